Background: an optimization exercise with open tools, aiming at small area, a short achievable clock period and few clock cycles. Do not read the settings as production practice.
RTL that was checked went through simulation tests only; none was proved equivalent to the original.
Runs are listed by start time; runs that overlapped did not see each other's results, and the first one shown may already differ from the original design.
Some runs may be left out. An edit can pass the tests and still lose a function that they never use.
The RTL of runs 2, 4 and 5 was laid out without a check of its function.

[design/flow/run.sh]
#!/bin/bash
# synth_recipe.tcl (not shown) runs the flow's synth.tcl, then flattens the netlist and writes it again
# the make line also repeats each setting of config.mk as NAME=value (left out here)
make -C /OpenROAD-flow-scripts/flow DESIGN_CONFIG=/design/flow/config.mk WORK_HOME=/design/flow/orfs CLKGATE_MAP_FILE= SYNTH_SCRIPT=/design/flow/synth_recipe.tcl finish
[design/flow/config.mk]
export PLATFORM = sky130hd
export DESIGN_NAME = processor
export DESIGN_NICKNAME = processor
export VERILOG_FILES = /design/flow/design.v
export SDC_FILE = /design/flow/constraint.sdc
export NUM_CORES = 4
export LEC_CHECK = 0
export CAP_MARGIN = 20
export CORE_MARGIN = 2
export CORE_UTILIZATION = 40
export SLEW_MARGIN = 20
[design/flow/constraint.sdc]
create_clock -name core_clock -period 11.0 [get_ports {clk}]
set_input_delay 2.2000 -clock core_clock [delete_from_list [all_inputs] [get_ports {clk}]]
set_output_delay 2.2000 -clock core_clock [all_outputs]
set_load 0.01 [all_outputs]
[design/flow/design.v]
`timescale 1ns / 1ps
module processor(clk,rst,ld,kernel,o_img_re,o_img_addr,i_img_data,
                 o_out_we,o_out_addr,o_out_data,o_complete);
input clk,rst,ld;
input [143:0] kernel;
output o_img_re;
output [16:0] o_img_addr;
input [7:0] i_img_data;
output o_out_we;
output [15:0] o_out_addr;
output [7:0] o_out_data;
output o_complete;
wire pc_ctrl_sig;
wire [31:0] new_pc,o_pc,o_instr;
wire [36:0] WB_DATA;
wire wb_en;
wire [2:0] o_ctrl_alu;
wire o_bse,o_rd_ctrl,o_en;
wire [5:0] o_funct;
wire [4:0] o_shift_amt;
wire [31:0] o_a,o_b,o_b_ex,o_se,o_aluout_ex,o_mem_data,o_aluout_mem;
wire [4:0] o_rd,o_rd_ex,o_rd_mem;
wire [2:0] o_ctrl_mux,o_ctrl_mux_ex;
wire complete;
assign o_complete = complete;
IF    instruction_fetch(clk,rst,ld,kernel,new_pc,pc_ctrl_sig,o_pc,o_instr,complete);
ID    instruction_decode(clk,rst,ld,wb_en,WB_DATA[36:32],WB_DATA[31:0],o_pc,o_instr,o_ctrl_alu,o_bse,o_funct,o_shift_amt,o_a,o_b,o_se,o_rd,o_ctrl_mux,new_pc,pc_ctrl_sig);
EX    execute(clk,rst,ld,o_ctrl_alu,o_bse,o_funct,o_shift_amt,o_a,o_b,o_se,o_rd,o_ctrl_mux,o_ctrl_mux_ex,o_aluout_ex,o_b_ex,o_rd_ex);
ME    memory (clk,rst,ld,o_ctrl_mux_ex,o_aluout_ex,o_rd_ex,o_img_re,o_img_addr,i_img_data,o_rd_ctrl,o_en,o_mem_data,o_aluout_mem,o_rd_mem);
MW    mem_write(o_ctrl_mux_ex,o_aluout_ex,o_b_ex,complete,o_out_we,o_out_addr,o_out_data);
WB    wirte_back(o_rd_ctrl,o_en,o_mem_data,o_aluout_mem,o_rd_mem,WB_DATA,wb_en);
endmodule
`timescale 1ns / 1ps
module p_c(clk,rst,ld,run,ppc,npc);
input clk,rst,ld,run;
input [31:0] ppc;
output reg [31:0] npc;
always @(posedge clk) begin
        if(rst | ld)
            npc <= 0;
        else if(run)
            npc <= ppc;
end
endmodule
module IRAM(mul_1,mul_2,mul_3,mul_4,mul_5,mul_6,mul_7,mul_8,mul_9,pc,instr);
input [15:0] mul_1,mul_2,mul_3,mul_4,mul_5,mul_6,mul_7,mul_8,mul_9;
input [31:0] pc;
output reg [31:0] instr;
localparam AAD   = 6'b000001,
           AADI  = 6'b000010,
           MULI  = 6'b000011,
           SUBI  = 6'b000100,
           BEQ   = 6'b000101,
           JUMP  = 6'b000110,
           STORE = 6'b000111,
           LOAD  = 6'b001000,
           NOOP  = 6'b001001;
localparam REG_0  = 5'b00000,
           REG_1  = 5'b00001,
           REG_2  = 5'b00010,
           REG_3  = 5'b00011,
           REG_4  = 5'b00100,
           REG_5  = 5'b00101,
           REG_6  = 5'b00110,
           REG_7  = 5'b00111,
           REG_8  = 5'b01000,
           REG_9  = 5'b01001,
           REG_10 = 5'b01010,
           REG_11 = 5'b01011,
           REG_12 = 5'b01100,
           REG_13 = 5'b01101,
           REG_14 = 5'b01110,
           REG_15 = 5'b01111,
           REG_16 = 5'b10000,
           REG_17 = 5'b10001,
           REG_18 = 5'b10010,
           REG_19 = 5'b10011,
           REG_20 = 5'b10100,
           REG_21 = 5'b10101,
           REG_22 = 5'b10110,
           REG_23 = 5'b10111,
           REG_24 = 5'b11000,
           REG_25 = 5'b11001,
           REG_26 = 5'b11010,
           REG_27 = 5'b11011,
           REG_28 = 5'b11100,
           REG_29 = 5'b11101,
           REG_30 = 5'b11110,
           REG_31 = 5'b11111;
always @(*) begin
            instr = {NOOP,REG_0 ,REG_0 ,16'b0000_0000_0000_0000};
            case (pc[31:2])
                0 : instr = {AADI,REG_0,REG_1,16'b0000_0000_0000_0000};      
                1 : instr = {AADI,REG_0,REG_2,16'b0000_0000_0000_0000};      
                2 : instr = {AADI,REG_0,REG_3,16'b0000_0000_0000_0000};      
                3 : instr = {AADI,REG_0,REG_4,16'b0000_0000_0000_0000};      
                4 : instr = {AADI,REG_0,REG_5,16'b0000_0000_0000_0000};      
                5 : instr = {AADI,REG_0,REG_6,16'b0000_0000_0000_0000};      
                6 : instr = {AADI,REG_0,REG_7,16'b0000_0000_0000_0000};      
                7 : instr = {AADI,REG_0,REG_8,16'b0000_0000_0000_0000};      
                8 : instr = {AADI,REG_0,REG_9,16'b0000_0000_0000_0000};      
                9 : instr = {AADI,REG_0,REG_10,16'b0000_0000_0000_0000};      
               10 : instr = {AADI,REG_0,REG_25,16'b0000_0000_0000_0000};      
               11 : instr = {AADI,REG_0,REG_26,16'b0000_0001_0000_0000};      
               12 : instr = {AADI,REG_0,REG_27,16'b0000_0000_0000_0000};      
               13 : instr = {AADI,REG_0,REG_28,16'b0000_0000_0000_0000};      
               14 : instr = {AADI,REG_0,REG_29,16'b0000_0000_0000_0000};      
               15 : instr = {AADI,REG_0,REG_30,16'b0000_0000_0000_0000};      
               16 : instr = {AADI,REG_0,REG_31,16'b0000_0000_0000_0000};      
               17 : instr = {NOOP,REG_0 ,REG_0 ,16'b0000_0000_0000_0000};      
               18 : instr = {NOOP,REG_0 ,REG_0 ,16'b0000_0000_0000_0000};      
               19 : instr = {NOOP,REG_0 ,REG_0 ,16'b0000_0000_0000_0000};      
               20 : instr = {NOOP,REG_0 ,REG_0 ,16'b0000_0000_0000_0000};      
               21 : instr = {NOOP,REG_0 ,REG_0 ,16'b0000_0000_0000_0000};      
               22 : instr = {MULI,REG_30,REG_29,16'b0000_0001_0000_0010};      
               23 : instr = {NOOP,REG_0 ,REG_0 ,16'b0000_0000_0000_0000};      
               24 : instr = {NOOP,REG_0 ,REG_0 ,16'b0000_0000_0000_0000};      
               25 : instr = {NOOP,REG_0 ,REG_0 ,16'b0000_0000_0000_0000};      
               26 : instr = {NOOP,REG_0 ,REG_0 ,16'b0000_0000_0000_0000};      
               27 : instr = {NOOP,REG_0 ,REG_0 ,16'b0000_0000_0000_0000};      
               28 : instr = {AAD ,REG_29,REG_31,REG_29,5'b00000,6'b000000};    
               29 : instr = {NOOP,REG_0 ,REG_0 ,16'b0000_0000_0000_0000};      
               30 : instr = {NOOP,REG_0 ,REG_0 ,16'b0000_0000_0000_0000};      
               31 : instr = {NOOP,REG_0 ,REG_0 ,16'b0000_0000_0000_0000};      
               32 : instr = {NOOP,REG_0 ,REG_0 ,16'b0000_0000_0000_0000};      
               33 : instr = {NOOP,REG_0 ,REG_0 ,16'b0000_0000_0000_0000};      
               34 : instr = {AADI,REG_29,REG_28,16'b0000_0001_0000_0010};      
               35 : instr = {AADI,REG_29,REG_27,16'b0000_0010_0000_0100};      
               36 : instr = {LOAD,REG_29,REG_1,16'b0000_0000_0000_0000};       
               37 : instr = {LOAD,REG_29,REG_2,16'b0000_0000_0000_0001};       
               38 : instr = {LOAD,REG_29,REG_3,16'b0000_0000_0000_0010};       
               39 : instr = {LOAD,REG_28,REG_4,16'b0000_0000_0000_0000};       
               40 : instr = {LOAD,REG_28,REG_5,16'b0000_0000_0000_0001};       
               41 : instr = {LOAD,REG_28,REG_6,16'b0000_0000_0000_0010};       
               42 : instr = {LOAD,REG_27,REG_7,16'b0000_0000_0000_0000};       
               43 : instr = {LOAD,REG_27,REG_8,16'b0000_0000_0000_0001};       
               44 : instr = {LOAD,REG_27,REG_9,16'b0000_0000_0000_0010};       
               45 : instr = {MULI,REG_1 ,REG_1,mul_1};                         
               46 : instr = {MULI,REG_2 ,REG_2,mul_2};                         
               47 : instr = {MULI,REG_3 ,REG_3,mul_3};                         
               48 : instr = {MULI,REG_4 ,REG_4,mul_4};                         
               49 : instr = {MULI,REG_5 ,REG_5,mul_5};                         
               50 : instr = {MULI,REG_6 ,REG_6,mul_6};                         
               51 : instr = {MULI,REG_7 ,REG_7,mul_7};                         
               52 : instr = {MULI,REG_8 ,REG_8,mul_8};                         
               53 : instr = {MULI,REG_9 ,REG_9,mul_9};                         
               54 : instr = {AAD ,REG_1 ,REG_2 ,REG_2 ,5'b00000,6'b000000};    
               55 : instr = {AAD ,REG_3 ,REG_4 ,REG_4 ,5'b00000,6'b000000};    
               56 : instr = {AAD ,REG_5 ,REG_6 ,REG_6 ,5'b00000,6'b000000};    
               57 : instr = {AAD ,REG_7 ,REG_8 ,REG_8 ,5'b00000,6'b000000};    
               58 : instr = {NOOP,REG_0 ,REG_0 ,16'b0000_0000_0000_0000};      
               59 : instr = {AAD ,REG_2 ,REG_9 ,REG_2 ,5'b00000,6'b000000};    
               60 : instr = {AAD ,REG_4 ,REG_6 ,REG_4 ,5'b00000,6'b000000};    
               61 : instr = {NOOP,REG_0 ,REG_0 ,16'b0000_0000_0000_0000};      
               62 : instr = {NOOP,REG_0 ,REG_0 ,16'b0000_0000_0000_0000};      
               63 : instr = {NOOP,REG_0 ,REG_0 ,16'b0000_0000_0000_0000};      
               64 : instr = {AAD ,REG_2 ,REG_8 ,REG_2 ,5'b00000,6'b000000};    
               65 : instr = {NOOP,REG_0 ,REG_0 ,16'b0000_0000_0000_0000};      
               66 : instr = {NOOP,REG_0 ,REG_0 ,16'b0000_0000_0000_0000};      
               67 : instr = {NOOP,REG_0 ,REG_0 ,16'b0000_0000_0000_0000};      
               68 : instr = {NOOP,REG_0 ,REG_0 ,16'b0000_0000_0000_0000};      
               69 : instr = {AAD ,REG_4 ,REG_2 ,REG_10 ,5'b00000,6'b000000};    
               70 : instr = {AADI ,REG_31 ,REG_31,16'b0000_0000_0000_0001};    
               71 : instr = {NOOP,REG_0 ,REG_0 ,16'b0000_0000_0000_0000};      
               72 : instr = {NOOP,REG_0 ,REG_0 ,16'b0000_0000_0000_0000};      
               73 : instr = {NOOP,REG_0 ,REG_0 ,16'b0000_0000_0000_0000};      
               74 : instr = {STORE,REG_25,REG_10 ,16'b0000_0000_0000_0000};    
               75 : instr = {AADI ,REG_25 ,REG_25,16'b0000_0000_0000_0001};    
               76 : instr = {BEQ  ,REG_31 ,REG_26,16'b0000_0000_0000_0011};    
               77 : instr = {NOOP,REG_0 ,REG_0 ,16'b0000_0000_0000_0000};      
               78 : instr = {NOOP,REG_0 ,REG_0 ,16'b0000_0000_0000_0000};      
               79 : instr = {JUMP , 26'b00_0000_0000_0000_0000_0001_0101};  
               80 : instr = {NOOP,REG_0 ,REG_0 ,16'b0000_0000_0000_0000};      
               81 : instr = {AADI ,REG_0 ,REG_31 ,16'b0000_0000_0000_0000};    
               82 : instr = {AADI ,REG_30 ,REG_30,16'b0000_0000_0000_0001};    
               83 : instr = {NOOP,REG_0 ,REG_0 ,16'b0000_0000_0000_0000};      
               84 : instr = {NOOP,REG_0 ,REG_0 ,16'b0000_0000_0000_0000};      
               85 : instr = {NOOP,REG_0 ,REG_0 ,16'b0000_0000_0000_0000};      
               86 : instr = {NOOP,REG_0 ,REG_0 ,16'b0000_0000_0000_0000};      
               87 : instr = {BEQ  ,REG_30 ,REG_26,16'b0000_0000_0000_0011};    
               88 : instr = {NOOP,REG_0 ,REG_0 ,16'b0000_0000_0000_0000};      
               89 : instr = {JUMP , 26'b00_0000_0000_0000_0000_0001_0101};  
               90 : instr = {NOOP,REG_0 ,REG_0 ,16'b0000_0000_0000_0000};      
               91 : instr = {NOOP,REG_0 ,REG_0 ,16'b0000_0000_0000_0000};      
               default : instr = {NOOP,REG_0 ,REG_0 ,16'b0000_0000_0000_0000};
            endcase
end
endmodule
module inc_pc(ppc,npc);
input  [31:0] ppc;
output [31:0] npc;
assign npc = ppc + 4;
endmodule
module if_mux(c_sig,inc_pc,jump_addr,pc);
input c_sig;
input [31:0] inc_pc;
input [31:0] jump_addr;
output reg [31:0] pc;
always @(*) begin
       case(c_sig)
             0 : pc = inc_pc;
             1 : pc = jump_addr;
             default : pc = inc_pc;
       endcase
end
endmodule
module IF(clk,rst,ld,kernel,new_pc,pc_ctrl_sig,o_pc,o_instr,comp);
input clk,rst,ld;
input [143:0] kernel;
input [31:0] new_pc;
input pc_ctrl_sig;
output reg [31:0] o_pc,o_instr;
output comp;
localparam NOOP_INSTR = {6'b001001,26'b0};
wire [31:0] ppc,npc,incre_pc;
wire [31:0] instr;
reg complete;
reg run;
reg [15:0] k1,k2,k3,k4,k5,k6,k7,k8,k9;
assign comp = complete;
always @(posedge clk) begin
      if(ld) begin
          k1 <= kernel[15:0];
          k2 <= kernel[31:16];
          k3 <= kernel[47:32];
          k4 <= kernel[63:48];
          k5 <= kernel[79:64];
          k6 <= kernel[95:80];
          k7 <= kernel[111:96];
          k8 <= kernel[127:112];
          k9 <= kernel[143:128];
      end
end
wire at_end = (npc[31:2] == 92);
always @(posedge clk) begin
      if(rst) begin
          run <= 0;
          complete <= 0;
      end
      else if(ld) begin
          run <= 1;
          complete <= 0;
      end
      else if(run & at_end) begin
          run <= 0;
          complete <= 1;
      end
end
p_c    pc(clk,rst,ld,run & ~at_end,ppc,npc);
IRAM   iram(k1,k2,k3,k4,k5,k6,k7,k8,k9,npc,instr);
inc_pc increment_pc(npc,incre_pc);
if_mux IF_mucx(pc_ctrl_sig,incre_pc,new_pc,ppc);
always @(posedge clk) begin
      if(rst | ld) begin
          o_pc <= 0;
          o_instr <= NOOP_INSTR;
      end
      else begin
          o_pc <= incre_pc;
          o_instr <= (run & ~at_end) ? instr : NOOP_INSTR;
      end
end
endmodule
`timescale 1ns / 1ps
module control_unit(opcode,c_sig);
input [5:0] opcode;
output reg [10:0]c_sig;
always @(*) begin
       case(opcode)
           1 : c_sig = 11'b0_0_0_0_0_000_0_0_1;  
           2 : c_sig = 11'b0_1_0_0_1_001_0_0_1;  
           3 : c_sig = 11'b0_1_0_0_1_010_0_0_1;  
           4 : c_sig = 11'b0_1_0_0_1_011_0_0_1;  
           5 : c_sig = 11'b1_0_1_0_0_111_0_0_0;  
           6 : c_sig = 11'b1_0_0_1_0_111_0_0_0;  
           7 : c_sig = 11'b0_1_0_0_1_001_0_1_0;  
           8 : c_sig = 11'b0_1_0_0_1_001_1_0_1;  
           default : c_sig = 11'b0_0_0_0_0_111_0_0_0;  
       endcase
end
endmodule
module sign_extend(in_1,out);
input [15:0] in_1;
output reg [31:0] out;
wire s_bit = in_1[15];
always @(*) begin
       out = {s_bit,{16{1'b0}},in_1[14:0]};
end
endmodule
module branch_npc_add(in_1,in_2,out);
input [31:0] in_1,in_2;
output reg [31:0] out;
always @(*) begin
     if(in_1[31] == in_2[31]) begin
           out[30:0] =   in_1[30:0] + in_2[30:0];
           out[31] = in_1[31];
     end
     else begin
          if(in_1[30:0] > in_2[30:0]) begin
                out[30:0] =   in_1[30:0] - in_2[30:0];
                out[31] = in_1[31];
          end
          else begin
                out[30:0] =   in_2[30:0] - in_1[30:0];
                out[31] = in_2[31];
          end
     end
end
endmodule
module regbank(clk,rs,rt,we,rd,i_data,a,b,comp_sig);
input clk;
input [4:0] rs,rt,rd;
input we;
input [31:0] i_data;
output reg [31:0] a,b;
output comp_sig;
reg [31:0] regs [0:31];
function exists;
input [4:0] n;
begin
      exists = (n >= 1 && n <= 10) || (n >= 25);
end
endfunction
always @(posedge clk) begin
      if(we && exists(rd))
            regs[rd] <= i_data;
end
always @(*) begin
      if(!exists(rs))
            a = 0;
      else if(we && rd == rs)
            a = i_data;
      else
            a = regs[rs];
      if(!exists(rt))
            b = 0;
      else if(we && rd == rt)
            b = i_data;
      else
            b = regs[rt];
end
assign comp_sig = (a == b);
endmodule
module ID(clk,rst,ld,i_we,i_rd,wb,i_pc,i_instr,o_ctrl_alu,o_bse,o_funct,o_shift_amt,o_a,o_b,o_se,o_rd,o_ctrl_mux,new_pc,pc_ctrl_sig);
input clk,rst,ld;
input i_we;
input [4:0]  i_rd;
input [31:0] wb;
input [31:0] i_pc,i_instr;
output reg [2:0] o_ctrl_alu;
output reg o_bse;
output reg [5:0] o_funct;
output reg [4:0] o_shift_amt;
output reg [31:0] o_a,o_b,o_se;
output reg [4:0] o_rd;
output reg [2:0] o_ctrl_mux;
output [31:0] new_pc;
output pc_ctrl_sig;
wire [10:0] c_sig;
wire [31:0] a,b,se,npc_se,npc_branch;
wire [4:0] rd;
wire comp_sig;
control_unit      cu(i_instr[31:26],c_sig);
regbank           reg_bank(clk,i_instr[25:21],i_instr[20:16],i_we,i_rd,wb,a,b,comp_sig);
sign_extend       sig_ext(i_instr[15:0],se);
assign rd = c_sig[9] ?  i_instr[20:16] : i_instr[15:11];
branch_npc_add bna({i_instr[15],{14{1'b0}},i_instr[14:0],2'b00},i_pc[31:0],npc_se);
assign npc_branch = (c_sig[8]&comp_sig) ? npc_se : i_pc[31:0];
assign new_pc = c_sig[7] ? {i_pc[31:28],i_instr[25:0],2'b00} : npc_branch;
assign pc_ctrl_sig = c_sig[10];
always @(posedge clk) begin
    o_ctrl_alu <= c_sig[5:3];
    o_bse <= c_sig[6];
    o_funct <= i_instr[5:0];
    o_shift_amt <= i_instr[10:6];
    o_a <= a;
    o_b <= b;
    o_se <= se;
    o_rd <= rd;
    if(rst | ld)
        o_ctrl_mux <= 3'b000;
    else
        o_ctrl_mux <= {c_sig[2],c_sig[1],c_sig[0]};
end
endmodule
`timescale 1ns / 1ps
module ctrl_alu(c_sig,i_func,i_shift_amt,func,shift_amt);
input [2:0]c_sig;
input [5:0] i_func;
input [4:0] i_shift_amt;
output reg [5:0] func;
output reg [4:0] shift_amt;
always @(*) begin
     shift_amt = i_shift_amt;
     case(c_sig)
          0 : func = i_func;       
          1 : func = 6'b0;         
          2 : func = 6'b000011;    
          3 : func = 6'b000001;    
          default : func = 6'b0;
     endcase
end
endmodule
module alu(func,shiftamt,a,b,o_data);
input [5:0] func;
input [4:0] shiftamt;
input [31:0] a,b;
output reg [31:0] o_data;
always @(*) begin
              o_data = 0;
              case(func)
                   0 : begin
                        if(a[31] == b[31]) begin
                             o_data[30:0] =   a[30:0] + b[30:0];
                             o_data[31] = a[31];
                        end
                       else begin
                            if(a[30:0] > b[30:0]) begin
                                  o_data[30:0] =   a[30:0] - b[30:0];
                                  o_data[31] =     a[31];
                            end
                       else begin
                                  o_data[30:0] =   b[30:0] - a[30:0];
                                  o_data[31] = b[31];
                       end
                  end
                   end
                   1 : o_data = a - b;
                   3 : begin
                         o_data[31]  = a[31]^b[31];
                         o_data[30:0]= a[30:0] * b[30:0];
                   end
                   4 : o_data = b >> shiftamt;
                   5 : o_data = b << shiftamt;
                   6 : o_data = a >> shiftamt;
                   7 : o_data = a << shiftamt;
                   default : o_data = 0;
              endcase
end
endmodule
module EX(clk,rst,ld,i_c_sig,i_bse,i_funct,i_shift_amt,i_a,i_b,i_se,i_rd,i_ctrl_mux,o_ctrl_mux,o_aluout,o_b,o_rd);
input clk,rst,ld;
input [2:0] i_c_sig;
input i_bse;
input [5:0] i_funct;
input [4:0] i_shift_amt;
input [31:0] i_a,i_b,i_se;
input [4:0] i_rd;
input [2:0] i_ctrl_mux;
output reg [2:0]  o_ctrl_mux;
output reg [31:0] o_aluout,o_b;
output reg [4:0]  o_rd;
wire [5:0] func;
wire [4:0] shift_amt;
wire [31:0] b_se,aluout;
ctrl_alu control_alu(i_c_sig,i_funct,i_shift_amt,func,shift_amt);
alu      ALU(func,shift_amt,i_a,b_se,aluout);
assign b_se = i_bse ? i_se : i_b;
always @(posedge clk) begin
      o_aluout   <= aluout;
      o_b        <= i_b;
      o_rd       <= i_rd;
      if(rst | ld)
            o_ctrl_mux <= 3'b000;
      else
            o_ctrl_mux <= i_ctrl_mux;
end
endmodule
`timescale 1ns / 1ps
module ME(clk,rst,ld,i_ctrl_mux_ex,i_aluout_ex,i_rd_ex,o_img_re,o_img_addr,i_img_data,o_rd_ctrl,o_en,o_mem_data,o_aluout_mem,o_rd_mem);
input clk,rst,ld;
input [2:0]  i_ctrl_mux_ex;
input [31:0] i_aluout_ex;
input [4:0]  i_rd_ex;
output o_img_re;
output [16:0] o_img_addr;
input [7:0] i_img_data;
output reg o_rd_ctrl,o_en;
output reg [31:0] o_mem_data,o_aluout_mem;
output reg [4:0] o_rd_mem;
assign o_img_re   = (i_ctrl_mux_ex[2:1] == 2);
assign o_img_addr = i_aluout_ex[16:0];
always @(posedge clk) begin
       o_rd_ctrl <= i_ctrl_mux_ex[2];
       if(rst | ld)
             o_en <= 1'b0;
       else
             o_en <= i_ctrl_mux_ex[0];
       o_mem_data <= {24'b0,i_img_data};
       o_aluout_mem <= i_aluout_ex;
       o_rd_mem <= i_rd_ex;
end
endmodule
module MW(i_ctrl_mux_ex,i_aluout_ex,i_b_ex,complete,o_we,o_addr,o_data);
input [2:0]  i_ctrl_mux_ex;
input [31:0] i_aluout_ex,i_b_ex;
input complete;
output o_we;
output [15:0] o_addr;
output reg [7:0] o_data;
assign o_we   = (i_ctrl_mux_ex[2:1] == 1) & ~complete;
assign o_addr = i_aluout_ex[15:0];
always @(*) begin
          if(i_b_ex[31] == 1)
              o_data = 8'b00000000;
          else if(i_b_ex >= 255)
              o_data = 8'b11111111;
          else
              o_data = i_b_ex[7:0];
end
endmodule
`timescale 1ns / 1ps
module WB(i_rd_ctrl,i_en,i_mem_data,i_aluout_mem,i_rd_mem,WB_DATA,o_we);
input i_rd_ctrl,i_en;
input [31:0] i_mem_data,i_aluout_mem;
input [4:0] i_rd_mem;
output [36:0] WB_DATA;
output o_we;
wire [31:0] data = i_rd_ctrl ? i_mem_data : i_aluout_mem;
assign WB_DATA = {i_rd_mem,data};
assign o_we = i_en;
endmodule
==> summary.md, run 1 <==
| Metric | Value |
|---|---|
| Critical path class | `register to register` |
| Initial DRC Count | `9189` |
| # rows | `177` |
| Mapped cell area | `93500 sq um` |
| Most used DFF post-synth | `edfxtp_1` |
| IO Pins | `199` |
| Setup Buffers After CTS | `0` |
| Max-slew violations | `0` |
| Initial antenna violation count | `26` |
| XOR/XNOR Fraction of Synth Area | `1.90%` |
| Synth top cells by count | `edfxtp_1, nor2_1, nand2_1` |
| RSZ-0062 raised after global routing | `false` |
| Area contributors post-synth | `edfxtp_1, mux4_2, fa_1` |
| Tightest Pin Transition | `1.24 ns` |
| Critical path launch point type | `register` |
| Htree depth | `4` |
| Most numerous cell in the Yosys netlist | `edfxtp_1` |
| Routed WL | `381 mm` |
| Final Hold Vio Count | `0` |
| Via density | `6.22` |
| Final setup fails | `0` |
| Clock sinks | `1481` |
| EDFF count, synth | `1168` |
| Mux cell area share after synthesis | `14.9%` |
| Maxcap violations | `0` |
| Vias after detailed routing | `72800` |
| Post-DP HPWL | `271 mm` |
| CTS tree | `done` |
| RD Place Congestion | `1.07` |
| TritonCTS buffer count | `165` |
| Crit. Startpoint | `instruction_decode.o_bse$_DFF_P_` |
| Fin crit period | `8.95 ns` |
| Die width | `488 microns` |
| #FFs+latches synth | `1481` |
| Area taken by multi-input logic gates | `49200 sq um` |
| Status | `timing/DRC/antenna clean` |
| Worst hold path class | `register to register` |
| Post-route ant nets | `0` |
| Post-synth ARST share | `0%` |
| Vias in the first global route | `71800` |
| Layout Area Growth over Synthesis | `13.2%` |
| Highest Clock Rate | `112 MHz` |
| Clk latency of the worst-skew pair | `0.85 ns` |
| Complex-gate fraction of the synthesized area | `11.7%` |
| Sequential-to-total area share from yosys stat | `44.2%` |
| Register Area | `41400 sq um` |
| Reg clk slew, reported paths | `0.06 ns` |
| Fin crit share | `81.3%` |
| Root Driver | `clkbuf_16` |
| First-pass GRT wire length | `535 mm` |
| DRC | `0` |
| CP Data Required Time | `11.75 ns` |
| Slew HR | `17.2%` |
| Largest family of logic cells by synthesized area | `multiplexers` |
| Clk_skew | `0.0751 ns` |
| Post-Syn Instances | `8005` |
| Distinct cells, synth | `108` |
| RR Startpoint | `instruction_decode.o_bse$_DFF_P_` |
| Post-DR wirelength/cell | `32.6 microns` |
| Critical path capture point type | `register` |
| Largest area contributor in the netlist | `edfxtp_1` |
| Pre-antenna DRT Iters | `8` |
| Port Buf Inserts | `198` |
| Mean Syn Cell Area | `11.7 sq um` |
| Die area | `238000 sq um` |
| Fillers | `21400` |
| Core region area | `233000 sq um` |
| Die span in y | `488 microns` |
| Clk buf depth | `3` |
| Starting Density | `40.2%` |
| Post-cts sizing count | `0` |
| GRT Total Usage | `31.6%` |
| Adder-cell share of the synthesized area | `11.7%` |
| TNS Setup | `0 ns` |
| Final #Nets | `9313` |
| Pin count of the biggest net entering global routing | `108` |
| Post-CTS Hold Buffers | `0` |
| Simple-Gate Fraction of Synth Area | `9.99%` |
| Layout cells sized above 1 | `13.1%` |
| YS warnings | `14` |
| Yosys top cell area share | `37.5%` |
| Worst-path fanout max | `16` |
| Gr ovfl total | `0` |
| Arrival @ worst endpoint | `9.69 ns` |
| Hold Startpoint | `execute.o_rd[3]$_DFF_P_` |
==> routing by layer <==
layer / wire [microns] / part of all wire, % / vias to the layer above / track usage [%]
met2: 168000 / 44 / 4464 / 47.9
met4: 29100 / 7.6 / 10 / 20.2
met1: 146000 / 38 / 37000 / 41.0
met3: 37900 / 9.9 / 1106 / 6.89
li1: - / - / 30200 / -
met5: 79 / 0.021 / - / 0
==> final cells by class <==
| type | count | area share (%) |
|---|---|---|
| repair buffers | 453 | 3.73 |
| inverters | 519 | 1.84 |
| well taps | 3043 | 3.60 |
| clock buffers | 219 | 4.23 |
| multi-input cells | 5891 | 46.5 |
| diodes | 14 | 0.0331 |
| flip-flops and latches | 1481 | 39.1 |
| clock inverters | 87 | 0.991 |
==> registers in the layout, summed over array words and instances (netlist names), 16 cells and up <==
register,flops
instruction_decode.reg_bank.regs,1024
execute.o_aluout,32
execute.o_b,32
instruction_decode.o_a,32
instruction_decode.o_b,32
instruction_fetch.o_pc,32
instruction_fetch.pc.npc,32
memory.o_aluout_mem,32
instruction_fetch.o_instr,26
instruction_fetch.k1,16
instruction_fetch.k2,16
instruction_fetch.k3,16
instruction_fetch.k4,16
instruction_fetch.k5,16
instruction_fetch.k6,16
instruction_fetch.k7,16
instruction_fetch.k8,16
instruction_fetch.k9,16
==> critical path, cell delays in order, from the launching register on <==
cell and delay [ns]:
dfxtp_2 0.65, mux2i_2 0.33, buf_4 0.35, clkinv_1 0.70, ha_1 0.66, fa_1 0.56, inv_1 0.07, fa_1 0.49
fa_1 0.52, fa_1 0.52, inv_1 0.05, fa_1 0.55, fa_1 0.43, fa_1 0.51, fa_1 0.47, ha_1 0.34
nor2_1 0.06, or2_2 0.32, a311oi_1 0.29, o21ai_0 0.26, a21boi_0 0.29, mux2i_1 0.13, a211o_1 0.27
==> kinds of logic after synthesis <==
family,count (synthesis)
flip-flops,1481
multiplexers,839
AO/OA/AOI/OAI,1656
XOR/XNOR,203
buffers and inverters,1112
other,1
AND/OR/NAND/NOR,2066
adder cells (fa/ha/maj),647
==> layout by cell type (no fill, tap or decap), types with 42 or more instances in the layout <==
master	n
a21o_1	61
a21oi_1	365
a22oi_1	126
a31oi_1	51
and3_1	42
buf_4	250
clkbuf_1	42
clkbuf_16	167
clkdlybuf4s50_1	197
clkinv_1	54
conb_1	480
dfxtp_1	288
edfxtp_1	1168
fa_1	385
ha_1	262
inv_1	484
mux2_2	66
mux2i_1	334
mux4_2	415
nand2_1	663
nand2b_1	59
nand3_1	131
nand4_1	50
nor2_1	698
nor2b_1	47
nor3_1	101
nor4_1	49
o211ai_1	48
o21ai_0	381
o22ai_1	129
xnor2_1	139
xor2_1	62
==> final timing paths <==
| kind | endpoint | slack (ns) | cells after the start |
|---|---|---|---|
| min | memory.o_rd_mem[3]$_DFF_P_ | 0.27 | 0 |
| max | execute.o_aluout[29]$_DFF_P_ | 2.05 | 22 |
| max reg2reg | execute.o_aluout[29]$_DFF_P_ | 2.05 | 22 |
| min reg2reg | memory.o_rd_mem[3]$_DFF_P_ | 0.27 | 0 |
==> per-stage QoR <==
stage / hold slack, ns / instances / worst slack [ns] / util [%] / area (sq um)
6_report: 0.270 / 11700 / 2.05 / 45.5 / 106000
5_1_grt: 0.286 / 11700 / 1.91 / 45.5 / 106000
4_1_cts: 0.286 / 11700 / 2.10 / 45.5 / 106000
3_5_place_dp: 0.314 / 11400 / 2.12 / 43.1 / 100000
3_3_place_gp: 0.312 / 11400 / 2.18 / 43.1 / 100000
2_1_floorplan: 0.310 / 8484 / 2.66 / - / 95300
Testbench counts, summed over its fixed seeds: cycles 23,998,584.
Power of run 1 is not shown: the default activity estimate is doubtful for this run.
## Run 2: large edit since run 1, in outline
design/flow/design.v: 522 -> 4467 lines; modules unchanged: 0
  processor: edited, 31 -> 4466 lines, shown in part
  removed: p_c, IRAM, inc_pc, if_mux, IF, control_unit, sign_extend, branch_npc_add, regbank, ID, ctrl_alu, alu, EX, ME, MW, WB
  code outside the modules changed too, not shown
==> module processor, changes in run 2, first 49 of 4477 lines <==
@@ -9,23 +9,4458 @@
 output [15:0] o_out_addr;
 output [7:0] o_out_data;
 output o_complete;
-wire pc_ctrl_sig;
-wire [31:0] new_pc,o_pc,o_instr;
-wire [36:0] WB_DATA;
-wire wb_en;
-wire [2:0] o_ctrl_alu;
-wire o_bse,o_rd_ctrl,o_en;
-wire [5:0] o_funct;
-wire [4:0] o_shift_amt;
-wire [31:0] o_a,o_b,o_b_ex,o_se,o_aluout_ex,o_mem_data,o_aluout_mem;
-wire [4:0] o_rd,o_rd_ex,o_rd_mem;
-wire [2:0] o_ctrl_mux,o_ctrl_mux_ex;
-wire complete;
+reg [15:0] k00;
+reg [15:0] k01;
+reg [15:0] k02;
+reg [15:0] k10;
+reg [15:0] k11;
+reg [15:0] k12;
+reg [15:0] k20;
+reg [15:0] k21;
+reg [15:0] k22;
+wire [15:0] kin00 = kernel[15:0];
+wire [15:0] kin01 = kernel[31:16];
+wire [15:0] kin02 = kernel[47:32];
+wire [15:0] kin10 = kernel[63:48];
+wire [15:0] kin11 = kernel[79:64];
+wire [15:0] kin12 = kernel[95:80];
+wire [15:0] kin20 = kernel[111:96];
+wire [15:0] kin21 = kernel[127:112];
+wire [15:0] kin22 = kernel[143:128];
+always @(posedge clk) begin
+    if (ld) begin
+        k00 <= kin00[15] ? (16'd0 - {1'b0, kin00[14:0]}) : {1'b0, kin00[14:0]};
+        k01 <= kin01[15] ? (16'd0 - {1'b0, kin01[14:0]}) : {1'b0, kin01[14:0]};
+        k02 <= kin02[15] ? (16'd0 - {1'b0, kin02[14:0]}) : {1'b0, kin02[14:0]};
+        k10 <= kin10[15] ? (16'd0 - {1'b0, kin10[14:0]}) : {1'b0, kin10[14:0]};
+        k11 <= kin11[15] ? (16'd0 - {1'b0, kin11[14:0]}) : {1'b0, kin11[14:0]};
+        k12 <= kin12[15] ? (16'd0 - {1'b0, kin12[14:0]}) : {1'b0, kin12[14:0]};
+        k20 <= kin20[15] ? (16'd0 - {1'b0, kin20[14:0]}) : {1'b0, kin20[14:0]};
+        k21 <= kin21[15] ? (16'd0 - {1'b0, kin21[14:0]}) : {1'b0, kin21[14:0]};
+        k22 <= kin22[15] ? (16'd0 - {1'b0, kin22[14:0]}) : {1'b0, kin22[14:0]};
+    end
+end
+wire [16:0] kx_k00 = {k00[15], k00};
+wire [16:0] kx_k01 = {k01[15], k01};
==> run 2 against run 1 <==
Against the previous run: global-route usage increased by 3.2 points; register-to-register slack improved by 3.9 ns; hold slack better by 0.042 ns; maximum frequency up 78%; via count shrank 44%; highest routed layer is now met4.
==> summary.md, run 2 <==
| Metric | Value |
|---|---|
| Commonest non-fill, non-tap cells in the layout | `inv_1, fa_1, dfxtp_1, mux2_2, nand2_1` |
| Starting Density | `40.4%` |
| Status | `timing/DRC/antenna clean` |
| IO Pins | `199` |
| Sequential-to-total area share from yosys stat | `34.1%` |
| Area contributors post-synth | `fa_1, dfxtp_1, edfxtp_1` |
| Port Buf Inserts | `198` |
| First-pass GRT wire length | `327 mm` |
| Critical path capture point type | `register` |
| Slew HR | `11.7%` |
| Layout cells sized above 1 | `14.9%` |
| Non-Filler Instances | `6878` |
| Maxcap violations | `0` |
| Critical Path, Cell by Cell | `nor2b_2 > a22oi_1 > fa_1 > fa_1 > inv_1 > fa_1 > fa_1` |
| Final Hold Vio Count | `0` |
| Die span in y | `372 microns` |
| Delay-heaviest family, CP | `adder cells` |
| DRC | `0` |
| Setup Buffers After CTS | `0` |
| RSZ-0062 raised after global routing | `false` |
| TNS Setup | `0 ns` |
| Tightest Pin Transition | `1.33 ns` |
| Pre-antenna DRT Iters | `6` |
| Post-Syn Instances | `4947` |
| Routed WL | `239 mm` |
| Post-DP HPWL | `179 mm` |
| Hold Startpoint | `sr17[3]$_DFF_P_` |
| Largest area contributor in the netlist | `fa_1` |
| Max-slew violations | `0` |
| Critical path launch point type | `register` |
| Inst Count DP | `6687` |
| Post-cts sizing count | `0` |
| Largest register FFs | `152` |
| Reg clk slew, reported paths | `0.06 ns` |
| YS warnings | `1` |
| Most common library cell in the layout ignoring fill and taps | `inv_1` |
| Arrival @ worst endpoint | `5.60 ns` |
| Hold path cells | `0` |
| Vias in the first global route | `40400` |
| Largest registers | `p1: 152 flops, ra: 27 flops, rb: 27 flops` |
| Die area | `138000 sq um` |
| Synth top cells by count | `inv_1, fa_1, dfxtp_1` |
| Worst hold path class | `register to register` |
| R2R Setup Slk | `5.99 ns` |
| CP Data Required Time | `11.59 ns` |
| Worst reg2reg endpoint | `p1[138]$_DFF_P_` |
| Critical path class | `register to register` |
| Worst stage delay on the critical path | `1.06 ns` |
| Clk latency of the worst-skew pair | `0.78 ns` |
| Worst-path fanout max | `21` |
| Clk buf depth | `3` |
| Largest Register | `p1` |
| Mapped cell area | `54100 sq um` |
| Distinct cells, synth | `73` |
| Fin crit share | `45.6%` |
| Post-route ant nets | `0` |
| Root Driver | `clkbuf_16` |
| Fin crit period | `5.01 ns` |
| Yosys top cell area share | `23.1%` |
| CTS tree | `done` |
| Initial antenna violation count | `15` |
| Pin count of the biggest net entering global routing | `102` |
| RD Place Congestion | `1.08` |
| Highest Clock Rate | `199 MHz` |
| RR Startpoint | `sr36[6]$_DFF_P_` |
| Most used DFF post-synth | `dfxtp_1` |
| EDFF count, synth | `221` |
| # rows | `134` |
| Cell mode on critical path | `fa_1` |
| Gr ovfl total | `0` |
| Most numerous cell in the Yosys netlist | `inv_1` |
| Reg2Reg Depth | `7` |
| #FFs+latches synth | `811` |
| CP bufs+invs | `1` |
| Htree depth | `3` |
| Clock sinks | `811` |
| Post-synth ARST share | `0%` |
| Initial DRC Count | `4664` |
| Hold path endpoint | `sr18[3]$_DFF_P_` |
| Mean Syn Cell Area | `10.9 sq um` |
| Clk_skew | `0.0830 ns` |
| TritonCTS buffer count | `92` |
| Final setup fails | `0` |
| Via density | `5.89` |
| Final #Nets | `5939` |
| Layout Area Growth over Synthesis | `13.4%` |
| Post-DR wirelength/cell | `34.8 microns` |
| Slowest cell on crit path | `nor2b_2` |
| Core region area | `134000 sq um` |
| Die width | `372 microns` |
| Vias after detailed routing | `40500` |
| Post-CTS Hold Buffers | `0` |
| GRT Total Usage | `34.8%` |
-- run 2: cell count changes after synthesis, moves of 131 or more --
cell / previous run / this run
edfxtp_1: 1168 / 221
nor2_1: 721 / 113
mux4_2: 415 / 0
mux2_2: 66 / 448
mux2i_1: 340 / 5
nand2_1: 663 / 335
a21oi_1: 365 / 65
dfxtp_1: 313 / 590
o21ai_0: 387 / 116
fa_1: 385 / 625
a22o_1: 26 / 233
inv_1: 485 / 672
a22oi_1: 126 / 312
ha_1: 262 / 131
-- run 2: per-stage QoR --
| stage | setup slack, ns | util (%) | hold slack [ns] | area (sq um) |
|---|---|---|---|---|
| 2_1_floorplan | 6.97 | - | 0.310 | 54100 |
| 3_3_place_gp | 6.25 | 43.2 | 0.310 | 57800 |
| 3_5_place_dp | 6.36 | 43.2 | 0.312 | 57800 |
| 4_1_cts | 6.32 | 45.7 | 0.313 | 61100 |
| 5_1_grt | 5.90 | 45.8 | 0.315 | 61300 |
| 6_report | 5.99 | 45.8 | 0.312 | 61300 |
-- run 2: kinds of logic after synthesis --
kind of cell	synth area share, %
compound gates	12.6
buf+inv	6.89
fa+ha+maj	26.2
xor+xnor	3.45
simple gates	7.37
flops	34.1
mux	9.43
-- run 2: cell type report --
cell class | instances | area, sq um
fill | 12500 | 72500
timing repair buffer | 295 | 2760
inverter | 672 | 2520
multi-input combinational | 3156 | 32000
tap | 1768 | 2210
clock inverter | 53 | 744
antenna | 6 | 15.0
sequential | 811 | 18500
clock buffer | 117 | 2570
-- run 2: worst max path at each step --
| stage | start | to | slack, ns | cells past startpoint |
|---|---|---|---|---|
| after floorplan | ld | cc[0]$_SDFFCE_PN0P_ | 6.97 | 3 |
| after global placement | sr38[0]$_DFF_P_ | p1[36]$_DFF_P_ | 6.25 | 7 |
| after detailed placement | sr36[6]$_DFF_P_ | p1[138]$_DFF_P_ | 6.36 | 7 |
| after CTS | sr36[6]$_DFF_P_ | p1[138]$_DFF_P_ | 6.32 | 7 |
| after global routing | sr36[6]$_DFF_P_ | p1[138]$_DFF_P_ | 5.90 | 7 |
| final | sr36[6]$_DFF_P_ | p1[138]$_DFF_P_ | 5.99 | 7 |
-- run 2: per-layer routing --
layer / GRT usage, % / part of all wire (%) / wire (microns) / vias to the layer above
li1: - / - / - / 16900
met1: 41.9 / 38 / 91200 / 20500
met2: 50.6 / 42 / 101000 / 2380
met3: 13.6 / 11 / 26400 / 697
met4: 25.0 / 8.8 / 21000 / 0
met5: 0 / 0 / 0 / -
Power of run 2 is not shown: the default activity estimate is doubtful for this run.
## Run 3: large edit since run 2, in outline
design/flow/design.v: 4467 -> 4938 lines; modules unchanged: 0
  processor: edited, 4466 -> 4920 lines, shown in part
  csa_fa: new, 6 lines
  csa_ha: new, 6 lines
  sel3: new, 5 lines
==> module processor, changes in run 3, first 99 of 6970 lines <==
@@ -67,26 +67,28 @@
 wire c_end = (cc == 257);
 wire s_end = (rs == 15);
 always @(posedge clk) begin
-    if (rst) begin
+    if (rst)
         rd_run <= 1'b0;
-    end else if (ld) begin
+    else if (ld)
         rd_run <= 1'b1;
+    else if (r_end & c_end & s_end)
+        rd_run <= 1'b0;
+end
+always @(posedge clk) begin
+    if (ld) begin
         rr <= 0; cc <= 0; rs <= 0; addr <= 0;
-    end else if (rd_run) begin
-        if (!r_end) begin
-            rr <= rr + 1'b1;
-            addr <= addr + 17'd258;
+    end else if (!r_end) begin
+        rr <= rr + 1'b1;
+        addr <= addr + 17'd258;
+    end else begin
+        rr <= 0;
+        if (!c_end) begin
+            cc <= cc + 1'b1;
+            addr <= addr - 17'd4385;
         end else begin
-            rr <= 0;
-            if (!c_end) begin
-                cc <= cc + 1'b1;
-                addr <= addr - 17'd4385;
-            end else begin
-                cc <= 0;
-                rs <= rs + 1'b1;
-                addr <= addr - 17'd515;
-                if (s_end) rd_run <= 1'b0;
-            end
+            cc <= 0;
+            rs <= rs + 1'b1;
+            addr <= addr - 17'd515;
         end
     end
 end
@@ -173,611 +175,611 @@
 wire z1;
 wire z2;
 wire z3;
-wire r4;
-wire r5;
-wire r6;
-wire r7;
-wire r8;
-wire r9;
-wire r10;
-wire r11;
-wire r12;
-wire r13;
-wire r14;
-wire r15;
-wire r16;
-wire r17;
-wire r18;
-wire r19;
-wire r20;
+wire y4;
+wire y5;
+wire y6;
+wire y7;
+wire y8;
+wire y9;
+wire y10;
+wire y11;
+wire y12;
+wire y13;
+wire y14;
+wire y15;
+wire y16;
+wire y17;
+wire y18;
+wire y19;
+wire z20;
 wire z21;
 wire z22;
-wire z23;
-wire r24;
-wire r25;
-wire r26;
-wire r27;
-wire r28;
-wire r29;
-wire r30;
-wire r31;
-wire r32;
-wire r33;
-wire r34;
-wire r35;
-wire r36;
==> module csa_fa as of run 3 <==
module csa_fa(a, b, c, s, co);
input a, b, c;
output s, co;
assign s = a ^ b ^ c;
assign co = (a & b) | (a & c) | (b & c);
endmodule
==> module csa_ha as of run 3 <==
module csa_ha(a, b, s, co);
input a, b;
output s, co;
assign s = a ^ b;
assign co = a & b;
endmodule
==> module sel3 as of run 3 <==
module sel3(z1, z2, z3, a, b, c, y);
input z1, z2, z3, a, b, c;
output y;
assign y = ~((z1 & a) | (z2 & b) | (z3 & c));
endmodule
--- a/design/flow/config.mk
+++ b/design/flow/config.mk
@@ -9,3 +9,5 @@
 export CORE_MARGIN = 2
 export CORE_UTILIZATION = 40
 export SLEW_MARGIN = 20
+export SYNTH_HIERARCHICAL = 1
+export SYNTH_MINIMUM_KEEP_SIZE = 0
==> run 3 against run 2 <==
Against the previous run: register-to-register slack improved by 0.89 ns; hold slack better by 0.0056 ns; wire length is 16% lower; non-clock buffer count shrank 28; via count fell by 7.5%; global-route usage is 2.2 points lower; final cell count decreased by 19%; setup slack better by 0.73 ns; flip-flop and latch count is 64 higher; count of clock-buffer cells in the layout up 7; first-iteration DRC count grew 75%; critical endpoint is now k11[13]$_DFFE_PP_; largest cell class unchanged; highest routed layer is now met5.
==> summary.md, run 3 <==
| Metric | Value |
|---|---|
| Status | `timing/DRC/antenna clean` |
| CTS tree | `done` |
| Largest Register | `p1` |
| Pin count of the biggest net entering global routing | `85` |
| Final #Nets | `4884` |
| R2R Setup Slk | `6.88 ns` |
| Sequential-to-total area share from yosys stat | `40.0%` |
| Largest area contributor in the netlist | `dfxtp_1` |
| TritonCTS buffer count | `93` |
| Mapped cell area | `47300 sq um` |
| Tightest Pin Transition | `1.40 ns` |
| Setup Buffers After CTS | `0` |
| Crit. Startpoint | `kernel[67]` |
| Critical path class | `primary input to register` |
| Inst Count DP | `5413` |
| Most used DFF post-synth | `dfxtp_1` |
| Post-synth ARST share | `0%` |
| Reg2Reg Depth | `10` |
| Post-cts sizing count | `0` |
| Fin crit period | `4.29 ns` |
| Critical path launch point type | `primary input` |
| Post-route ant nets | `0` |
| CP endpoint | `k11[13]$_DFFE_PP_` |
| RR Startpoint | `k00[1]$_DFFE_PP_` |
| Highest Clock Rate | `233 MHz` |
| Die area | `121000 sq um` |
| DRC | `0` |
| Routed WL | `201 mm` |
| Fillers | `10500` |
| Post-DP HPWL | `146 mm` |
| GRT Total Usage | `32.6%` |
| Post-DR wirelength/cell | `36.0 microns` |
| Die span in y | `348 microns` |
| Distinct cells, synth | `79` |
| Non-Filler Instances | `5588` |
| Maxcap violations | `0` |
| YS warnings | `7` |
| Core region area | `118000 sq um` |
| Reg clk slew, reported paths | `0.07 ns` |
| First-pass GRT wire length | `279 mm` |
| Vias in the first global route | `37600` |
| Max-slew violations | `0` |
| Fin crit share | `39.0%` |
| Gr ovfl total | `0` |
| Final Hold Vio Count | `0` |
| Post-Syn Instances | `3651` |
| Port Buf Inserts | `198` |
| RSZ-0062 raised after global routing | `false` |
| Vias after detailed routing | `37500` |
| Htree depth | `3` |
| Layout cells sized above 1 | `8.37%` |
| Clk latency of the worst-skew pair | `0.70 ns` |
| Mean Syn Cell Area | `13.0 sq um` |
| Starting Density | `40.2%` |
| Commonest non-fill, non-tap cells in the layout | `dfxtp_1, fa_1, a222oi_1, nand2_1, clkdlybuf4s50_1` |
| TNS Setup | `0 ns` |
| Initial DRC Count | `8173` |
| Slew HR | `6.76%` |
| Post-CTS Hold Buffers | `0` |
| Synth top cells by count | `dfxtp_1, fa_1, a222oi_1` |
| Area taken by multi-input logic gates | `27900 sq um` |
| Die width | `348 microns` |
| IO Pins | `199` |
| Pre-antenna DRT Iters | `19` |
| # rows | `126` |
| RD Place Congestion | `1.02` |
| Worst-path fanout max | `4` |
| EDFF count, synth | `144` |
| #FFs+latches synth | `875` |
| Worst hold path class | `register to register` |
| Root Driver | `clkbuf_16` |
| Critical path capture point type | `register` |
| Layout Area Growth over Synthesis | `16.3%` |
| Arrival @ worst endpoint | `4.73 ns` |
| Final setup fails | `0` |
| Clk buf depth | `3` |
| CP Data Required Time | `11.45 ns` |
| Worst reg2reg endpoint | `kp_k00k01[15]$_DFF_P_` |
| Most numerous cell in the Yosys netlist | `dfxtp_1` |
| Initial antenna violation count | `5` |
| Via density | `6.71` |
| Register Area | `19000 sq um` |
| Clock sinks | `875` |
| Largest register FFs | `216` |
| Clk_skew | `0.0594 ns` |
| Yosys top cell area share | `30.9%` |
| Most common library cell in the layout ignoring fill and taps | `dfxtp_1` |
| Largest registers | `p1: 216 flops, ra: 27 flops, rb: 27 flops` |
| Area contributors post-synth | `dfxtp_1, fa_1, a222oi_1` |
run 3: cells by family (layout without fill, tap and decap cells):
| group | Yosys count | in the layout | synth area share (%) |
|---|---|---|---|
| DFF | 875 | 875 | 40.0 |
| muxes | 36 | 36 | 0.856 |
| xor gates and xnor gates | 206 | 206 | 3.81 |
| and+or+nand+nor | 690 | 690 | 7.17 |
| AOI/OAI and AO/OA | 906 | 906 | 16.6 |
| buffers and inverters | 180 | 569 | 1.43 |
| other | 1 | 13 | 0.00792 |
| adders and majority gates | 757 | 757 | 30.1 |
run 3: layout make-up:
type,instances,share of cell area (%)
Antenna cell,1,0.00454
Multi-Input combinational cell,2607,50.7
Clock buffer,124,4.74
Clock inverter,50,1.23
Inverter,128,0.872
Tap cell,1536,3.49
Timing Repair Buffer,267,4.54
Sequential cell,875,34.4
run 3: modules after synthesis (local to each module, per instance):
module	flip-flops and latches	times used	cells	area, sq um
sel3	0	512	1	10.0
csa_ha	0	5	1	12.5
csa_fa	0	630	1	20.0
processor	875	1	2504	29500
run 3: how the worst min path moves through the flow:
| stage | from | end | slack [ns] | cells past startpoint |
|---|---|---|---|---|
| 2_1_floorplan | p1[0]$_DFF_P_ | ra[0]$_DFF_P_ | 0.31 | 0 |
| 3_3_place_gp | sr33[5]$_DFF_P_ | sr34[5]$_DFF_P_ | 0.31 | 0 |
| 3_5_place_dp | sr21[7]$_DFF_P_ | sr22[7]$_DFF_P_ | 0.31 | 0 |
| 4_1_cts | sr34[2]$_DFF_P_ | sr35[2]$_DFF_P_ | 0.32 | 0 |
| 5_1_grt | sr26[6]$_DFF_P_ | sr27[6]$_DFF_P_ | 0.32 | 0 |
| 6_report | sr34[2]$_DFF_P_ | sr35[2]$_DFF_P_ | 0.32 | 0 |
run 3: through the flow:
step	util (%)	hold WS, ns	area, sq um	worst slack (ns)
final	46.8	0.317	55100	6.71
after global routing	46.8	0.325	55100	6.57
after CTS	46.8	0.319	55100	6.76
after detailed placement	44.0	0.312	51800	6.02
after global placement	44.0	0.310	51800	6.09
after floorplan	-	0.310	47400	7.13
run 3: worst max-delay path: stages:
cell             delay (ns)
clkdlybuf4s50_1        0.47
nor3_1                 0.29
nand2b_1               0.24
nor4_1                 0.61
nand2_1                0.16
or3_1                  0.41
o31ai_1                0.26
xnor2_1                0.09
run 3: routing by layer:
metal  vias up  wire length [microns]  part of all wire [%]  track usage [%]
li1      14800                      -                     -                -
met5         -                    318                  0.16             1.32
met1     18700                  77100                    38             41.5
met4        16                  11900                   5.9             15.3
met3       838                  28400                    14             14.0
met2      3128                  83300                    41             47.7
Testbench counts for the RTL of run 3, summed over its fixed seeds: cycles 445,848.
Power of run 3 is not shown: the default activity estimate is doubtful for this run.
--- run 4: outline of the changes from run 3 ---
design/flow/design.v: 4938 -> 4874 lines; modules unchanged: 3
  processor: edited, 4920 -> 4856 lines, shown in part
==> module processor, changes in run 4, first 25 of 1297 lines <==
@@ -4031,613 +4031,613 @@
 csa_fa u_s1333 (.a(s1321), .b(s1323), .c(s1325), .s(s1333), .co(c1334));
 csa_fa u_s1335 (.a(c1306), .b(c1308), .c(s1327), .s(s1335), .co(c1336));
 csa_fa u_s1337 (.a(s1329), .b(s1331), .c(s1333), .s(s1337), .co(c1338));
-csa_fa u_s1339 (.a(1'b1), .b(r681), .c(r764), .s(s1339), .co(c1340));
-csa_fa u_s1341 (.a(r847), .b(r930), .c(r1013), .s(s1341), .co(c1342));
-csa_fa u_s1343 (.a(r613), .b(r630), .c(r647), .s(s1343), .co(c1344));
-csa_fa u_s1345 (.a(r664), .b(r696), .c(r713), .s(s1345), .co(c1346));
-csa_fa u_s1347 (.a(r730), .b(r747), .c(r779), .s(s1347), .co(c1348));
-csa_fa u_s1349 (.a(r796), .b(r813), .c(r830), .s(s1349), .co(c1350));
-csa_fa u_s1351 (.a(r862), .b(r879), .c(r896), .s(s1351), .co(c1352));
-csa_fa u_s1353 (.a(r913), .b(r945), .c(r962), .s(s1353), .co(c1354));
-csa_fa u_s1355 (.a(r979), .b(r996), .c(c1314), .s(s1355), .co(c1356));
-csa_fa u_s1357 (.a(s1339), .b(s1341), .c(c1316), .s(s1357), .co(c1358));
-csa_fa u_s1359 (.a(c1318), .b(c1320), .c(c1322), .s(s1359), .co(c1360));
-csa_fa u_s1361 (.a(c1324), .b(c1326), .c(s1343), .s(s1361), .co(c1362));
-csa_fa u_s1363 (.a(s1345), .b(s1347), .c(s1349), .s(s1363), .co(c1364));
-csa_fa u_s1365 (.a(s1351), .b(s1353), .c(s1355), .s(s1365), .co(c1366));
-csa_fa u_s1367 (.a(c1328), .b(c1330), .c(c1332), .s(s1367), .co(c1368));
-csa_fa u_s1369 (.a(c1334), .b(s1357), .c(s1359), .s(s1369), .co(c1370));
-csa_fa u_s1371 (.a(1'b1), .b(r682), .c(r765), .s(s1371), .co(c1372));
-csa_fa u_s1373 (.a(r848), .b(r931), .c(r1014), .s(s1373), .co(c1374));
-csa_fa u_s1375 (.a(r1097), .b(r614), .c(r631), .s(s1375), .co(c1376));
-csa_fa u_s1377 (.a(r648), .b(r665), .c(r697), .s(s1377), .co(c1378));
-csa_fa u_s1379 (.a(r714), .b(r731), .c(r748), .s(s1379), .co(c1380));
removed: design/flow/run.sh
==> design/flow/flow/run.sh (new file) <==
#!/bin/bash
set -euo pipefail
MARGIN=${MARGIN:-7.0}
bash standard.sh finish \
  "BUFFER_PORTS_ARGS=-buffer_cell sky130_fd_sc_hd__buf_2" \
  "SETUP_SLACK_MARGIN=$MARGIN" > standard_finish.log 2>&1
==> design/flow/standard.sh (new file) <==
#!/bin/bash
# synth_recipe.tcl (not shown) runs the flow's synth.tcl, then flattens the netlist and writes it again
# the make line also repeats each setting of config.mk as NAME=value (left out here)
make -C /OpenROAD-flow-scripts/flow DESIGN_CONFIG=/design/flow/config.mk WORK_HOME=/design/flow/orfs CLKGATE_MAP_FILE= SYNTH_SCRIPT=/design/flow/synth_recipe.tcl "${@:-finish}"
==> run 4 against run 3 <==
Against the previous run: design area shrank 4.6%; first-iteration DRC count rose by 8.2%; flip-flop and latch count down 64; count of clock-buffer cells in the layout is 14 lower; critical path type is now register to register; critical endpoint is now p1[120]$_DFF_P_; largest cell class unchanged.
==> summary.md, run 4 <==
| Metric | Value |
|---|---|
| CP Data Required Time | `11.53 ns` |
| Post-synth ARST share | `0%` |
| Die span in y | `343 microns` |
| CTS tree | `done` |
| Largest register FFs | `152` |
| Area contributors post-synth | `dfxtp_1, fa_1, a222oi_1` |
| Vias after detailed routing | `37200` |
| TNS Setup | `0 ns` |
| Most numerous cell in the Yosys netlist | `dfxtp_1` |
| Final setup fails | `0` |
| Fin crit share | `37.0%` |
| First-pass GRT wire length | `274 mm` |
| Reg clk slew, reported paths | `0.09 ns` |
| RSZ-0062 raised after global routing | `false` |
| Root Driver | `clkbuf_16` |
| Critical Path, Cell by Cell | `nor2b_4 > a222oi_1 > fa_1 > fa_1 > fa_1 > fa_1` |
| Worst stage delay on the critical path | `0.83 ns` |
| #FFs+latches synth | `811` |
| # rows | `124` |
| Maxcap violations | `0` |
| Commonest non-fill, non-tap cells in the layout | `dfxtp_1, fa_1, a222oi_1, nand2_1, buf_2` |
| Worst reg2reg endpoint | `p1[120]$_DFF_P_` |
| WP depth | `6` |
| Slowest cell on crit path | `nor2b_4` |
| Initial DRC Count | `8845` |
| Worst-path fanout max | `16` |
| Simple-Gate Fraction of Synth Area | `7.37%` |
| Routed WL | `197 mm` |
| Sequential-to-total area share from yosys stat | `38.4%` |
| Initial antenna violation count | `5` |
| Die width | `343 microns` |
| Largest family of logic cells by synthesized area | `adder cells` |
| Critical path capture point type | `register` |
| Mux cell area share after synthesis | `0.880%` |
| Pre-antenna DRT Iters | `22` |
| Largest registers | `p1: 152 flops, ra: 27 flops, rb: 27 flops` |
| Clk latency of the worst-skew pair | `0.71 ns` |
| Most used DFF post-synth | `dfxtp_1` |
| Port Buf Inserts | `198` |
| Post-DP HPWL | `143 mm` |
| Post-DR wirelength/cell | `35.9 microns` |
| YS warnings | `7` |
| Status | `timing/DRC/antenna clean` |
| Clock sinks | `811` |
| Adder-cell share of the synthesized area | `30.9%` |
| Tightest Pin Transition | `1.18 ns` |
| Clk buf depth | `3` |
| Post-route ant nets | `0` |
| Vias in the first global route | `37300` |
| Worst hold path class | `register to register` |
| R2R Setup Slk | `6.93 ns` |
| DRC | `0` |
| Cell mode on critical path | `fa_1` |
| Yosys top cell area share | `29.0%` |
| Highest Clock Rate | `246 MHz` |
| Complex-gate fraction of the synthesized area | `17.1%` |
| Critical path class | `register to register` |
| Layout Area Growth over Synthesis | `14.1%` |
| Delay-heaviest family, CP | `adder cells` |
| Synth top cells by count | `dfxtp_1, fa_1, a222oi_1` |
| Fillers | `10300` |
| Layout cells sized above 1 | `13.6%` |
| Slew HR | `21.1%` |
| Core region area | `114000 sq um` |
| Final Hold Vio Count | `0` |
| Crit. Startpoint | `sr2[6]$_DFF_P_` |
| Distinct cells, synth | `79` |
| Final #Nets | `4813` |
| Via density | `6.79` |
| Arrival @ worst endpoint | `4.61 ns` |
| Fin crit period | `4.07 ns` |
| RD Place Congestion | `1.03` |
| IO Pins | `199` |
| Max-slew violations | `0` |
| Clk_skew | `0.0646 ns` |
| RR Startpoint | `sr2[6]$_DFF_P_` |
| Hold path cells | `0` |
| Starting Density | `40.3%` |
| Post-Syn Instances | `3587` |
| Pin count of the biggest net entering global routing | `82` |
| Mapped cell area | `46100 sq um` |
| Mean Syn Cell Area | `12.8 sq um` |
| Gr ovfl total | `0` |
| EDFF count, synth | `144` |
| Htree depth | `3` |
| Die area | `118000 sq um` |
| Largest Register | `p1` |
| Critical path launch point type | `register` |
| CP bufs+invs | `0` |
| Largest area contributor in the netlist | `dfxtp_1` |
| TritonCTS buffer count | `86` |
| Most common library cell in the layout ignoring fill and taps | `dfxtp_1` |
| XOR/XNOR Fraction of Synth Area | `3.92%` |
| GRT Total Usage | `32.8%` |
| CP endpoint | `p1[120]$_DFF_P_` |
| Reg2Reg Depth | `6` |
==> run 4: cell count changes in the layout (fill, tap and decap cells not counted), sizes merged <==
cell,change
buf,+196
bufinv,-8
clkbuf,-13
clkdlybuf4s50,-197
clkinv,+7
clkinvlp,-2
dfxtp,-64
diode,+3
==> run 4: modules after synthesis, one instance, submodules excluded <==
| module | flops+latches | cell area [sq um] | cells |
|---|---|---|---|
| csa_fa | 0 | 20.0 | 1 |
| csa_ha | 0 | 12.5 | 1 |
| processor | 811 | 28300 | 2440 |
| sel3 | 0 | 10.0 | 1 |
==> run 4: worst reg2reg max path: cells and delay by family (launching register included) <==
| family | cells | cell delay [ns] |
|---|---|---|
| AOI/OAI and AO/OA | 1 | 0.38 |
| adders and majority gates | 4 | 2.25 |
| DFF | 1 | 0.45 |
| and+or+nand+nor | 1 | 0.83 |
==> run 4: final cells by class <==
type                    instances  area [sq um]  share of cell area (%)
clock inverters                47           524                   0.997
multi-input cells            2607         28100                    53.4
repair buffers                267          1530                    2.91
flip-flops and latches        811         17700                    33.6
diodes                          4          10.0                  0.0190
inverters                     128           480                   0.914
clock buffers                 110          2390                    4.56
well taps                    1512          1890                    3.60
==> run 4: worst min path at each step <==
| stage | slack [ns] | start | to |
|---|---|---|---|
| after floorplan | 0.31 | p1[0]$_DFF_P_ | ra[0]$_DFF_P_ |
| after global placement | 0.31 | sr31[5]$_DFF_P_ | sr32[5]$_DFF_P_ |
| final | 0.30 | sr33[4]$_DFF_P_ | sr34[4]$_DFF_P_ |
| after CTS | 0.31 | sr17[6]$_DFF_P_ | sr18[6]$_DFF_P_ |
| after global routing | 0.31 | sr30[1]$_DFF_P_ | sr31[1]$_DFF_P_ |
| after detailed placement | 0.31 | sr15[7]$_DFF_P_ | sr16[7]$_DFF_P_ |
==> run 4: cells by family (layout without fill, tap and decap cells) <==
| logic type | count (synthesis) | after routing |
|---|---|---|
| muxes | 36 | 36 |
| adders and majority gates | 757 | 757 |
| xor gates and xnor gates | 206 | 206 |
| other | 1 | 16 |
| DFF | 811 | 811 |
| AOI/OAI and AO/OA | 906 | 906 |
| and+or+nand+nor | 690 | 690 |
| buffers and inverters | 180 | 552 |
==> run 4: metal layers <==
layer	global-route usage [%]	share of wire [%]	vias up
li1	-	-	14500
met1	41.6	38	18600
met4	17.1	6.7	6
met3	15.3	15	911
met2	46.4	40	3204
met5	0.921	0.062	-
==> run 4: what timing repair did <==
| action | in CTS | in global routing |
|---|---|---|
| gates resized for setup | 7 | 15 |
| pin swaps | 2 | 1 |
| buffers inserted | 1 | 2 |
| cloned | 0 | 0 |
| endpoints found under the setup margin | 49 | 67 |
| hold buffers | 0 | 0 |
==> run 4: through the flow <==
stage | std cells | hold slack [ns] | util, % | cell area [sq um] | setup WS (ns)
floorplan | 3598 | 0.310 | - | 46100 | 7.13
global placement | 5321 | 0.309 | 43.3 | 49500 | 6.11
detailed placement | 5321 | 0.312 | 43.3 | 49500 | 6.15
CTS | 5479 | 0.309 | 45.9 | 52500 | 7.00
global route | 5483 | 0.314 | 46.0 | 52500 | 7.01
finish | 5486 | 0.302 | 46.0 | 52600 | 6.93
Power of run 4 is not shown: the default activity estimate is doubtful for this run.
## Run 5: large edit since run 4, in outline
design/flow/design.v: 4874 -> 4957 lines; modules unchanged: 3
  processor: edited, 4856 -> 4939 lines, shown in part
==> module processor, changes in run 5, first 45 of 1306 lines <==
@@ -2722,6 +2722,24 @@
 wire c2548;
 wire s2549;
 wire c2550;
+wire s2551;
+wire c2552;
+wire s2553;
+wire c2554;
+wire s2555;
+wire c2556;
+wire s2557;
+wire c2558;
+wire s2559;
+wire c2560;
+wire s2561;
+wire c2562;
+wire s2563;
+wire c2564;
+wire s2565;
+wire c2566;
+wire s2567;
+wire c2568;
 assign z1 = sr38[0] & ~sr20[0];
 assign z2 = ~sr38[0] & sr20[0];
 assign z3 = sr38[0] & sr20[0];
@@ -4005,638 +4023,647 @@
 csa_fa u_s1281 (.a(1'b1), .b(r677), .c(r609), .s(s1281), .co(c1282));
 csa_fa u_s1283 (.a(r626), .b(r643), .c(r660), .s(s1283), .co(c1284));
 csa_fa u_s1285 (.a(r678), .b(r761), .c(r610), .s(s1285), .co(c1286));
-csa_fa u_s1287 (.a(r627), .b(r644), .c(r661), .s(s1287), .co(c1288));
-csa_fa u_s1289 (.a(r693), .b(r710), .c(r727), .s(s1289), .co(c1290));
-csa_fa u_s1291 (.a(r744), .b(c1282), .c(c1284), .s(s1291), .co(c1292));
-csa_fa u_s1293 (.a(s1285), .b(s1287), .c(s1289), .s(s1293), .co(c1294));
+csa_fa u_s1287 (.a(r693), .b(r627), .c(r710), .s(s1287), .co(c1288));
+csa_fa u_s1289 (.a(r644), .b(r727), .c(r661), .s(s1289), .co(c1290));
+csa_fa u_s1291 (.a(r744), .b(s1287), .c(c1284), .s(s1291), .co(c1292));
+csa_fa u_s1293 (.a(s1289), .b(s1285), .c(c1282), .s(s1293), .co(c1294));
 csa_fa u_s1295 (.a(r679), .b(r762), .c(r845), .s(s1295), .co(c1296));
-csa_fa u_s1297 (.a(r611), .b(r628), .c(r645), .s(s1297), .co(c1298));
-csa_fa u_s1299 (.a(r662), .b(r694), .c(r711), .s(s1299), .co(c1300));
-csa_fa u_s1301 (.a(r728), .b(r745), .c(r777), .s(s1301), .co(c1302));
-csa_fa u_s1303 (.a(r794), .b(r811), .c(r828), .s(s1303), .co(c1304));
-csa_fa u_s1305 (.a(s1295), .b(c1286), .c(c1288), .s(s1305), .co(c1306));
-csa_fa u_s1307 (.a(c1290), .b(s1297), .c(s1299), .s(s1307), .co(c1308));
-csa_fa u_s1309 (.a(s1301), .b(s1303), .c(c1292), .s(s1309), .co(c1310));
==> design/flow/flow/run.sh (replaced) <==
#!/bin/bash
set -euo pipefail
MARGIN=${MARGIN:-7.5}
bash standard.sh finish \
  "BUFFER_PORTS_ARGS=-buffer_cell sky130_fd_sc_hd__buf_2" \
  "SETUP_SLACK_MARGIN=$MARGIN" > standard_finish.log 2>&1
--- a/design/flow/config.mk
+++ b/design/flow/config.mk
@@ -6,8 +6,12 @@
 export NUM_CORES = 4
 export LEC_CHECK = 0
 export CAP_MARGIN = 20
+export CELL_PAD_IN_SITES_DETAIL_PLACEMENT = 1
 export CORE_MARGIN = 2
 export CORE_UTILIZATION = 40
+export CTS_BUF_LIST = sky130_fd_sc_hd__clkbuf_8
+export CTS_CLUSTER_SIZE = 24
+export PLACE_DENSITY = 0.5
 export SLEW_MARGIN = 20
 export SYNTH_HIERARCHICAL = 1
 export SYNTH_MINIMUM_KEEP_SIZE = 0
==> run 5 against run 4 <==
Against the previous run: register-to-register slack better by 0.25 ns; flip-flop and latch count up 3; area after synthesis up 0.37%; count of clock-buffer cells in the layout up 59; largest cell class unchanged.
==> summary.md, run 5 <==
| Metric | Value |
|---|---|
| Clk buf depth | `3` |
| Largest area contributor in the netlist | `dfxtp_1` |
| IO Pins | `199` |
| Root Driver | `clkbuf_8` |
| RD Place Congestion | `0.957` |
| # rows | `124` |
| Reg clk slew, reported paths | `0.07 ns` |
| GRT Total Usage | `29.1%` |
| Util after Layout | `48.8%` |
| DRC | `0` |
| Pin count of the biggest net entering global routing | `78` |
| Most common library cell in the layout ignoring fill and taps | `dfxtp_1` |
| Yosys top cell area share | `29.0%` |
| Clock sinks | `814` |
| Synth top cells by count | `dfxtp_1, fa_1, a222oi_1` |
| CP Data Required Time | `11.71 ns` |
| Die area | `118000 sq um` |
| Crit. Startpoint | `sr20[0]$_DFF_P_` |
| Vias in the first global route | `37700` |
| TritonCTS buffer count | `144` |
| Post-synth ARST share | `0%` |
| CTS tree | `done` |
| Pre-antenna DRT Iters | `17` |
| Hold Startpoint | `sr22[7]$_DFF_P_` |
| Worst hold path class | `register to register` |
| CP endpoint | `p1[77]$_DFF_P_` |
| TNS Setup | `0 ns` |
| Clk latency of the worst-skew pair | `0.88 ns` |
| Mapped cell area | `46200 sq um` |
| Commonest non-fill, non-tap cells in the layout | `dfxtp_1, fa_1, a222oi_1, nand2_1` |
| Final Hold Slack | `0.311 ns` |
| Vias after detailed routing | `36200` |
| Post-DP HPWL | `129 mm` |
| Worst reg2reg endpoint | `p1[77]$_DFF_P_` |
| Htree depth | `4` |
| RSZ-0062 raised after global routing | `true` |
| Final setup fails | `0` |
| Initial antenna violation count | `13` |
| Core region area | `115000 sq um` |
| Largest register FFs | `152` |
| Highest Clock Rate | `261 MHz` |
| Post-CTS Hold Buffers | `0` |
| Area taken by multi-input logic gates | `28800 sq um` |
| Final #Nets | `5065` |
| Register Area | `18000 sq um` |
| Status | `timing/DRC/antenna clean` |
| Fin crit period | `3.83 ns` |
| Final Hold Vio Count | `0` |
| Fillers | `11800` |
| Arrival @ worst endpoint | `4.54 ns` |
| Layout cells sized above 1 | `24.8%` |
| Starting Density | `40.4%` |
| Critical path capture point type | `register` |
| Clk_skew | `0.0539 ns` |
| Largest Register | `p1` |
| Post-route ant nets | `0` |
| Initial DRC Count | `6482` |
| Critical path launch point type | `register` |
| Area contributors post-synth | `dfxtp_1, fa_1, a222oi_1` |
| Worst-path fanout max | `8` |
| Critical path class | `register to register` |
| Largest registers | `p1: 152 flops, p2: 57 flops` |
| Distinct cells, synth | `70` |
| Die width | `344 microns` |
| R2R Setup Slk | `7.17 ns` |
| Max-slew violations | `0` |
| Most used DFF post-synth | `dfxtp_1` |
| Routed WL | `174 mm` |
| Gr ovfl total | `0` |
| Die span in y | `344 microns` |
| RR Startpoint | `sr20[0]$_DFF_P_` |
| Reg2Reg Depth | `6` |
| Layout Area Growth over Synthesis | `21.0%` |
| #FFs+latches synth | `814` |
| Tightest Pin Transition | `1.17 ns` |
| Most numerous cell in the Yosys netlist | `dfxtp_1` |
| First-pass GRT wire length | `253 mm` |
| YS warnings | `7` |
| Via density | `6.26` |
| Post-DR wirelength/cell | `30.1 microns` |
| Sequential-to-total area share from yosys stat | `38.4%` |
| Maxcap violations | `0` |
| EDFF count, synth | `144` |
| Post-Syn Instances | `3591` |
| Port Buf Inserts | `198` |
| Fin crit share | `34.8%` |
| Mean Syn Cell Area | `12.9 sq um` |
| Slew HR | `22.0%` |
==> run 5: cell count changes after synthesis, moves of 4 or more <==
cell	previous run	this run
nand2_1	247	239
xor2_1	58	68
nand3_1	30	23
mux2i_1	2	9
o31a_1	11	19
nor2_1	116	99
inv_1	128	134
o41ai_1	21	17
a211oi_1	12	8
a22oi_1	4	0
or3_1	32	28
a21o_1	21	25
o21bai_1	5	10
ha_1	121	131
==> run 5: stage by stage <==
step | instance area, sq um | std cells | worst slack, ns
floorplan | 46600 | 3602 | 7.30
global placement | 49700 | 5318 | 6.80
detailed placement | 49700 | 5319 | 6.76
CTS | 55200 | 5728 | 7.18
global route | 55900 | 5779 | 7.15
finish | 55900 | 5779 | 7.17
==> run 5: cells by family after synthesis <==
logic type | after synthesis | share of synthesized area [%]
AOI/OAI and AO/OA | 904 | 16.9
DFF | 814 | 38.4
adders and majority gates | 766 | 31.0
and+or+nand+nor | 659 | 7.04
xor gates and xnor gates | 215 | 4.07
buffers and inverters | 190 | 1.55
muxes | 42 | 0.999
other | 1 | 0.00811
==> run 5: how the worst min path moves through the flow <==
stage	to	slack (ns)	depth (start not counted)
floorplan	p2[0]$_DFF_P_	0.31	0
finish	sr23[7]$_DFF_P_	0.31	0
detailed placement	sr24[1]$_DFF_P_	0.31	0
CTS	sr18[1]$_DFF_P_	0.31	0
global route	sr35[4]$_DFF_P_	0.32	0
global placement	sr15[6]$_DFF_P_	0.31	0
==> run 5: final cells by class <==
cell class	count	area share [%]
Inverter	134	0.899
Sequential cell	814	32.1
Clock inverter	98	1.48
Timing Repair Buffer	451	6.42
Tap cell	1512	3.38
Antenna cell	2	0.00895
Multi-Input combinational cell	2599	51.5
Clock buffer	169	4.16
==> run 5: per-layer routing <==
metal  share of wire (%)  vias to the layer above  global-route usage (%)
li1                    -                    15100                       -
met3                  11                      535                    8.47
met1                  38                    18200                    36.7
met4                 6.5                       10                    15.9
met2                  45                     2292                    45.2
met5               0.038                        -                  0.0401
==> run 5: Yosys stat by module, one instance, submodules excluded <==
module	cells	copies in the design	cell area [sq um]	flip-flops and latches
csa_fa	1	629	20.0	0
csa_ha	1	15	12.5	0
processor	2435	1	28300	814
sel3	1	512	10.0	0
==> run 5: timing repair <==
action / CTS / global route
resized for setup: 371 / 118
pin swaps: 177 / 190
buffers inserted: 138 / 43
endpoints found under the setup margin: 190 / 154
gates cloned: 4 / 4
==> run 5: critical path, cell delays in order (launching register included) <==
cell and delay (ns):
dfxtp_4 0.40, and2_4 0.20, a222oi_1 0.96, fa_1 0.60
fa_2 0.47, fa_2 0.60, fa_2 0.43
Power of run 5 is not shown: the default activity estimate is doubtful for this run.
--- run 6: outline of the changes from run 5 ---
design/flow/design.v: 4957 -> 5151 lines; modules unchanged: 3
  processor: edited, 4939 -> 5126 lines, shown in part
  pair_dec: new, 7 lines
==> module processor, changes in run 6, first 34 of 5192 lines <==
@@ -27,17 +27,170 @@
 wire [15:0] kin20 = kernel[111:96];
 wire [15:0] kin21 = kernel[127:112];
 wire [15:0] kin22 = kernel[143:128];
+wire [15:0] ktc00;
+assign ktc00[0] = kin00[0];
+assign ktc00[1] = kin00[1] ^ (kin00[15] & (|kin00[0:0]));
+assign ktc00[2] = kin00[2] ^ (kin00[15] & (|kin00[1:0]));
+assign ktc00[3] = kin00[3] ^ (kin00[15] & (|kin00[2:0]));
+assign ktc00[4] = kin00[4] ^ (kin00[15] & (|kin00[3:0]));
+assign ktc00[5] = kin00[5] ^ (kin00[15] & (|kin00[4:0]));
+assign ktc00[6] = kin00[6] ^ (kin00[15] & (|kin00[5:0]));
+assign ktc00[7] = kin00[7] ^ (kin00[15] & (|kin00[6:0]));
+assign ktc00[8] = kin00[8] ^ (kin00[15] & (|kin00[7:0]));
+assign ktc00[9] = kin00[9] ^ (kin00[15] & (|kin00[8:0]));
+assign ktc00[10] = kin00[10] ^ (kin00[15] & (|kin00[9:0]));
+assign ktc00[11] = kin00[11] ^ (kin00[15] & (|kin00[10:0]));
+assign ktc00[12] = kin00[12] ^ (kin00[15] & (|kin00[11:0]));
+assign ktc00[13] = kin00[13] ^ (kin00[15] & (|kin00[12:0]));
+assign ktc00[14] = kin00[14] ^ (kin00[15] & (|kin00[13:0]));
+assign ktc00[15] = kin00[15] & (|kin00[14:0]);
+wire [15:0] ktc01;
+assign ktc01[0] = kin01[0];
+assign ktc01[1] = kin01[1] ^ (kin01[15] & (|kin01[0:0]));
+assign ktc01[2] = kin01[2] ^ (kin01[15] & (|kin01[1:0]));
+assign ktc01[3] = kin01[3] ^ (kin01[15] & (|kin01[2:0]));
+assign ktc01[4] = kin01[4] ^ (kin01[15] & (|kin01[3:0]));
+assign ktc01[5] = kin01[5] ^ (kin01[15] & (|kin01[4:0]));
+assign ktc01[6] = kin01[6] ^ (kin01[15] & (|kin01[5:0]));
+assign ktc01[7] = kin01[7] ^ (kin01[15] & (|kin01[6:0]));
+assign ktc01[8] = kin01[8] ^ (kin01[15] & (|kin01[7:0]));
+assign ktc01[9] = kin01[9] ^ (kin01[15] & (|kin01[8:0]));
+assign ktc01[10] = kin01[10] ^ (kin01[15] & (|kin01[9:0]));
+assign ktc01[11] = kin01[11] ^ (kin01[15] & (|kin01[10:0]));
==> module pair_dec as of run 6 <==
module pair_dec(pa, pc, z1, z2, z3);
input pa, pc;
output z1, z2, z3;
assign z1 = pa & ~pc;
assign z2 = ~pa & pc;
assign z3 = pa & pc;
endmodule
==> design/flow/flow/run.sh (replaced) <==
#!/bin/bash
set -euo pipefail
MARGIN=${MARGIN:-7.0}
bash standard.sh finish \
  "BUFFER_PORTS_ARGS=-buffer_cell sky130_fd_sc_hd__buf_2" \
  "SETUP_SLACK_MARGIN=$MARGIN" > standard_finish.log 2>&1
--- a/design/flow/config.mk
+++ b/design/flow/config.mk
@@ -9,8 +9,6 @@
 export CELL_PAD_IN_SITES_DETAIL_PLACEMENT = 1
 export CORE_MARGIN = 2
 export CORE_UTILIZATION = 40
-export CTS_BUF_LIST = sky130_fd_sc_hd__clkbuf_8
-export CTS_CLUSTER_SIZE = 24
 export PLACE_DENSITY = 0.5
 export SLEW_MARGIN = 20
 export SYNTH_HIERARCHICAL = 1
==> run 6 against run 5 <==
Against the previous run: non-clock buffer count is 200 lower; register-to-register slack worse by 0.23 ns; highest routed layer unchanged; critical endpoint is now k01[15]$_DFFE_PP_; setup slack worse by 0.31 ns.
==> summary.md, run 6 <==
| Metric | Value |
|---|---|
| Most common library cell in the layout ignoring fill and taps | `dfxtp_1` |
| Pre-antenna DRT Iters | `17` |
| First-pass GRT wire length | `245 mm` |
| Fillers | `12000` |
| TritonCTS buffer count | `89` |
| Pre-CTS setup slack | `6.09 ns` |
| CTS tree | `done` |
| Sequential-to-total area share from yosys stat | `38.0%` |
| Mean Syn Cell Area | `12.8 sq um` |
| Post-synth ARST share | `0%` |
| Arrival @ worst endpoint | `4.59 ns` |
| Critical path capture point type | `register` |
| GRT Total Usage | `28.2%` |
| Vias in the first global route | `35800` |
| Initial antenna violation count | `5` |
| Area taken by multi-input logic gates | `28200 sq um` |
| Largest register FFs | `152` |
| Critical path class | `primary input to register` |
| # rows | `125` |
| Slew HR | `22.4%` |
| TNS Setup | `0 ns` |
| Highest Clock Rate | `242 MHz` |
| Pin count of the biggest net entering global routing | `124` |
| Routed WL | `169 mm` |
| CP Data Required Time | `11.45 ns` |
| Initial DRC Count | `7414` |
| Die area | `119000 sq um` |
| Worst hold path class | `register to register` |
| Yosys top cell area share | `28.7%` |
| Layout Area Growth over Synthesis | `14.0%` |
| Vias after detailed routing | `34700` |
| YS warnings | `7` |
| Fin crit period | `4.14 ns` |
| Synth top cells by count | `dfxtp_1, fa_1, a222oi_1` |
| Most used DFF post-synth | `dfxtp_1` |
| Post-DR wirelength/cell | `30.7 microns` |
| Final #Nets | `4821` |
| Maxcap violations | `0` |
| #FFs+latches synth | `811` |
| Critical path launch point type | `primary input` |
| Root Driver | `clkbuf_16` |
| RSZ-0062 raised after global routing | `true` |
| Most numerous cell in the Yosys netlist | `dfxtp_1` |
| Core region area | `116000 sq um` |
| EDFF count, synth | `144` |
| RD Place Congestion | `0.988` |
| Largest area contributor in the netlist | `dfxtp_1` |
| Post-DP HPWL | `132 mm` |
| IO Pins | `199` |
| Final Hold Vio Count | `0` |
| Setup ws final | `6.86 ns` |
| Layout cells sized above 1 | `15.8%` |
| Final Hold Slack | `0.307 ns` |
| Worst-path fanout max | `3` |
| Tightest Pin Transition | `1.16 ns` |
| Largest registers | `p1: 152 flops, p2: 54 flops` |
| Clk latency of the worst-skew pair | `0.70 ns` |
| Clk buf depth | `3` |
| Post-CTS Hold Buffers | `0` |
| Distinct cells, synth | `70` |
| Max-slew violations | `0` |
| Die width | `345 microns` |
| Post-Syn Instances | `3630` |
| Gr ovfl total | `0` |
| Final setup fails | `0` |
| DRC | `0` |
| Clock sinks | `811` |
| Area contributors post-synth | `dfxtp_1, fa_1, a222oi_1` |
| Clk_skew | `0.0370 ns` |
| Util after Layout | `45.8%` |
| Mapped cell area | `46500 sq um` |
| Htree depth | `3` |
| Reg clk slew, reported paths | `0.06 ns` |
| Register Area | `17700 sq um` |
| Port Buf Inserts | `198` |
| Die span in y | `345 microns` |
| Via density | `6.28` |
| Post-route ant nets | `0` |
| Largest Register | `p1` |
| Starting Density | `40.2%` |
| Status | `timing/DRC/antenna clean` |
| Fin crit share | `37.6%` |
| Commonest non-fill, non-tap cells in the layout | `dfxtp_1, fa_1, a222oi_1, nand2_1, buf_2` |
==> run 6: Yosys stat by module (local to each module, per instance) <==
module | times used | cell area (sq um) | flip-flops and latches
processor | 1 | 27200 | 811
csa_ha | 5 | 12.5 | 0
pair_dec | 64 | 22.5 | 0
csa_fa | 630 | 20.0 | 0
sel3 | 512 | 10.0 | 0
==> run 6: critical path, stage by stage <==
cell and delay [ns]:
buf_8 0.10, or4_4 0.54, or3_4 0.36, or4_4 0.45
or4_4 0.44, or2_4 0.26, o31a_1 0.24
==> run 6: what timing repair did <==
action                                  4_1_cts  5_1_grt
pin swaps                                    20       16
buffers inserted                             31        6
gates cloned                                  0        0
endpoints found under the setup margin       49       49
endpoints found under the hold margin         0        0
gates resized for setup                      59       36
==> run 6: cell families (layout without fill, tap and decap cells) <==
family / Yosys count / count (layout) / share of synthesized area, %
DFF: 811 / 811 / 38.0
muxes: 5 / 5 / 0.110
buffers and inverters: 206 / 558 / 1.66
adders and majority gates: 748 / 748 / 30.4
and+or+nand+nor: 770 / 770 / 9.39
AOI/OAI and AO/OA: 875 / 875 / 16.3
other: 1 / 14 / 0.00807
xor gates and xnor gates: 214 / 214 / 4.03
==> run 6: layer usage <==
| metal | GRT usage [%] | part of all wire (%) |
|---|---|---|
| met1 | 37.0 | 40 |
| met2 | 44.3 | 45 |
| met3 | 6.30 | 9.5 |
| met4 | 13.6 | 5.7 |
| met5 | 0 | 0.072 |
==> run 6: layout make-up <==
type / count / area share, %
antenna: 2 / 0.00945
timing repair buffer: 251 / 2.94
sequential: 811 / 33.4
inverter: 141 / 0.999
multi-input combinational: 2624 / 53.2
clock inverter: 36 / 0.905
tap: 1524 / 3.60
clock buffer: 130 / 4.92
==> run 6: metrics by stage <==
step / std cells / instance area (sq um)
6_report: 5519 / 53000
5_1_grt: 5517 / 53000
4_1_cts: 5508 / 52800
3_5_place_dp: 5311 / 49300
3_3_place_gp: 5311 / 49300
2_1_floorplan: 3641 / 46500
==> run 6: path summary, 6_finish.rpt <==
path	startpoint	endpoint	slack (ns)	cells past startpoint
min reg2reg	sr12[2]$_DFF_P_	sr13[2]$_DFF_P_	0.31	0
max	kernel[17]	k01[15]$_DFFE_PP_	6.86	7
max reg2reg	sr19[1]$_DFF_P_	p1[28]$_DFF_P_	6.94	6
min	sr12[2]$_DFF_P_	sr13[2]$_DFF_P_	0.31	0
Testbench counts for the RTL of run 6, summed over its fixed seeds: cycles 445,848.
Power of run 6 is not shown: the default activity estimate is doubtful for this run.
--- run 7: outline of the changes from run 6 ---
design/flow/design.v: 5151 -> 5101 lines; modules unchanged: 4
  processor: edited, 5126 -> 5076 lines, shown in part
==> module processor, changes in run 7, first 34 of 1602 lines <==
@@ -27,170 +27,17 @@
 wire [15:0] kin20 = kernel[111:96];
 wire [15:0] kin21 = kernel[127:112];
 wire [15:0] kin22 = kernel[143:128];
-wire [15:0] ktc00;
-assign ktc00[0] = kin00[0];
-assign ktc00[1] = kin00[1] ^ (kin00[15] & (|kin00[0:0]));
-assign ktc00[2] = kin00[2] ^ (kin00[15] & (|kin00[1:0]));
-assign ktc00[3] = kin00[3] ^ (kin00[15] & (|kin00[2:0]));
-assign ktc00[4] = kin00[4] ^ (kin00[15] & (|kin00[3:0]));
-assign ktc00[5] = kin00[5] ^ (kin00[15] & (|kin00[4:0]));
-assign ktc00[6] = kin00[6] ^ (kin00[15] & (|kin00[5:0]));
-assign ktc00[7] = kin00[7] ^ (kin00[15] & (|kin00[6:0]));
-assign ktc00[8] = kin00[8] ^ (kin00[15] & (|kin00[7:0]));
-assign ktc00[9] = kin00[9] ^ (kin00[15] & (|kin00[8:0]));
-assign ktc00[10] = kin00[10] ^ (kin00[15] & (|kin00[9:0]));
-assign ktc00[11] = kin00[11] ^ (kin00[15] & (|kin00[10:0]));
-assign ktc00[12] = kin00[12] ^ (kin00[15] & (|kin00[11:0]));
-assign ktc00[13] = kin00[13] ^ (kin00[15] & (|kin00[12:0]));
-assign ktc00[14] = kin00[14] ^ (kin00[15] & (|kin00[13:0]));
-assign ktc00[15] = kin00[15] & (|kin00[14:0]);
-wire [15:0] ktc01;
-assign ktc01[0] = kin01[0];
-assign ktc01[1] = kin01[1] ^ (kin01[15] & (|kin01[0:0]));
-assign ktc01[2] = kin01[2] ^ (kin01[15] & (|kin01[1:0]));
-assign ktc01[3] = kin01[3] ^ (kin01[15] & (|kin01[2:0]));
-assign ktc01[4] = kin01[4] ^ (kin01[15] & (|kin01[3:0]));
-assign ktc01[5] = kin01[5] ^ (kin01[15] & (|kin01[4:0]));
-assign ktc01[6] = kin01[6] ^ (kin01[15] & (|kin01[5:0]));
-assign ktc01[7] = kin01[7] ^ (kin01[15] & (|kin01[6:0]));
-assign ktc01[8] = kin01[8] ^ (kin01[15] & (|kin01[7:0]));
-assign ktc01[9] = kin01[9] ^ (kin01[15] & (|kin01[8:0]));
-assign ktc01[10] = kin01[10] ^ (kin01[15] & (|kin01[9:0]));
-assign ktc01[11] = kin01[11] ^ (kin01[15] & (|kin01[10:0]));
==> design/flow/flow/run.sh (replaced) <==
#!/bin/bash
set -euo pipefail
MARGIN=${MARGIN:-7.6}
bash standard.sh finish \
  "BUFFER_PORTS_ARGS=-buffer_cell sky130_fd_sc_hd__buf_2" \
  "SETUP_SLACK_MARGIN=$MARGIN" > standard_finish.log 2>&1
--- a/design/flow/config.mk
+++ b/design/flow/config.mk
@@ -6,10 +6,9 @@
 export NUM_CORES = 4
 export LEC_CHECK = 0
 export CAP_MARGIN = 20
-export CELL_PAD_IN_SITES_DETAIL_PLACEMENT = 1
 export CORE_MARGIN = 2
 export CORE_UTILIZATION = 40
-export PLACE_DENSITY = 0.5
+export CTS_CLUSTER_SIZE = 24
 export SLEW_MARGIN = 20
 export SYNTH_HIERARCHICAL = 1
 export SYNTH_MINIMUM_KEEP_SIZE = 0
==> run 7 against run 6 <==
Against the previous run: still clean; hold slack improved by 0.0014 ns; flip-flop and latch count increased by 51; register-to-register slack improved by 0.55 ns; area after synthesis increased by 3.6%; sequential share of layout area increased by 0.65 points; highest routed layer is now met4.
==> summary.md, run 7 <==
| Metric | Value |
|---|---|
| Worst-path fanout max | `9` |
| Mux cell area share after synthesis | `0.104%` |
| EDFF count, synth | `144` |
| RR Startpoint | `k00[12]$_DFFE_PP_` |
| Layout cells sized above 1 | `17.3%` |
| Pre-CTS setup slack | `6.63 ns` |
| Slew HR | `8.21%` |
| Largest registers | `p1: 216 flops, p2: 57 flops` |
| Worst reg2reg endpoint | `p1[102]$_DFF_P_` |
| Largest register FFs | `216` |
| RD Place Congestion | `0.980` |
| Clk latency of the worst-skew pair | `0.70 ns` |
| Met1 GRT Util | `33.7%` |
| Port Buf Inserts | `198` |
| Post-synth ARST share | `0%` |
| Largest area contributor in the netlist | `dfxtp_1` |
| Final Hold Vio Count | `0` |
| Area contributors post-synth | `dfxtp_1, fa_1, a222oi_1` |
| Highest Clock Rate | `285 MHz` |
| Synth top cells by count | `dfxtp_1, fa_1, a222oi_1` |
| Layout Area Growth over Synthesis | `14.7%` |
| Hold path cells | `0` |
| Distinct cells, synth | `77` |
| Initial antenna violation count | `6` |
| Final #Nets | `4999` |
| Final setup fails | `0` |
| DRC | `0` |
| Reg clk slew, reported paths | `0.06 ns` |
| R2R Setup Slk | `7.49 ns` |
| Post-DP HPWL | `125 mm` |
| YS warnings | `7` |
| Root Driver | `clkbuf_16` |
| Initial DRC Count | `8212` |
| Simple-Gate Fraction of Synth Area | `9.16%` |
| Pre-antenna DRT Iters | `28` |
| Maxcap violations | `0` |
| First-pass GRT wire length | `234 mm` |
| Gr ovfl total | `0` |
| Tightest Pin Transition | `1.38 ns` |
| GR Util met2 | `40.2%` |
| Largest Register | `p1` |
| Clk buf depth | `3` |
| Vias after detailed routing | `35800` |
| TritonCTS buffer count | `94` |
| Clock sinks | `862` |
| Reg2Reg Depth | `4` |
| Util after Layout | `46.2%` |
| Critical path class | `register to register` |
| Starting Density | `40.2%` |
| #FFs+latches synth | `862` |
| Worst hold path class | `register to register` |
| Most numerous cell in the Yosys netlist | `dfxtp_1` |
| Sequential-to-total area share from yosys stat | `38.8%` |
| TNS Setup | `0 ns` |
| Via density | `6.20` |
| Arrival @ worst endpoint | `4.08 ns` |
| Post-Syn Instances | `3798` |
| Max-slew violations | `0` |
| Die width | `351 microns` |
| Yosys top cell area share | `29.8%` |
| XOR/XNOR Fraction of Synth Area | `3.78%` |
| Fin crit share | `31.9%` |
| Mapped cell area | `48200 sq um` |
| Complex-gate fraction of the synthesized area | `16.3%` |
| Fin crit period | `3.51 ns` |
| Adder-cell share of the synthesized area | `29.8%` |
| Most common library cell in the layout ignoring fill and taps | `dfxtp_1` |
| IO Pins | `199` |
| Routed WL | `161 mm` |
| Htree depth | `3` |
| # rows | `127` |
| CP endpoint | `p1[102]$_DFF_P_` |
| Vias in the first global route | `35400` |
| Post-route ant nets | `0` |
| RSZ-0062 raised after global routing | `true` |
| Clk_skew | `0.0249 ns` |
| Commonest non-fill, non-tap cells in the layout | `dfxtp_1, fa_1, a222oi_1, nand2_1, buf_2` |
| Crit. Startpoint | `k00[12]$_DFFE_PP_` |
| Die span in y | `351 microns` |
| Critical path capture point type | `register` |
| Mean Syn Cell Area | `12.7 sq um` |
| Largest family of logic cells by synthesized area | `adder cells` |
| Most used DFF post-synth | `dfxtp_1` |
| GRT Total Usage | `25.9%` |
| CP Data Required Time | `11.57 ns` |
| GRT busiest layer | `met2` |
| CTS tree | `done` |
| Post-CTS Hold Buffers | `0` |
| Post-DR wirelength/cell | `27.9 microns` |
| Core region area | `120000 sq um` |
| GR Layer Usage met3 | `6.18%` |
| Status | `timing/DRC/antenna clean` |
| Critical path launch point type | `register` |
| Pin count of the biggest net entering global routing | `73` |
| Die area | `123000 sq um` |
| Final Hold Slack | `0.308 ns` |
| Setup ws final | `7.49 ns` |
[run 7: how the worst min path moves through the flow]
stage	start	endpoint	slack, ns
after floorplan	p1[0]$_DFF_P_	p2[0]$_DFF_P_	0.31
after global placement	sr10[7]$_DFF_P_	sr11[7]$_DFF_P_	0.31
after detailed placement	sr12[1]$_DFF_P_	sr13[1]$_DFF_P_	0.31
after CTS	sr31[1]$_DFF_P_	sr32[1]$_DFF_P_	0.31
after global routing	sr31[1]$_DFF_P_	sr32[1]$_DFF_P_	0.32
final	sr31[1]$_DFF_P_	sr32[1]$_DFF_P_	0.31
[run 7: metrics by stage]
stage / instances / instance area (sq um)
3_3_place_gp: 5549 / 51300
2_1_floorplan: 3809 / 48600
6_report: 5772 / 55300
3_5_place_dp: 5549 / 51300
4_1_cts: 5748 / 54900
5_1_grt: 5769 / 55200
[run 7: per-module statistics from Yosys (local to each module, per instance)]
module	flops+latches	times used
csa_fa	0	629
csa_ha	0	15
pair_dec	0	64
processor	862	1
sel3	0	512
[run 7: cells by family after synthesis]
family          count (synthesis)
simple gates                  816
fa+ha+maj                     766
mux                             5
compound gates                895
xor+xnor                      208
buf+inv                       245
flops                         862
other cells                     1
[run 7: cell type report]
type                       instances  area [sq um]
sequential                       862         18800
timing repair buffer             250          1480
inverter                         168           658
multi-input combinational       2702         29000
fill                           10800         64400
tap                             1612          2020
clock buffer                     122          2670
antenna                            3          7.51
clock inverter                    53           578
[run 7: per-layer routing]
metal	routed length [microns]	part of all wire (%)
met5	0	0
met4	9260	5.7
met3	16700	10
met2	72400	45
met1	62800	39
[run 7: what timing repair did]
| item | CTS | global route |
|---|---|---|
| setup endpoints to repair | 87 | 116 |
| pin swaps | 16 | 19 |
| resized for setup | 73 | 60 |
| buffers inserted | 24 | 18 |
[run 7: critical path, stage by stage, from the launching register on]
cell and delay [ns]:
edfxtp_1 0.58, a222oi_1 1.23, fa_1 0.59, fa_1 0.55, fa_1 0.42
Testbench counts for the RTL of run 7, summed over its fixed seeds: cycles 445,848.
Power of run 7 is not shown: the default activity estimate is doubtful for this run.
==> inputs of run 8 (changes only) <==
--- a/design/flow/design.v
+++ b/design/flow/design.v
@@ -63,10 +63,17 @@
 reg [3:0] rs;       
 reg [16:0] addr;
 assign o_img_re = rd_run;
-assign o_img_addr = addr;
 wire r_end = (rr == 17);
 wire c_end = (cc == 257);
 wire s_end = (rs == 15);
+reg [16:0] naddr;
+always @(*) begin
+    if (ld) naddr = 17'd0;
+    else if (!r_end) naddr = addr + 17'd258;
+    else if (!c_end) naddr = addr - 17'd4385;
+    else naddr = addr - 17'd515;
+end
+out_reg17 u_img_addr (.clk(clk), .d(naddr), .q(o_img_addr));
 always @(posedge clk) begin
     if (rst)
         rd_run <= 1'b0;
@@ -5020,33 +5027,17 @@
 reg [3:0] ws;
 reg we;
 reg [7:0] odata;
+reg [15:0] oaddr;
 reg complete;
 assign o_out_we = we;
-assign o_out_addr = {ws, wr[3:0], wc[7:0]};
+assign o_out_addr = oaddr;
 assign o_out_data = odata;
 assign o_complete = complete;
 wire w_rend = (wr == 5'd15);
 wire w_cend = (wc == 9'd255);
 wire w_send = (ws == 15);
+wire w_valid = wr_run & ~wr[4] & ~wc[8];
 wire w_last = w_rend & w_cend & w_send;
-wire done_now = we & w_last;
-reg [4:0] nwr;
-reg [8:0] nwc;
-reg [3:0] nws;
-always @(*) begin
-    nwr = wr; nwc = wc; nws = ws;
-    if (!w_rend) begin
-        nwr = wr + 1'b1;
-    end else begin
-        nwr = 5'd30;
-        if (!w_cend) begin
-            nwc = wc + 1'b1;
-        end else begin
-            nwc = 9'd510;
-            nws = ws + 1'b1;
-        end
-    end
-end
 always @(posedge clk) begin
     if (rst) begin
         wr_run <= 1'b0;
@@ -5057,21 +5048,28 @@
         we <= 1'b0;
         complete <= 1'b0;
     end else begin
-        we <= wr_run & ~done_now & ~nwr[4] & ~nwc[8];
-        if (done_now) begin
-            wr_run <= 1'b0;
-            complete <= 1'b1;
-        end
+        we <= w_valid;
+        if (w_valid & w_last) wr_run <= 1'b0;
+        if (we & (oaddr == 16'hffff)) complete <= 1'b1;
     end
 end
 always @(posedge clk) begin
+    oaddr <= {ws, wr[3:0], wc[7:0]};
     odata <= clamp;
     if (ld) begin
-        wr <= 5'd12;
+        wr <= 5'd13;
         wc <= 9'd509;
         ws <= 0;
+    end else if (!w_rend) begin
+        wr <= wr + 1'b1;
     end else begin
-        wr <= nwr; wc <= nwc; ws <= nws;
+        wr <= 5'd30;
+        if (!w_cend) begin
+            wc <= wc + 1'b1;
+        end else begin
+            wc <= 9'd510;
+            ws <= ws + 1'b1;
+        end
     end
 end
 endmodule
@@ -5087,6 +5085,12 @@
 assign s = a ^ b;
 assign co = a & b;
 endmodule
+module out_reg17(clk, d, q);
+input clk;
+input [16:0] d;
+output reg [16:0] q;
+always @(posedge clk) q <= d;
+endmodule
 module pair_dec(pa, pc, z1, z2, z3);
 input pa, pc;
 output z1, z2, z3;
==> design/flow/flow/run.sh (replaced) <==
#!/bin/bash
set -euo pipefail
MARGIN=${MARGIN:-7.7}
bash standard.sh finish \
  "BUFFER_PORTS_ARGS=-buffer_cell sky130_fd_sc_hd__buf_2" \
  "SETUP_SLACK_MARGIN=$MARGIN" > standard_finish.log 2>&1
--- a/design/flow/config.mk
+++ b/design/flow/config.mk
@@ -8,7 +8,6 @@
 export CAP_MARGIN = 20
 export CORE_MARGIN = 2
 export CORE_UTILIZATION = 40
-export CTS_CLUSTER_SIZE = 24
 export SLEW_MARGIN = 20
 export SYNTH_HIERARCHICAL = 1
 export SYNTH_MINIMUM_KEEP_SIZE = 0
==> run 8 against run 7 <==
Against the previous run: critical path depth rose by 2; die area rose by 0.69%; still clean; clock skew rose by 0.013 ns; register-to-register slack barely moved; count of clock-buffer cells in the layout rose by 16; setup slack got worse by 0.012 ns; first-iteration DRC count rose by 1.6%; flip-flop and latch count rose by 33; global-route usage fell by 0.64 points.
==> summary.md, run 8 <==
| Metric | Value |
|---|---|
| Distinct cells, synth | `72` |
| Post-Syn Instances | `3800` |
| Mux cell area share after synthesis | `0.168%` |
| Post-DP HPWL | `123 mm` |
| Critical path class | `register to register` |
| Layout cells sized above 1 | `19.2%` |
| Largest family of logic cells by synthesized area | `adder cells` |
| Post-DR wirelength/cell | `27.4 microns` |
| DRC | `0` |
| Arrival @ worst endpoint | `4.09 ns` |
| Most common library cell in the layout ignoring fill and taps | `dfxtp_1` |
| Critical Path, Cell by Cell | `nor2b_1 > buf_4 > a222oi_1 > fa_2 > fa_2 > fa_2` |
| Port Buf Inserts | `198` |
| Via density | `6.15` |
| EDFF count, synth | `144` |
| Area taken by multi-input logic gates | `29000 sq um` |
| Worst stage delay on the critical path | `1.05 ns` |
| Clock sinks | `895` |
| Largest registers | `p1: 216 flops, p2: 57 flops` |
| Adder-cell share of the synthesized area | `29.6%` |
| Tightest Pin Transition | `1.29 ns` |
| TritonCTS buffer count | `97` |
| Clk_skew | `0.0381 ns` |
| #FFs+latches synth | `895` |
| # rows | `127` |
| Slowest cell on crit path | `a222oi_1` |
| Most numerous cell in the Yosys netlist | `dfxtp_1` |
| Final Hold Vio Count | `0` |
| Htree depth | `3` |
| Largest area contributor in the netlist | `dfxtp_1` |
| Commonest non-fill, non-tap cells in the layout | `dfxtp_1, fa_1, a222oi_1, nand2_1, buf_2` |
| Worst hold path class | `register to register` |
| Simple-Gate Fraction of Synth Area | `8.75%` |
| RD Place Congestion | `0.989` |
| Die width | `352 microns` |
| Post-synth ARST share | `0%` |
| Fillers | `10800` |
| Pin count of the biggest net entering global routing | `76` |
| CP Data Required Time | `11.57 ns` |
| Root Driver | `clkbuf_16` |
| XOR/XNOR Fraction of Synth Area | `3.83%` |
| Reg clk slew, reported paths | `0.07 ns` |
| Final Hold Slack | `0.312 ns` |
| Fin crit period | `3.52 ns` |
| Non-Filler Instances | `5845` |
| Inst Count DP | `5564` |
| YS warnings | `8` |
| Cell mode on critical path | `fa_2` |
| Pre-antenna DRT Iters | `22` |
| Area contributors post-synth | `dfxtp_1, fa_1, a222oi_1` |
| Routed WL | `160 mm` |
| Fin crit share | `32.0%` |
| Mean Syn Cell Area | `12.8 sq um` |
| TNS Setup | `0 ns` |
| Largest register FFs | `216` |
| GRT Total Usage | `25.2%` |
| Die span in y | `352 microns` |
| RSZ-0062 raised after global routing | `true` |
| Synth top cells by count | `dfxtp_1, fa_1, a222oi_1` |
| Critical path capture point type | `register` |
| Maxcap violations | `0` |
| Worst-path fanout max | `8` |
| Clk latency of the worst-skew pair | `0.70 ns` |
| Most used DFF post-synth | `dfxtp_1` |
| Gr ovfl total | `0` |
| Clk buf depth | `3` |
| Die area | `124000 sq um` |
| Max-slew violations | `0` |
| Layout Area Growth over Synthesis | `17.2%` |
| Initial antenna violation count | `6` |
| Final #Nets | `5070` |
| Highest Clock Rate | `284 MHz` |
| Starting Density | `40.4%` |
| Mapped cell area | `48500 sq um` |
| Complex-gate fraction of the synthesized area | `15.9%` |
| Post-route ant nets | `0` |
| Yosys top cell area share | `31.0%` |
| Largest Register | `p1` |
| Register Area | `19500 sq um` |
| Vias in the first global route | `35800` |
| Initial DRC Count | `8340` |
| Sequential-to-total area share from yosys stat | `39.9%` |
| Slew HR | `14.1%` |
| Status | `timing/DRC/antenna clean` |
| First-pass GRT wire length | `235 mm` |
| Critical path launch point type | `register` |
| Final setup fails | `0` |
| IO Pins | `199` |
| Core region area | `120000 sq um` |
| CTS tree | `done` |
| Vias after detailed routing | `35900` |
run 8: layout make-up:
cell class | instances | area share (%)
Multi-Input combinational cell | 2687 | 51.1
Antenna cell | 3 | 0.0132
Inverter | 167 | 1.15
Tap cell | 1612 | 3.55
Timing Repair Buffer | 301 | 3.60
Sequential cell | 895 | 34.3
Clock inverter | 42 | 1.21
Clock buffer | 138 | 5.10
run 8: kinds of logic (layout without fill, tap and decap cells):
family / count (synthesis) / count (layout)
simple gates: 794 / 794
mux: 8 / 8
other cells: 1 / 15
flops: 895 / 895
fa+ha+maj: 766 / 766
buf+inv: 229 / 648
compound gates: 895 / 895
xor+xnor: 212 / 212
run 8: timing repair:
item / in CTS / in global routing
buffers inserted: 37 / 60
pin swaps: 34 / 62
resized for setup: 122 / 124
setup endpoints to repair: 177 / 155
gates cloned: 0 / 0
hold buffers: 0 / 0
run 8: worst paths after layout:
kind / from / endpoint / slack [ns] / depth (start not counted)
worst max-delay path: sr19[5]$_DFF_P_ / p1[23]$_DFF_P_ / 7.48 / 6
worst min-delay path: sr13[3]$_DFF_P_ / sr14[3]$_DFF_P_ / 0.31 / 0
worst max register to register: sr19[5]$_DFF_P_ / p1[23]$_DFF_P_ / 7.48 / 6
worst min register to register: sr13[3]$_DFF_P_ / sr14[3]$_DFF_P_ / 0.31 / 0
run 8: per-stage QoR:
step / worst slack [ns] / utilization, % / instance area (sq um)
detailed placement: 6.90 / 43.1 / 51700
finish: 7.48 / 47.3 / 56800
CTS: 7.52 / 46.6 / 56000
global route: 7.51 / 47.3 / 56800
floorplan: 7.30 / - / 48900
global placement: 6.92 / 43.1 / 51700
run 8: layer usage:
metal	track usage [%]	vias up	share of wire, %
met3	6.81	442	11
li1	-	15300	-
met1	32.6	18000	38
met4	13.3	0	6.3
met5	0	-	0
met2	38.7	2259	44
run 8: critical path, delay by kind of cell, from the launching register on:
kind / cells / cell delay [ns]
flip-flops: 1 / 0.37
AO/OA/AOI/OAI: 1 / 1.05
adder cells (fa/ha/maj): 3 / 1.71
AND/OR/NAND/NOR: 1 / 0.13
buffers and inverters: 1 / 0.16
run 8: Yosys stat by module (local to each module, per instance):
| module | times used | cells inside | cell area (sq um) |
|---|---|---|---|
| sel3 | 512 | 1 | 10.0 |
| csa_ha | 15 | 1 | 12.5 |
| out_reg17 | 1 | 17 | 340 |
| csa_fa | 629 | 1 | 20.0 |
| pair_dec | 64 | 3 | 22.5 |
| processor | 1 | 2435 | 28800 |
Testbench counts for the RTL of run 8, summed over its fixed seeds: cycles 445,848.
Power of run 8 is not shown: the default activity estimate is doubtful for this run.
--- run 9: outline of the changes from run 8 ---
design/flow/design.v: 5105 -> 4957 lines; modules unchanged: 3
  processor: edited, 5074 -> 4939 lines, shown in part
  removed: out_reg17, pair_dec
==> module processor, changes in run 9, first 131 of 5117 lines <==
@@ -62,17 +62,10 @@
 reg [3:0] rs;       
 reg [16:0] addr;
 assign o_img_re = rd_run;
+assign o_img_addr = addr;
 wire r_end = (rr == 17);
 wire c_end = (cc == 257);
 wire s_end = (rs == 15);
-reg [16:0] naddr;
-always @(*) begin
-    if (ld) naddr = 17'd0;
-    else if (!r_end) naddr = addr + 17'd258;
-    else if (!c_end) naddr = addr - 17'd4385;
-    else naddr = addr - 17'd515;
-end
-out_reg17 u_img_addr (.clk(clk), .d(naddr), .q(o_img_addr));
 always @(posedge clk) begin
     if (rst)
         rd_run <= 1'b0;
@@ -182,9 +175,9 @@
 wire z1;
 wire z2;
 wire z3;
-wire z4;
-wire z5;
-wire z6;
+wire y4;
+wire y5;
+wire y6;
 wire y7;
 wire y8;
 wire y9;
@@ -198,15 +191,15 @@
 wire y17;
 wire y18;
 wire y19;
-wire y20;
-wire y21;
-wire y22;
-wire z23;
-wire z24;
-wire z25;
-wire z26;
-wire z27;
-wire z28;
+wire z20;
+wire z21;
+wire z22;
+wire y23;
+wire y24;
+wire y25;
+wire y26;
+wire y27;
+wire y28;
 wire y29;
 wire y30;
 wire y31;
@@ -217,18 +210,18 @@
 wire y36;
 wire y37;
 wire y38;
-wire y39;
-wire y40;
-wire y41;
+wire z39;
+wire z40;
+wire z41;
 wire y42;
 wire y43;
 wire y44;
-wire z45;
-wire z46;
-wire z47;
-wire z48;
-wire z49;
-wire z50;
+wire y45;
+wire y46;
+wire y47;
+wire y48;
+wire y49;
+wire y50;
 wire y51;
 wire y52;
 wire y53;
@@ -236,28 +229,28 @@
 wire y55;
 wire y56;
 wire y57;
-wire y58;
-wire y59;
-wire y60;
+wire z58;
+wire z59;
+wire z60;
 wire y61;
 wire y62;
 wire y63;
 wire y64;
 wire y65;
 wire y66;
-wire z67;
-wire z68;
-wire z69;
-wire z70;
-wire z71;
-wire z72;
+wire y67;
+wire y68;
+wire y69;
+wire y70;
+wire y71;
+wire y72;
 wire y73;
 wire y74;
 wire y75;
 wire y76;
-wire y77;
-wire y78;
-wire y79;
+wire z77;
+wire z78;
+wire z79;
 wire y80;
 wire y81;
 wire y82;
@@ -267,16 +260,16 @@
 wire y86;
 wire y87;
 wire y88;
-wire z89;
==> design/flow/flow/run.sh (replaced) <==
#!/bin/bash
set -euo pipefail
MARGIN=${MARGIN:-7.5}
bash standard.sh finish \
  "BUFFER_PORTS_ARGS=-buffer_cell sky130_fd_sc_hd__buf_2" \
  "SETUP_SLACK_MARGIN=$MARGIN" > standard_finish.log 2>&1
==> run 9 against run 8 <==
Against the previous run: flip-flop and latch count down 81; first-iteration DRC count down 1.9%; register-to-register slack worse by 0.18 ns; non-clock buffer count up 109; critical path depth up 1; sequential share of layout area down 2.3 points; design area down 1.8%; largest cell class unchanged.
==> summary.md, run 9 <==
| Metric | Value |
|---|---|
| Clk latency of the worst-skew pair | `0.70 ns` |
| Largest register FFs | `152` |
| Die area | `118000 sq um` |
| Crit. Startpoint | `sr2[6]$_DFF_P_` |
| Htree depth | `3` |
| Reg clk slew, reported paths | `0.07 ns` |
| Final setup fails | `0` |
| R2R Setup Slk | `7.30 ns` |
| Worst stage delay on the critical path | `1.07 ns` |
| Die span in y | `344 microns` |
| CP endpoint | `p1[36]$_DFF_P_` |
| Cell mode on critical path | `fa_2` |
| Commonest non-fill, non-tap cells in the layout | `dfxtp_1, fa_1, a222oi_1, nand2_1, buf_2` |
| Final #Nets | `4970` |
| Slew HR | `14.4%` |
| Worst-path fanout max | `8` |
| Port Buf Inserts | `198` |
| First-pass GRT wire length | `267 mm` |
| Layout cells sized above 1 | `21.6%` |
| Via density | `6.68` |
| Most numerous cell in the Yosys netlist | `dfxtp_1` |
| IO Pins | `199` |
| RR Startpoint | `sr2[6]$_DFF_P_` |
| Most common library cell in the layout ignoring fill and taps | `dfxtp_1` |
| Final instance area | `55800 sq um` |
| Pre-antenna DRT Iters | `15` |
| TritonCTS buffer count | `86` |
| Pin count of the biggest net entering global routing | `86` |
| TNS Setup | `0 ns` |
| Post-synth ARST share | `0%` |
| Tightest Pin Transition | `1.28 ns` |
| Worst hold path class | `register to register` |
| Fin crit share | `33.6%` |
| Post-DR wirelength/cell | `34.1 microns` |
| CP Data Required Time | `11.62 ns` |
| #FFs+latches synth | `814` |
| Slowest cell on crit path | `a222oi_1` |
| RSZ-0062 raised after global routing | `true` |
| Clk buf depth | `3` |
| Setup ws final | `7.30 ns` |
| YS warnings | `7` |
| Layout Area Growth over Synthesis | `20.7%` |
| Arrival @ worst endpoint | `4.32 ns` |
| Largest registers | `p1: 152 flops, p2: 57 flops` |
| CTS tree | `done` |
| Distinct cells, synth | `70` |
| Critical path launch point type | `register` |
| Synth top cells by count | `dfxtp_1, fa_1, a222oi_1` |
| # rows | `124` |
| Vias in the first global route | `37600` |
| Critical Path, Cell by Cell | `and2_4 > buf_12 > a222oi_1 > fa_2 > fa_2 > fa_2 > fa_2` |
| Fin crit period | `3.70 ns` |
| Fillers | `10100` |
| Mean Syn Cell Area | `12.9 sq um` |
| Post-DP HPWL | `140 mm` |
| Area contributors post-synth | `dfxtp_1, fa_1, a222oi_1` |
| RD Place Congestion | `1.04` |
| Sequential-to-total area share from yosys stat | `38.4%` |
| GRT Total Usage | `31.5%` |
| Final Hold Slack | `0.305 ns` |
| Largest area contributor in the netlist | `dfxtp_1` |
| Critical path capture point type | `register` |
| Final Hold Vio Count | `0` |
| Post-Syn Instances | `3591` |
| Critical path class | `register to register` |
| Root Driver | `clkbuf_16` |
| Starting Density | `40.4%` |
| Status | `timing/DRC/antenna clean` |
| Reg2Reg Depth | `7` |
| Clk_skew | `0.0421 ns` |
| Die width | `344 microns` |
| Mapped cell area | `46200 sq um` |
| Post-Place Cell Area | `49700 sq um` |
| Worst reg2reg endpoint | `p1[36]$_DFF_P_` |
| Max-slew violations | `0` |
| Initial antenna violation count | `10` |
| Initial DRC Count | `8185` |
| Most used DFF post-synth | `dfxtp_1` |
| Yosys top cell area share | `29.0%` |
| DRC | `0` |
| Largest Register | `p1` |
| Clock sinks | `814` |
| Maxcap violations | `0` |
| Gr ovfl total | `0` |
| Vias after detailed routing | `37600` |
| Highest Clock Rate | `270 MHz` |
| Core region area | `115000 sq um` |
| Post-route ant nets | `0` |
| Pre-CTS setup slack | `6.68 ns` |
| Routed WL | `192 mm` |
| EDFF count, synth | `144` |
[run 9: cell count changes in the layout (fill, tap and decap cells not counted), sizes merged, moves of 30 or more]
cell,change
and2,-32
dfxtp,-81
a222oi,-33
and2b,-64
clkbuf,-30
a22o,+32
mux2,+32
buf,+108
[run 9: layout make-up]
| cell class | instances | area (sq um) | area share, % |
|---|---|---|---|
| antenna | 4 | 10.0 | 0.0179 |
| clock buffer | 107 | 2370 | 4.25 |
| clock inverter | 51 | 677 | 1.21 |
| inverter | 134 | 503 | 0.901 |
| multi-input combinational | 2603 | 28900 | 51.8 |
| sequential | 814 | 17800 | 32.0 |
| tap | 1512 | 1890 | 3.39 |
| timing repair buffer | 410 | 3590 | 6.43 |
[run 9: metrics by stage]
| step | instances | utilization (%) |
|---|---|---|
| CTS | 5558 | 47.6 |
| detailed placement | 5294 | 43.4 |
| finish | 5635 | 48.7 |
| floorplan | 3602 | - |
| global route | 5633 | 48.7 |
| global placement | 5294 | 43.4 |
[run 9: cells by family (layout without fill, tap and decap cells)]
family,after synthesis,in the layout,share of synthesized area [%]
AOI/OAI and AO/OA,904,904,16.9
xor gates and xnor gates,215,215,4.07
adders and majority gates,766,766,31.0
buffers and inverters,190,702,1.55
DFF,814,814,38.4
muxes,42,42,0.999
other,1,16,0.00811
and+or+nand+nor,659,664,7.04
[run 9: worst min path at each step]
stage | from | to | cells after the start
6_report | sr27[0]$_DFF_P_ | sr28[0]$_DFF_P_ | 0
5_1_grt | sr9[0]$_DFF_P_ | sr10[0]$_DFF_P_ | 0
4_1_cts | sr9[0]$_DFF_P_ | sr10[0]$_DFF_P_ | 0
3_5_place_dp | sr23[4]$_DFF_P_ | sr24[4]$_DFF_P_ | 0
3_3_place_gp | sr13[4]$_DFF_P_ | sr14[4]$_DFF_P_ | 0
2_1_floorplan | p1[0]$_DFF_P_ | p2[0]$_DFF_P_ | 0
[run 9: repair_timing]
| item | CTS | global route |
|---|---|---|
| gates resized for setup | 179 | 131 |
| setup buffers | 103 | 69 |
| hold buffers | 0 | 0 |
| pin swaps | 92 | 153 |
| setup endpoints to repair | 149 | 106 |
| gates cloned | 3 | 4 |
[run 9: per-module statistics from Yosys (local to each module, per instance)]
module,cells,flip-flops and latches
csa_fa,1,0
csa_ha,1,0
processor,2435,814
sel3,1,0
[run 9: critical path, delay by kind of cell, from the launching register on]
kind | cells | cell delay (ns)
fa+ha+maj | 4 | 1.86
buf+inv | 1 | 0.15
simple gates | 1 | 0.17
flops | 1 | 0.36
compound gates | 1 | 1.07
[run 9: per-layer routing]
layer	vias up	routed length, microns	track usage [%]
met5	-	244	0
met4	14	12800	15.2
met3	891	27500	12.7
met2	3185	80500	46.6
met1	18700	70800	40.0
li1	14900	-	-
Testbench counts for the RTL of run 9, summed over its fixed seeds: cycles 445,848.
Power of run 9 is not shown: the default activity estimate is doubtful for this run.

## static timing again, ports no longer ideal
Ports are ideal in the flow. The routed layouts listed here were re-timed in OpenROAD.
Step 1 (the two cells are an assumption about what drives the block):
set clk [get_ports {clk}]
set_driving_cell -lib_cell sky130_fd_sc_hd__clkbuf_16 $clk
set_driving_cell -lib_cell sky130_fd_sc_hd__buf_2 [delete_from_list [all_inputs] $clk]
Step 2 adds t to the input delays and takes it off the output delays; t is the mean of the earliest and latest rising clock arrival at the registers after step 1. Input paths then give back, and output paths get back, about the clock's delay inside the block.
Slacks: no drivers / after step 1 / after step 2; pairs: no drivers / after step 1.
run | shift t [ns] | setup WS [ns] | clock arrival spread, ns | cell pins on the clock port's net
run 1 | 0.912 | 2.055 / 2.055 / 2.055 | 0.077 / 0.077 | 1
run 2 | 0.818 | 5.987 / 5.987 / 5.987 | 0.083 / 0.083 | 1
run 3 | 0.753 | 6.713 / 6.762 / 6.009 | 0.060 / 0.060 | 1
run 4 | 0.756 | 6.927 / 6.927 / 6.461 | 0.074 / 0.075 | 1
run 5 | 0.925 | 7.173 / 7.173 / 6.920 | 0.058 / 0.058 | 1
run 6 | 0.758 | 6.860 / 6.895 / 6.136 | 0.039 / 0.039 | 1
run 7 | 0.776 | 7.492 / 7.492 / 6.937 | 0.027 / 0.027 | 1
run 8 | 0.751 | 7.480 / 7.480 / 7.016 | 0.038 / 0.038 | 1
run 9 | 0.759 | 7.300 / 7.300 / 6.907 | 0.042 / 0.042 | 1
After both steps setup and hold are still met in every run listed. The setup slack of run 6, which loses most, moves by +0.035 ns with the drivers and by -0.724 ns with both steps.
